This design comes from an exercise in tuning for small area, a short achievable clock period and few clock cycles per item on the open sky130 flow, not from production work. In this exercise RTL edits were held to simulation tests only and were not proved equivalent to the original. The runs stand in the order in which they began. Some may have run side by side, so a run need not build on the results above it, and the first need not be the original design. The series may have gaps, and a smaller design here may also do less where the tests do not look. Power is estimated from default activity; no workload was simulated.

## flow/config.mk

```make
export PLATFORM = sky130hd
export DESIGN_NAME = updateNeuron
export DESIGN_NICKNAME = updateNeuron
export VERILOG_FILES = /design/flow/design.v
export SDC_FILE = /design/flow/constraint.sdc
export NUM_CORES = 4
export LEC_CHECK = 0
export CAP_MARGIN = 20
export CORE_MARGIN = 2
export CORE_UTILIZATION = 40
export SLEW_MARGIN = 20
```

## flow/constraint.sdc

```tcl
create_clock -name core_clock -period 7.2 [get_ports {clk}]
set_input_delay 1.4400 -clock core_clock [delete_from_list [all_inputs] [get_ports {clk}]]
set_output_delay 1.4400 -clock core_clock [all_outputs]
set_load 0.01 [all_outputs]
```

## flow/design.v

```verilog
`timescale 1ns/1ps
module updateNeuron
(
	input						clk				,
	input						rst_n			,
	input						i_run			,
	input						i_init			,
	input						i_s_lern		,
	input						i_s_infr		,
	input signed 	[24:0]  	exc_current		,
	input signed 	[24:0]  	inh_current		,
	output 						o_s_init		,
	output						o_spike			,
	output						o_valid			,
	output			[4:0]		o_neuron_idx	,
	output			[49:0]		d_c				,
	output			[4:0]		addr_c			,
	output						ce_c			,
	output						we_c			,
	input			[49:0]		q_c				,
	output			[54:0]		d_m				,
	output			[4:0]		addr_m			,
	output						ce_m			,
	output						we_m			,
	input			[54:0]		q_m
);
wire 					s_idle					;
wire 					s_init					;
wire 					s_read					;
wire 					s_calc					;
wire 					s_wrte					;
wire 					s_done					;
reg 			[3:0] 	fsm						;
reg 			[2:0] 	c_state					;
reg 			[2:0] 	n_state					;
reg 			[4:0] 	neuron_idx				;
reg signed 		[24:0] 	exc_cur_buf				;
reg signed 		[24:0] 	inh_cur_buf				;
wire signed 	[24:0] 	c_ge					;
wire signed 	[24:0] 	c_gi					;
wire signed 	[24:0] 	c_vm					;
wire signed 	[24:0] 	c_vt					;
wire 					c_ref_check				;
wire 			[3:0] 	c_ref_count				;
wire signed 	[24:0] 	e_rest = 25'd5242880	;		 
wire signed 	[24:0] 	e_exc = 25'd6881280		;		 
wire signed 	[24:0] 	e_inh = 25'd3604480		;		 
wire signed 	[24:0] 	thresh_add  = 25'd11240	;	 
wire signed 	[24:0] 	inh_max = 25'd655360	;		 
reg signed 		[24:0] 	mult_1_in_1				;
reg signed 		[17:0] 	mult_1_in_2				;
reg signed 		[24:0] 	mult_2_in_1				;
reg signed 		[17:0] 	mult_2_in_2				;
reg signed 		[24:0] 	add_max					;	
reg signed 		[42:0] 	mult_1_out				;
reg signed 		[42:0] 	mult_2_out				;
reg signed 		[24:0] 	n_ge					;
reg signed 		[24:0] 	n_gi					;
reg signed 		[24:0] 	n_vm					;
reg signed 		[24:0] 	n_vt					;
reg 					n_ref_check				;
reg 			[3:0] 	n_ref_count				;
reg 					fire					;
localparam S_IDLE = 3'b000;
localparam S_READ = 3'b001;
localparam S_CALC = 3'b010;
localparam S_WRTE = 3'b011;
localparam S_INIT = 3'b111;
localparam S_DONE = 3'b100;
always @(posedge clk or negedge rst_n) begin
	if(!rst_n) begin
		exc_cur_buf <= 25'd0;
		inh_cur_buf <= 25'd0;
	end else if(i_run) begin
		exc_cur_buf <= exc_current;
		inh_cur_buf <= inh_current;
	end
end
always @(*) begin
	n_state = c_state;
	case(c_state)
		S_IDLE: begin
			if(i_run)
				n_state = S_READ;
			if(i_init)
				n_state = S_INIT;
		end 
		S_INIT:
			if(neuron_idx == 5'd17) 
				n_state = S_IDLE;
		S_READ:
			n_state = S_CALC;
		S_CALC:
			if(fsm == 4'd9)
				n_state = S_WRTE;
		S_WRTE:
			n_state = S_DONE;
		S_DONE:
			n_state = S_IDLE;
	endcase
end
always @(posedge clk or negedge rst_n) begin
	if(!rst_n) begin
		c_state <= S_IDLE;
	end else begin
		c_state <= n_state;
	end
end
assign s_idle = (c_state == S_IDLE);
assign s_init = (c_state == S_INIT);
assign s_read = (c_state == S_READ);
assign s_calc = (c_state == S_CALC);
assign s_wrte = (c_state == S_WRTE);
assign s_done = (c_state == S_DONE);
always @(posedge clk or negedge rst_n) begin
	if(!rst_n) begin
		fsm <= 4'd0;
	end else begin
		if(s_calc) begin
			fsm <= fsm + 4'd1;
		end else begin
			fsm <= 4'd0;
		end
	end
end
always @(posedge clk or negedge rst_n) begin
	if(!rst_n) begin
		neuron_idx <= 5'd0;
	end else begin
		if(s_done || s_init) begin
			if(neuron_idx == 5'd17) begin
				neuron_idx <= 5'd0;
			end else begin
				neuron_idx <= neuron_idx + 5'd1;
			end
		end else begin
			neuron_idx <= neuron_idx;
		end
	end
end
reg signed [24:0] add2_1_in_1;
reg signed [24:0] add2_1_in_2;
reg signed [24:0] add2_2_in_1;
reg signed [24:0] add2_2_in_2;
reg signed [24:0] add3_1_in_1;
reg signed [24:0] add3_1_in_2;
reg signed [24:0] add3_1_in_3;
reg signed [24:0] add3_2_in_1;
reg signed [24:0] add3_2_in_2;
reg signed [24:0] add3_2_in_3;
(* dont_touch = "true" *) wire signed [24:0] add2_1_out;
(* dont_touch = "true" *) wire signed [24:0] add2_2_out;
(* dont_touch = "true" *) wire signed [24:0] add3_1_out;
(* dont_touch = "true" *) wire signed [24:0] add3_2_out;
always @(posedge clk or negedge rst_n) begin
	if(!rst_n) begin
		add2_1_in_1 <= 25'd0;
		add2_1_in_2 <= 25'd0;
		add2_2_in_1 <= 25'd0;
		add2_2_in_2 <= 25'd0;
		add3_1_in_1 <= 25'd0;
		add3_1_in_2 <= 25'd0;
		add3_1_in_3 <= 25'd0;
		add3_2_in_1 <= 25'd0;
		add3_2_in_2 <= 25'd0;
		add3_2_in_3 <= 25'd0;
	end else begin
		case (fsm)
			4'd0: begin
				add2_1_in_1 <= 25'd0;
				add2_1_in_2 <= 25'd0;
				add2_2_in_1 <= 25'd0;
				add2_2_in_2 <= 25'd0;
				add3_1_in_1 <= 25'd0;
				add3_1_in_2 <= 25'd0;
				add3_1_in_3 <= 25'd0;
				add3_2_in_1 <= 25'd0;
				add3_2_in_2 <= 25'd0;
				add3_2_in_3 <= 25'd0;
			end
			4'd1: begin
				add2_1_in_1 <= 25'd0;		
				add2_1_in_2 <= 25'd0;
				add2_2_in_1 <= 25'd0;		
				add2_2_in_2 <= 25'd0;
				add3_1_in_1 <= 25'd0;
				add3_1_in_2 <= 25'd0;
				add3_1_in_3 <= 25'd0;
				add3_2_in_1 <= c_ref_check ? 25'd0 : c_gi;
				add3_2_in_2 <= c_ref_check ? 25'd0 : inh_cur_buf;
				add3_2_in_3 <= c_ref_check ? 25'd0 : -(c_gi >>> 4);
			end
			4'd2: begin
				if(!c_ref_check) begin
					add2_1_in_1 <= e_exc;		 
					add2_1_in_2 <= -c_vm;
					add2_2_in_1 <= e_inh;		 
					add2_2_in_2 <= -c_vm;
					add3_1_in_1 <= c_ge;
					add3_1_in_2 <= exc_cur_buf;
					add3_1_in_3 <= -(c_ge >>> 3);
					add3_2_in_1 <= add3_2_in_1;
					add3_2_in_2 <= add3_2_in_2;
					add3_2_in_3 <= add3_2_in_3;
				end else begin
					add2_1_in_1 <= 25'd0;		 
					add2_1_in_2 <= 25'd0;
					add2_2_in_1 <= 25'd0;		 
					add2_2_in_2 <= 25'd0;
					add3_1_in_1 <= 25'd0;
					add3_1_in_2 <= 25'd0;
					add3_1_in_3 <= 25'd0;
					add3_2_in_1 <= 25'd0;
					add3_2_in_2 <= 25'd0;
					add3_2_in_3 <= 25'd0;
				end
			end
			4'd3: begin
				add2_1_in_1 <= add2_1_in_1;		
				add2_1_in_2 <= add2_1_in_2;
				add2_2_in_1 <= add2_2_in_1;		
				add2_2_in_2 <= add2_2_in_2;
				add3_1_in_1 <= add3_1_in_1;
				add3_1_in_2 <= add3_1_in_2;
				add3_1_in_3 <= add3_1_in_3;
				add3_2_in_1 <= add3_2_in_1;
				add3_2_in_2 <= add3_2_in_2;
				add3_2_in_3 <= add3_2_in_3;
			end
			4'd4: begin
				if(!c_ref_check) begin
					add2_1_in_1 <= e_rest;		 
					add2_1_in_2 <= -c_vm;
					add2_2_in_1 <= add2_2_in_1;		
					add2_2_in_2 <= add2_2_in_2;
					add3_1_in_1 <= add3_1_in_1;
					add3_1_in_2 <= add3_1_in_2;
					add3_1_in_3 <= add3_1_in_3;
					add3_2_in_1 <= add3_2_in_1;
					add3_2_in_2 <= add3_2_in_2;
					add3_2_in_3 <= add3_2_in_3;
				end else begin
					add2_1_in_1 <= 25'd0;		
					add2_1_in_2 <= 25'd0;
					add2_2_in_1 <= add2_2_in_1;		
					add2_2_in_2 <= add2_2_in_2;
					add3_1_in_1 <= add3_1_in_1;
					add3_1_in_2 <= add3_1_in_2;
					add3_1_in_3 <= add3_1_in_3;
					add3_2_in_1 <= add3_2_in_1;
					add3_2_in_2 <= add3_2_in_2;
					add3_2_in_3 <= add3_2_in_3;
				end
			end
			4'd5: begin
				add2_1_in_1 <= i_s_lern ? e_rest : 25'd0;		 
				add2_1_in_2 <= i_s_lern ? -c_vt : 25'd0;
				add2_2_in_1 <= add2_2_in_1;		
				add2_2_in_2 <= add2_2_in_2;
				add3_1_in_1 <= mult_1_out >>> 10;
				add3_1_in_2 <= mult_2_out >>> 10;
				add3_1_in_3 <= add2_1_out >>> 1;
				add3_2_in_1 <= add3_2_in_1;
				add3_2_in_2 <= add3_2_in_2;
				add3_2_in_3 <= add3_2_in_3;
			end
			4'd6: begin
				if(!c_ref_check) begin
					add2_1_in_1 <= c_vm;
					add2_1_in_2 <= add3_1_out >>> 7;
					add2_2_in_1 <= c_vt;
					add2_2_in_2 <= add2_1_out >>> 17;
					add3_1_in_1 <= add3_1_in_1;
					add3_1_in_2 <= add3_1_in_2;
					add3_1_in_3 <= add3_1_in_3;
					add3_2_in_1 <= add3_2_in_1;
					add3_2_in_2 <= add3_2_in_2;
					add3_2_in_3 <= add3_2_in_3;
				end else begin
					add2_1_in_1 <= c_vm;
					add2_1_in_2 <= 25'd0;
					add2_2_in_1 <= c_vt;
					add2_2_in_2 <= add2_1_out >>> 17;
					add3_1_in_1 <= add3_1_in_1;
					add3_1_in_2 <= add3_1_in_2;
					add3_1_in_3 <= add3_1_in_3;
					add3_2_in_1 <= add3_2_in_1;
					add3_2_in_2 <= add3_2_in_2;
					add3_2_in_3 <= add3_2_in_3;
				end
			end
			4'd7: begin
				add2_1_in_1 <= add2_1_in_1;
				add2_1_in_2 <= add2_1_in_2;
				add2_2_in_1 <= add2_2_in_1;
				add2_2_in_2 <= add2_2_in_2;
				add3_1_in_1 <= add3_1_in_1;
				add3_1_in_2 <= add3_1_in_2;
				add3_1_in_3 <= add3_1_in_3;
				add3_2_in_1 <= add3_2_in_1;
				add3_2_in_2 <= add3_2_in_2;
				add3_2_in_3 <= add3_2_in_3;
			end
			4'd8: begin
				if(fire) begin
					add2_1_in_1 <= i_s_infr ? 25'd0 : thresh_add;		 
					add2_1_in_2 <= n_vt;
					add2_2_in_1 <= add2_2_in_1;		
					add2_2_in_2 <= add2_2_in_2;
					add3_1_in_1 <= add3_1_in_1;
					add3_1_in_2 <= add3_1_in_2;
					add3_1_in_3 <= add3_1_in_3;
					add3_2_in_1 <= add3_2_in_1;
					add3_2_in_2 <= add3_2_in_2;
					add3_2_in_3 <= add3_2_in_3;
				end else begin
					add2_1_in_1 <= add2_1_in_1;		
					add2_1_in_2 <= add2_1_in_2;
					add2_2_in_1 <= add2_2_in_1;		
					add2_2_in_2 <= add2_2_in_2;
					add3_1_in_1 <= add3_1_in_1;
					add3_1_in_2 <= add3_1_in_2;
					add3_1_in_3 <= add3_1_in_3;
					add3_2_in_1 <= add3_2_in_1;
					add3_2_in_2 <= add3_2_in_2;
					add3_2_in_3 <= add3_2_in_3;
				end
			end
			default: begin
				add2_1_in_1 <= add2_1_in_1;
				add2_1_in_2 <= add2_1_in_2;
				add2_2_in_1 <= add2_2_in_1;
				add2_2_in_2 <= add2_2_in_2;
				add3_1_in_1 <= add3_1_in_1;
				add3_1_in_2 <= add3_1_in_2;
				add3_1_in_3 <= add3_1_in_3;
				add3_2_in_1 <= add3_2_in_1;
				add3_2_in_2 <= add3_2_in_2;
				add3_2_in_3 <= add3_2_in_3;
			end
		endcase
	end
end
assign add2_1_out = add2_1_in_1 + add2_1_in_2;
assign add2_2_out = add2_2_in_1 + add2_2_in_2;
assign add3_1_out = add3_1_in_1 + add3_1_in_2 + add3_1_in_3;
assign add3_2_out = add3_2_in_1 + add3_2_in_2 + add3_2_in_3;
always @(posedge clk or negedge rst_n) begin
	if(!rst_n) begin
		add_max <= 25'd0;
	end else begin
		if(fsm == 4'd2) begin
			add_max <= (inh_max < add3_2_out) ? inh_max : add3_2_out;
		end else if(fsm == 4'd8) begin
			add_max <= 25'd0;
		end else begin
			add_max <= add_max;
		end
	end
end
always @(posedge clk) begin
	mult_1_out <= mult_1_in_1 * mult_1_in_2;
	mult_2_out <= mult_2_in_1 * mult_2_in_2;
end
always @(posedge clk or negedge rst_n) begin
	if(!rst_n) begin
		mult_1_in_1 <= 25'd0;  
		mult_1_in_2 <= 18'd0; 
		mult_2_in_1 <= 25'd0; 
		mult_2_in_2 <= 18'd0; 
	end else begin
		if(fsm == 4'd3) begin
			mult_1_in_1 <= add3_1_out;  
			mult_1_in_2 <= add2_1_out >>> 7; 
			mult_2_in_1 <= add_max; 
			mult_2_in_2 <= add2_2_out >>> 7; 
		end else begin
			mult_1_in_1 <= 25'd0;  
			mult_1_in_2 <= 18'd0; 
			mult_2_in_1 <= 25'd0; 
			mult_2_in_2 <= 18'd0; 
		end
	end
end
always @(posedge clk or negedge rst_n) begin
	if(!rst_n) begin
		n_ge <= 25'd0;
		n_gi <= 25'd0;
		n_vm <= 25'd0;
		n_vt <= 25'd0;
		fire <= 1'd0;
		n_ref_check <= 1'b0;
		n_ref_count <= 4'd0;
	end else begin 
		case (fsm)
			4'd3: begin
				n_ge <= add3_1_out;
				n_gi <= add_max;
				fire <= 1'b0;
			end
			4'd5: begin
				if(c_ref_check) begin
					n_ref_count <= c_ref_count + 4'd1;
				end else begin
					n_ref_count <= c_ref_count;
				end
				n_ref_check <= c_ref_check;
			end
			4'd7: begin
				n_vm <= add2_1_out;
				n_vt <= add2_2_out;
				if(add2_1_out > add2_2_out) begin
					fire <= 1'b1;
					n_ref_check <= 1'b1;
					n_ge <= 25'd0;
					n_gi <= 25'd0;
				end
			end
			4'd9: begin
				if(fire) begin
					n_vm <= e_rest;		 
					n_vt <= add2_1_out;
				end
				if(n_ref_count == 4'd11) begin
					n_ref_check <= 1'b0;
					n_ref_count <= 4'd0;
				end
			end
		endcase
	end
end
assign ce_c 		= 		s_init || s_read || s_wrte;
assign we_c 		= 		s_init || s_wrte; 
assign ce_m 		= 		s_init || s_read || s_wrte;
assign we_m 		= 		s_init || s_wrte;
assign addr_c 		= 		neuron_idx;
assign addr_m 		= 		neuron_idx;
assign d_c 			= 		s_init ? 50'd0 : {n_ge, n_gi};
assign d_m 			= 		s_init ? {1'b0, 4'd0, e_rest, 25'd5406720} : {n_ref_check, n_ref_count, n_vm, n_vt};
assign c_ge 		= 		q_c[49:25];
assign c_gi 		= 		q_c[24:0];
assign c_vm 		= 		q_m[49:25];
assign c_vt 		= 		q_m[24:0];
assign c_ref_check 	= 		q_m[54];
assign c_ref_count 	= 		q_m[53:50];
assign o_s_init 	=	 	s_init;
assign o_spike 		= 		fire;
assign o_valid 		= 		s_done;
assign o_neuron_idx = 		neuron_idx;
endmodule
```

## flow/run.sh

```bash
#!/bin/bash
# synth_recipe.tcl (not shown) runs the flow's synth.tcl, then flattens the netlist and writes it again
# the make line also repeats each setting of config.mk as NAME=value (left out here)
make -C /OpenROAD-flow-scripts/flow DESIGN_CONFIG=/design/flow/config.mk WORK_HOME=/design/flow/orfs CLKGATE_MAP_FILE= SYNTH_SCRIPT=/design/flow/synth_recipe.tcl finish
```

==> results by group, run 1 <==
CTS
  – Worst-skew pair later-pin latency: 0.69 ns
  – CTS tree: built
  – H-tree levels: 3
  – CTS Buffer Depth: 3
  – CTS sink count: between 500 and 600
  – Worst-path clk slew: 0.06 ns
  – Post-cts resize count: 0
  – CTS Buf Count: 73
  – Post-CTS Hold Buffers: 0
  – Clock root cell: clkbuf_16
  – # Post-CTS Setup Buffers: 0

Yosys
  – Unique masters post-synth: 88
  – #FFs+latches synth: between 500 and 600
  – Warnings from Yosys: 1
  – Mapped Area: about 0.056 mm^2
  – Top post-synthesis cells by area: fa_1, dfrtp_1, ha_1
  – Cells after synthesis: 5733
  – Post-synthesis adder-cell area fraction: 35.2%
  – Simple-Gate Fraction of Synth Area: 14.6%
  – Top cell type by total area after synthesis: fa_1
  – Top cells by count, synth: inv_1, fa_1, nand2_1
  – Syn avg cell area: 9.73 um^2
  – Main flop type after synthesis: dfrtp_1
  – Area fraction of the dominant cell type after synthesis: approximately 28%
  – Post-synth EDFFs: 0
  – Largest family of logic cells by synthesized area: adder cells
  – Seq/Total Area, Yosys: 25.5%
  – Most frequent cell after synthesis: inv_1
  – Post-synth ARST share: 91.3%
  – Synthesized Nets: about 7000
  – Synth Area in Compound Gates: 11.1%
  – Post-synthesis mux area share: 1.08%
  – XOR/XNOR Fraction of Synth Area: slightly below 4%

Finish
  – FILL cells: 13346
  – Nets@finish: 7191
  – Layout cells sized above 1: 5.78%
  – P&R area growth vs syn: 13.6%

STA
  – Final WS setup: 0.532 ns
  – Worst-Margin Slew: ~1.1 ns
  – Total negative slack: 0 ns
  – RSZ-0062 raised after global routing: false
  – Final setup viols: 0
  – Tcrit/Tclk final: 92.6%
  – WHS: 0.468 ns
  – Final Skew: 0.0366 ns
  – Tmin final: 6.67 ns
  – Final Hold Viols: 0
  – Max Freq: ~150 MHz
  – Relative max-transition margin: 23.9%
  – Max Slew Vio Count: 0

Floorplan
  – Die Area: 0.143 mm^2
  – Starting Density: approximately two fifths
  – Core area: 0.139 mm^2
  – Rows: 137
  – # IOs: 288
  – Die height: 378 um
  – Chip width: 378 um

Route
  – Via density per instance: around 5.3
  – Via count: 41960
  – Routed length per placed instance: 21.7 um
  – DRC viols: 0
  – Detail Route Antenna Nets: 0
  – Initial DRC count: roughly 3500
  – Routed WL: 170000 um
  – DRT Pass-1 Iters: 10

Global route
  – Initial antenna violation count: 20
  – First-pass GRT wire length: 264000 um
  – Vias in the first global route: 43655
  – Total track usage: between 20% and 30%
  – Largest net degree at the start of global routing: ~190
  – Global route total overflow: 0

Placement
  – Setup Slack @ Placement: approximately 0.56 ns
  – Port bufs: between 200 and 300
  – Routability cong.: 0.910
  – DP HPWL: 134000 um

Job
  – Max capacitance violation total: 0

Critical path
  – Critical Path Sink Type: flop
  – CP Class: flop to flop
  – CP Launch Type: flop
  – Crit Path Max Fanout: 17
  – Worst path required time: a little under 8 ns
  – CP arrival: 7.27 ns

Status
  – Status: timing/DRC/antenna clean

Power
  – LEAKAGE: about 32 nW
  – Worst VDD drop: approximately 0.21 mV
  – PwrDens: 144 mW/mm^2

Hold path
  – Hold Path Class: flop to flop
## state kept, by name, indices dropped and copies added, names as in the netlist, 5 cells and up
register / flops
mult_1_in_1: 25
n_ge: 25
mult_1_out: 25
mult_1_in_2: 18
add2_1_in_1: 25
add2_2_in_1: 25
add3_1_in_2: 25
add_max: 25
add2_2_in_2: 25
add3_2_in_1: 25
add3_2_in_2: 25
add3_1_in_1: 25
exc_cur_buf: 25
inh_cur_buf: 25
n_vm: 25
mult_2_in_1: 25
n_gi: 25
neuron_idx: 5
mult_2_in_2: 18
add3_2_in_3: 24
n_vt: 25
add2_1_in_2: 25
add3_1_in_3: 25
mult_2_out: 25
## cell type report
cell class / count / area [um^2] / area share [%]
antenna: 6 / 15.0 / 0.0237
clock buffer: 99 / 1990 / 3.14
clock inverter: 34 / 429 / 0.677
inverter: 1008 / 3780 / 5.97
multi-input combinational: 3868 / 36900 / 58.1
sequential: 578 / 14200 / 22.4
tap: 1876 / 2350 / 3.70
timing repair buffer: 402 / 3780 / 5.96
## cell families after synthesis
family | after synthesis
multiplexers | 54
AO/OA/AOI/OAI | 848
buffers and inverters | 1287
AND/OR/NAND/NOR | 1622
flip-flops | 578
adder cells (fa/ha/maj) | 1099
XOR/XNOR | 245
## through the flow
stage	cell area [um^2]	cells	power, W	utilization [%]
final	63400	7871	0.00911	45.6
after global routing	63400	7865	0.00949	45.6
after CTS	63400	7862	0.00919	45.6
after detailed placement	60900	7729	0.00538	43.8
after global placement	60900	7729	0.00536	43.8
after floorplan	55800	5733	0.00464	-
## layout by cell type (no fill, tap or decap), types with 26 or more instances in the layout
cell	instances
nand2_1	594
dfrtp_1	528
o21ai_0	157
ha_1	317
and3_1	50
a221o_1	38
inv_1	1008
a21oi_1	119
mux2_2	50
o221ai_1	27
xor2_1	101
a22o_1	116
a222oi_1	68
or3_1	34
nand3_1	51
buf_4	110
dfxtp_1	50
nor2_1	196
a22oi_1	26
nor3_1	61
a21o_1	103
fa_1	782
xnor2_1	135
nor2b_1	120
and2_1	383
clkbuf_16	73
clkdlybuf4s50_1	285
## report_power, final
part | internal (W) | leakage [nW] | switching, W
sequential | 0.00342 | 7.62 | 0.000181
clock | 0.00219 | 1.19 | 0.00160
combinational | 0.000664 | 22.8 | 0.00106
## critical path, stage by stage, from the launching register on
cell and delay (ns):
dfrtp_1 0.81, buf_4 0.27, and2_1 0.15, fa_1 0.42
inv_1 0.08, fa_1 0.43, fa_1 0.51, inv_1 0.06
fa_1 0.48, fa_1 0.51, inv_1 0.05, fa_1 0.48
inv_1 0.06, ha_1 0.33, a21o_1 0.17, a21oi_1 0.17
o21ai_0 0.19, a32oi_1 0.21, o21ai_1 0.16, a221o_1 0.42
a211o_1 0.31, a21oi_1 0.18, xnor2_1 0.13
## per-layer routing
metal,wire [um],GRT usage [%]
met4,6960,9.56
met2,77100,37.8
met5,116,0
met3,13000,4.94
met1,73300,33.4
## path summary, 6_finish.rpt
kind | slack [ns] | startpoint | cells after the start | to
setup / recovery | 0.53 | mult_1_in_2[7] | 22 | mult_1_out[34]
hold / removal | 0.47 | n_gi[16] | 1 | n_gi[16]
setup reg to reg | 0.53 | mult_1_in_2[7] | 22 | mult_1_out[34]
hold reg to reg | 0.47 | n_gi[16] | 1 | n_gi[16]
max in group asynchronous | 4.79 | rst_n | 3 | mult_2_in_1[21]
min in group asynchronous | 0.80 | rst_n | 1 | add2_1_in_1[21]
Testbench counts, summed over its fixed seeds: cycles 36,288, items 2,592.
==> run 2, diff against run 1 <==
==> flow/design.v (replaced) <==
`timescale 1ns/1ps
module updateNeuron
(
	input						clk				,
	input						rst_n			,
	input						i_run			,
	input						i_init			,
	input						i_s_lern		,
	input						i_s_infr		,
	input signed 	[24:0]  	exc_current		,
	input signed 	[24:0]  	inh_current		,
	output 						o_s_init		,
	output						o_spike			,
	output						o_valid			,
	output			[4:0]		o_neuron_idx	,
	output			[49:0]		d_c				,
	output			[4:0]		addr_c			,
	output						ce_c			,
	output						we_c			,
	input			[49:0]		q_c				,
	output			[54:0]		d_m				,
	output			[4:0]		addr_m			,
	output						ce_m			,
	output						we_m			,
	input			[54:0]		q_m
);
localparam [24:0] E_REST     = 25'd5242880;	 
localparam [24:0] E_EXC      = 25'd6881280;	 
localparam [24:0] E_INH      = 25'd3604480;	 
localparam [24:0] THRESH_ADD = 25'd11240;
localparam [24:0] INH_MAX    = 25'd655360;
localparam [24:0] VT_INIT    = 25'd5406720;
reg			busy2;		 
reg			busy;		 
reg			initing;	 
reg			init_rd;	 
reg	[4:0]	idx;
wire idle       = !busy2 && !busy && !initing;
wire run        = idle && i_run;
wire init_start = idle && i_init;
wire [4:0] idx_nx = (idx == 5'd17) ? 5'd0 : idx + 5'd1;
always @(posedge clk or negedge rst_n) begin
	if (!rst_n) begin
		busy2   <= 1'b0;
		busy    <= 1'b0;
		initing <= 1'b0;
		init_rd <= 1'b0;
		idx     <= 5'd0;
	end else begin
		busy2 <= run;
		busy  <= busy2;
		if (init_start) begin
			initing <= 1'b1;
			init_rd <= 1'b1;
		end else if (initing) begin
			init_rd <= 1'b0;
			if (idx == 5'd17)
				initing <= 1'b0;
			idx <= idx_nx;
		end else if (busy) begin
			idx <= idx_nx;
		end
	end
end
wire		mem_ce   = busy2 || busy || init_start || initing;
wire		mem_we   = busy || init_start || (initing && !init_rd);
wire [4:0]	mem_addr = busy2 ? idx_nx : init_rd ? 5'd0 : idx;
wire	[24:0]	q_ge = q_c[49:25];
wire	[24:0]	q_gi = q_c[24:0];
wire	[24:0]	q_vt = q_m[24:0];
wire	[24:0]	q_dvt = E_REST - q_vt;
reg		[24:0]	pf_g, pf_gi, pf_vm, pf_vt, pf_vtl;
reg				pf_ref;
reg		[3:0]	pf_cnt;
always @(posedge clk) begin
	pf_g   <= q_ge - {{3{q_ge[24]}}, q_ge[24:3]};
	pf_gi  <= q_gi - {4'd0, q_gi[24:4]};
	pf_vm  <= q_m[49:25];
	pf_vt  <= q_vt;
	pf_vtl <= q_vt + {{17{q_dvt[24]}}, q_dvt[24:17]};	 
	pf_ref <= q_m[54];
	pf_cnt <= q_m[53:50];
end
wire	[24:0]	ge_n = pf_g + exc_current;
wire	[24:0]	gi_v = pf_gi[23:0] + inh_current[23:0];
wire	[25:0]	gi_w = pf_gi[23:0] + inh_current[23:0] + (25'd16777216 - 25'd655361);
wire	[24:0]	gi_t = {pf_gi[24] ^ inh_current[24] ^ gi_v[24], gi_v[23:0]};
wire			gi_big = !gi_t[24] && (gi_v[24] ? gi_w[25] : (gi_w[25] | gi_w[24]));
wire	[24:0]	gi_n = gi_big ? INH_MAX : gi_t;
wire	[24:0]	d_exc = E_EXC - pf_vm;
wire	[24:0]	d_inh = E_INH - pf_vm;
wire	[17:0]	ma = pf_ref ? 18'd0 : d_exc[24:7];
wire	[17:0]	mb = pf_ref ? 18'd0 : d_inh[24:7];
wire	[24:0]	d_rest = E_REST - pf_vm;
wire	[24:0]	rr = pf_ref ? 25'd0 : {d_rest[24], d_rest[24:1]};
function [26:0] bz;
	input [24:0] x;
	input [2:0]  m;		 
	reg one, two, neg;
	reg [25:0] w;
	begin
		one = m[1] ^ m[0];
		two = (m[2] & ~m[1] & ~m[0]) | (~m[2] & m[1] & m[0]);
		neg = m[2];
		w = (one ? {x[24], x} : two ? {x, 1'b0} : 26'd0) ^ {26{neg}};
		bz = {~w[25], w};
	end
endfunction
wire [18:0] ma_x = {ma, 1'b0};
wire [18:0] mb_x = {mb, 1'b0};
wire [34:0] r1 [0:8];
wire [34:0] r2 [0:8];
wire [8:0]  n1, n2;
genvar gv;
generate for (gv = 0; gv < 9; gv = gv + 1) begin : g_pp
	assign r1[gv] = {8'd0, bz(ge_n, ma_x[2*gv+2:2*gv])} << (2*gv);
	assign r2[gv] = {8'd0, bz(gi_n, mb_x[2*gv+2:2*gv])} << (2*gv);
	assign n1[gv] = ma_x[2*gv+2];
	assign n2[gv] = mb_x[2*gv+2];
end endgenerate
wire [12:0] lo1 = r1[0][9:0] + r1[1][9:0] + r1[2][9:0] + r1[3][9:0] + r1[4][9:0]
				+ {n1[4], 1'b0, n1[3], 1'b0, n1[2], 1'b0, n1[1], 1'b0, n1[0]};
wire [12:0] lo2 = r2[0][9:0] + r2[1][9:0] + r2[2][9:0] + r2[3][9:0] + r2[4][9:0]
				+ {n2[4], 1'b0, n2[3], 1'b0, n2[2], 1'b0, n2[1], 1'b0, n2[0]};
localparam [34:0] KOFF = 35'h2AC000000;
localparam [24:0] KHI  = (KOFF >> 10) + (KOFF >> 10);
wire [25:0] h [0:18];
generate for (gv = 0; gv < 9; gv = gv + 1) begin : g_hi
	if (gv >= 6) begin : g_n
		assign h[gv]     = {1'b0, r1[gv][34:10]} | ({24'd0, n1[gv-1]} << (2*gv-12));
		assign h[gv + 9] = {1'b0, r2[gv][34:10]} | ({24'd0, n2[gv-1]} << (2*gv-12));
	end else begin : g_p
		assign h[gv]     = {1'b0, r1[gv][34:10]};
		assign h[gv + 9] = {1'b0, r2[gv][34:10]};
	end
end endgenerate
assign h[18] = {1'b0, rr + KHI + ({23'd0, n1[8]} << 6) + ({23'd0, n2[8]} << 6)};
function [51:0] csa;	 
	input [25:0] x, y, z;
	begin
		csa[25:0]  = x ^ y ^ z;
		csa[51:26] = {((x & y) | (x & z) | (y & z)), 1'b0};
	end
endfunction
wire [25:0] l1 [0:12];
wire [25:0] l2 [0:8];
wire [25:0] l3 [0:5];
generate for (gv = 0; gv < 6; gv = gv + 1) begin : g_l1
	assign {l1[2*gv+1], l1[2*gv]} = csa(h[3*gv], h[3*gv+1], h[3*gv+2]);
end endgenerate
assign l1[12] = h[18];
generate for (gv = 0; gv < 4; gv = gv + 1) begin : g_l2
	assign {l2[2*gv+1], l2[2*gv]} = csa(l1[3*gv], l1[3*gv+1], l1[3*gv+2]);
end endgenerate
assign l2[8] = l1[12];
generate for (gv = 0; gv < 3; gv = gv + 1) begin : g_l3
	assign {l3[2*gv+1], l3[2*gv]} = csa(l2[3*gv], l2[3*gv+1], l2[3*gv+2]);
end endgenerate
reg [25:0] s1_u [0:5];
reg [2:0]  s1_k1, s1_k2;
reg [24:0] s1_ge, s1_gi;
integer ii;
always @(posedge clk) begin
	for (ii = 0; ii < 6; ii = ii + 1)
		s1_u[ii] <= l3[ii];
	s1_k1 <= lo1[12:10];
	s1_k2 <= lo2[12:10];
	if (run) begin
		s1_ge <= ge_n;
		s1_gi <= gi_n;
	end
end
wire [28:0] qs = s1_u[0] + s1_u[1] + s1_u[2] + s1_u[3] + s1_u[4] + s1_u[5] + s1_k1 + s1_k2;
wire [31:0] ms = {pf_vm, 7'd0} + s1_u[0] + s1_u[1] + s1_u[2] + s1_u[3] + s1_u[4] + s1_u[5] + s1_k1 + s1_k2;
wire [6:0]  corr = {3'd0, qs[28:25]} + {6'd0, qs[24]};
wire [24:0] vm_c = {ms[31:25] - corr, ms[24:7]};
reg [24:0] s2_vm;
always @(posedge clk)
	s2_vm <= vm_c;
wire [24:0] vm_n = s2_vm;
function sgt;
	input [24:0] a, b;
	reg [24:0] g, e;
	reg r;
	integer i;
	begin
		g = a & ~b;
		e = a | ~b;
		g[24] = ~a[24] & b[24];
		e[24] = ~a[24] | b[24];
		r = 1'b0;
		for (i = 0; i < 25; i = i + 1)
			r = g[i] | (e[i] & r);
		sgt = r;
	end
endfunction
wire [24:0] vt_n = i_s_lern ? pf_vtl : pf_vt;
wire [24:0] vt_f = vt_n + (i_s_infr ? 25'd0 : THRESH_ADD);
wire        fire = sgt(vm_n, vt_n);
wire [3:0]  rc1    = pf_ref ? pf_cnt + 4'd1 : pf_cnt;
wire        eleven = (rc1 == 4'd11);
wire [49:0] c_out = (fire || pf_ref) ? 50'd0 : {s1_ge, s1_gi};
wire [54:0] m_out = {(pf_ref | fire) & ~eleven, eleven ? 4'd0 : rc1,
					 fire ? E_REST : vm_n, fire ? vt_f : vt_n};
assign ce_c   = mem_ce;
assign ce_m   = mem_ce;
assign we_c   = mem_we;
assign we_m   = mem_we;
assign addr_c = mem_addr;
assign addr_m = mem_addr;
assign d_c    = busy ? c_out : 50'd0;
assign d_m    = busy ? m_out : {1'b0, 4'd0, E_REST, VT_INIT};
assign o_s_init     = initing;
assign o_spike      = fire;
assign o_valid      = busy;
assign o_neuron_idx = idx;
endmodule
==> results by group, run 2 <==
Status
  – Status: timing/DRC/antenna clean

Floorplan
  – Chip width: around 340 um
  – Die Area: ~0.11 mm^2
  – Rows: 122
  – Starting Density: 40.4%
  – Die height: between 300 and 400 um
  – Core area: 0.111 mm^2
  – # IOs: 288

Critical path
  – CP arrival: 7.54 ns
  – Worst path required time: 7.78 ns
  – Buf/Inv on CP: 3
  – Critical Path Sink Type: flop
  – Critical-path top delay cell: fa_1
  – CP Launch Type: input pin
  – Most common cell on crit path: fa_1
  – CP max stage delay: 0.50 ns
  – CP top delay family: adder cells
  – Flop-to-flop setup slack: approximately 0.4 ns
  – CP Class: input pin to flop
  – Crit Path Max Fanout: 5

Finish
  – Nets@finish: about 6500
  – FILL cells: 10785
  – Layout cells sized above 1: 10.6%
  – Max reg flops: approximately 150
  – Most frequent cells in the layout: inv_1, fa_1, buf_4, ha_1, dfxtp_1
  – Final instance area: 0.0529 mm^2
  – Most common cell after layout, fill and taps aside: inv_1
  – Final cell count without fillers: 7032
  – P&R area growth vs syn: 18.1%
  – Biggest register: s1_u

Global route
  – Global route total overflow: 0
  – Largest net degree at the start of global routing: 65
  – Vias in the first global route: 39336
  – First-pass GRT wire length: 243000 um
  – Initial antenna violation count: 1
  – Total track usage: 27.5%

STA
  – Max Slew Vio Count: 0
  – Final Hold Viols: 0
  – Worst-Margin Slew: 1.17 ns
  – Max Freq: 144 MHz
  – Relative max-transition margin: 21.6%
  – WHS: approximately 0.59 ns
  – Final Skew: 0.0444 ns
  – Tcrit/Tclk final: 96.7%
  – Final setup viols: 0
  – Tmin final: 6.97 ns
  – Total negative slack: 0 ns

Yosys
  – Top cells by count, synth: inv_1, fa_1, ha_1
  – Syn avg cell area: slightly below 9 um^2
  – Mapped Area: 0.0448 mm^2
  – Post-synthesis adder-cell area fraction: approximately a third
  – Post-synth ARST share: 2.42%
  – Top cell type by total area after synthesis: fa_1
  – Post-synthesis mux area share: under 10%
  – Synth Area in Compound Gates: 20.8%
  – Area fraction of the dominant cell type after synthesis: between 20 and 25%
  – Most frequent cell after synthesis: inv_1
  – Post-synth EDFFs: 50
  – Seq/Total Area, Yosys: between 10% and 20%
  – #FFs+latches synth: 372
  – Warnings from Yosys: 2
  – Cells after synthesis: 5133
  – Largest family of logic cells by synthesized area: adder cells
  – Unique masters post-synth: 110
  – Main flop type after synthesis: dfxtp_1
  – XOR/XNOR Fraction of Synth Area: under 10%
  – Synthesized Nets: 6127
  – Top post-synthesis cells by area: fa_1, dfxtp_1, ha_1
  – Simple-Gate Fraction of Synth Area: under 10%

Route
  – DRC viols: 0
  – Detail Route Antenna Nets: 0
  – Routed WL: 161000 um
  – Routed length per placed instance: 22.9 um
  – Initial DRC count: 3834
  – Via density per instance: 5.66
  – Via count: about 40000
  – DRT Pass-1 Iters: 8

CTS
  – Worst-path clk slew: approximately 0.060 ns
  – Worst-skew pair later-pin latency: between 0.6 and 0.7 ns
  – CTS Buf Count: 48
  – H-tree levels: 2
  – Post-CTS Hold Buffers: 0
  – CTS Buffer Depth: 3
  – CTS sink count: approximately 370
  – Clock root cell: clkbuf_16
  – CTS tree: built

Placement
  – Cells after DPL: 6937
  – DP HPWL: 128000 um
  – Port bufs: 287
  – Routability cong.: a little under 1
  – Area post-placement: 0.0511 mm^2

Hold path
  – Hold Path Class: flop to flop

Job
  – Max capacitance violation total: 0
## run 2: changes by cell type after synthesis, moves of 167 or more
cell and delta:
inv_1 -207, xnor2_1 +167, nand2_1 -398, and2_1 -361
a21oi_1 +179, dfrtp_1 -519, fa_1 -281, dfxtp_1 +263
## run 2: worst min-delay path, cell delays in order (launching register included)
cell and delay [ns]:
dfrtp_1 0.39, nor2_1 0.06, nor2_1 0.09
## run 2: final timing paths
| kind | cells after the start | end | start |
|---|---|---|---|
| worst max-delay path | 26 | s1_k2[1] | inh_current[0] |
| worst max register to register | 28 | s2_vm[24] | s1_u[1][2] |
| worst min register to register | 2 | init_rd | init_rd |
| min in group asynchronous | 1 | idx[2] | rst_n |
| max in group asynchronous | 1 | idx[0] | rst_n |
| worst min-delay path | 2 | init_rd | init_rd |
## run 2: cells by family (layout without fill, tap and decap cells)
logic type | after synthesis | in the layout
XOR/XNOR | 424 | 424
other | 0 | 2
buffers and inverters | 1162 | 1571
AND/OR/NAND/NOR | 863 | 863
multiplexers | 44 | 44
AO/OA/AOI/OAI | 1416 | 1416
flip-flops | 372 | 372
adder cells (fa/ha/maj) | 852 | 852
## run 2: what timing repair did
item | CTS | global route
endpoints found under the setup margin | 0 | 15
gates resized for setup | 0 | 18
endpoints found under the hold margin | 0 | 0
setup buffers | 0 | 4
## run 2: layer usage
| metal | wire [um] | track usage (%) | share of wire [%] | vias up |
|---|---|---|---|---|
| met4 | 8200 | 12.1 | 5.1 | 2 |
| met1 | 65500 | 35.7 | 41 | 19266 |
| met2 | 73000 | 44.2 | 45 | 1871 |
| li1 | - | - | - | 18260 |
| met5 | 11 | 0 | 0.0068 | - |
| met3 | 14300 | 5.79 | 8.9 | 383 |
## run 2: metrics by stage
| step | worst slack [ns] | utilization, % |
|---|---|---|
| final | 0.235 | 47.7 |
| after global routing | -0.0563 | 47.7 |
| after CTS | 0.126 | 47.6 |
| after detailed placement | -0.570 | 46.1 |
| after global placement | -0.508 | 46.1 |
| after floorplan | -0.0373 | - |
## run 2: layout make-up
| class | count | area [um^2] | area share (%) |
|---|---|---|---|
| antenna | 2 | 5.00 | 0.00947 |
| clock buffer | 64 | 1380 | 2.62 |
| clock inverter | 24 | 262 | 0.495 |
| inverter | 822 | 3090 | 5.84 |
| multi-input combinational | 3599 | 32400 | 61.4 |
| sequential | 372 | 7990 | 15.1 |
| tap | 1488 | 1860 | 3.52 |
| timing repair buffer | 661 | 5830 | 11.0 |
Testbench counts for the RTL of run 2, summed over its fixed seeds: cycles 7,776, items 2,592.
Power of run 2 is left out: the tool's default activity adds up to more than one toggle a clock period on the data nets, which glitch-free logic cannot reach.
==> run 3, diff against run 2 <==
--- a/flow/design.v
+++ b/flow/design.v
@@ -122,4 +122,11 @@
 				+ {n1[4], 1'b0, n1[3], 1'b0, n1[2], 1'b0, n1[1], 1'b0, n1[0]};
-wire [12:0] lo2 = r2[0][9:0] + r2[1][9:0] + r2[2][9:0] + r2[3][9:0] + r2[4][9:0]
+wire [26:0] r2t [0:4];
+generate for (gv = 0; gv < 5; gv = gv + 1) begin : g_pp2t
+	assign r2t[gv] = bz(gi_t, mb_x[2*gv+2:2*gv]);
+end endgenerate
+wire [12:0] lo2 = r2t[0][9:0] + {r2t[1][7:0], 2'd0} + {r2t[2][5:0], 4'd0}
+				+ {r2t[3][3:0], 6'd0} + {r2t[4][1:0], 8'd0}
 				+ {n2[4], 1'b0, n2[3], 1'b0, n2[2], 1'b0, n2[1], 1'b0, n2[0]};
+wire [2:0]  k2_big = {2'd0, n2[0]} + {2'd0, n2[1]} + {2'd0, n2[2]} + {2'd0, n2[3]} + {2'd0, n2[4]};
+wire [2:0]  k2 = gi_big ? k2_big : lo2[12:10];
 localparam [34:0] KOFF = 35'h2AC000000;
@@ -166,3 +173,3 @@
 	s1_k1 <= lo1[12:10];
-	s1_k2 <= lo2[12:10];
+	s1_k2 <= k2;
 	if (run) begin
==> results by group, run 3 <==
Global route
  – Global route total overflow: 0
  – Largest net degree at the start of global routing: 52
  – Total track usage: 27.3%
  – First-pass GRT wire length: 234000 um
  – Initial antenna violation count: 6
  – Vias in the first global route: 37965

Yosys
  – Synthesized Nets: 6049
  – Post-synth EDFFs: 50
  – Warnings from Yosys: 2
  – Area fraction of the dominant cell type after synthesis: 22.9%
  – Synth Area in Compound Gates: 18.6%
  – Top cells by count, synth: inv_1, fa_1, ha_1
  – Main flop type after synthesis: dfxtp_1
  – Top cell type by total area after synthesis: fa_1
  – Syn avg cell area: 8.69 um^2
  – #FFs+latches synth: 372
  – Seq/Total Area, Yosys: 18.2%
  – Post-synthesis adder-cell area fraction: 32.5%
  – Post-synthesis mux area share: 1.04%
  – Largest family of logic cells by synthesized area: adder cells
  – XOR/XNOR Fraction of Synth Area: 9.55%
  – Most frequent cell after synthesis: inv_1
  – Mapped Area: 0.0439 mm^2
  – Simple-Gate Fraction of Synth Area: about a tenth
  – Post-synth ARST share: 2.42%
  – Top post-synthesis cells by area: fa_1, dfxtp_1, ha_1
  – Unique masters post-synth: 97
  – Cells after synthesis: between 5000 and 6000

CTS
  – Post-CTS Hold Buffers: 0
  – CTS Buf Count: between 40 and 50
  – H-tree levels: 2
  – CTS tree: built
  – Worst-skew pair later-pin latency: 0.66 ns
  – CTS Buffer Depth: 3
  – Clock root cell: clkbuf_16
  – CTS sink count: 372
  – Worst-path clk slew: 0.06 ns

Critical path
  – Flop-to-flop setup slack: approximately 0.27 ns
  – CP Launch Type: flop
  – Worst R2R End: s2_vm[23]
  – Reg2Reg Depth: 30
  – Critical-path top delay cell: or4b_2
  – CP max stage delay: 0.63 ns
  – CP Class: flop to flop
  – Worst path required time: between 7 and 8 ns
  – Critical Path Sink Type: flop
  – CP arrival: between 7 and 8 ns
  – Crit Path Max Fanout: 4
  – Most common cell on crit path: inv_1
  – Critical R2R Launch: s1_u[2][1]

Status
  – Status: timing/DRC/antenna clean

Route
  – DRT Pass-1 Iters: 6
  – DRC viols: 0
  – Detail Route Antenna Nets: 0
  – Via density per instance: ~5.5
  – Via count: 38252
  – Routed length per placed instance: around 23 um
  – Routed WL: around 160000 um
  – Initial DRC count: approximately 3400

Finish
  – Nets@finish: 6444
  – Multi-input logic area: 0.0318 mm^2
  – Most frequent cells in the layout: inv_1, fa_1, buf_4, ha_1, xnor2_1
  – Biggest register: s1_u
  – Ant. Diodes: 0
  – Layout cells sized above 1: just under 10%
  – Most common cell after layout, fill and taps aside: inv_1
  – FILL cells: 10418
  – Reg area: 0.00799 mm^2
  – P&R area growth vs syn: 18.6%
  – Max reg flops: approximately 150

Floorplan
  – Starting Density: 40.3%
  – Die Area: 0.112 mm^2
  – Chip width: approximately 340 um
  – Rows: 121
  – Die height: 335 um
  – Core area: approximately 0.11 mm^2
  – # IOs: about 290

STA
  – Max Slew Vio Count: 0
  – Relative max-transition margin: approximately a quarter
  – RSZ-0062 raised after global routing: true
  – Tmin final: 6.93 ns
  – Worst-Margin Slew: 1.13 ns
  – Final Skew: 0.0415 ns
  – Tcrit/Tclk final: 96.3%
  – Final setup viols: 0
  – Final WS setup: 0.267 ns
  – Max Freq: ~140 MHz
  – Final Hold Viols: 0

Hold path
  – Hold depth: 2
  – Hold Path Class: flop to flop
  – Worst hold start: init_rd
  – Sink of the worst hold path: init_rd

Placement
  – Setup Slack @ Placement: -0.294 ns
  – Routability cong.: 1.04
  – DP HPWL: 125000 um
  – Port bufs: 287

Job
  – Max capacitance violation total: 0
## run 3: cell types whose count changed in the layout (fill, tap and decap cells not counted), sizes merged, moves of 15 or more
cell	before	now
o221ai	70	6
o21ai	282	248
xor2	113	156
buf	375	359
and2	23	83
o211ai	49	27
o21a	24	42
a21oi	305	326
nor3	79	108
and3	92	23
a22oi	188	173
nor2	229	272
## run 3: through the flow
step / util, % / hold WS, ns / TNS [ns] / std cells / area, um^2
2_1_floorplan: - / 0.379 / 0 / 5054 / 43900
3_3_place_gp: 46.2 / 0.561 / -10.15 / 6810 / 50300
3_5_place_dp: 46.2 / 0.566 / -13.81 / 6810 / 50300
4_1_cts: 47.7 / 0.582 / 0 / 6898 / 51900
5_1_grt: 47.8 / 0.623 / -0.183 / 6902 / 52100
6_report: 47.8 / 0.577 / 0 / 6902 / 52100
## run 3: logic make-up (layout without fill, tap and decap cells)
kind of cell / count (synthesis) / after routing
mux: 44 / 44
simple gates: 914 / 914
fa+ha+maj: 842 / 842
xor+xnor: 478 / 478
flops: 372 / 372
buf+inv: 1120 / 1554
compound gates: 1284 / 1284
## run 3: worst max-delay path, delay by kind of cell (launching register included)
| family | cells | cell delay (ns) |
|---|---|---|
| fa+ha+maj | 7 | 2.65 |
| compound gates | 11 | 2.10 |
| simple gates | 4 | 1.01 |
| buf+inv | 7 | 0.60 |
| flops | 1 | 0.34 |
| xor+xnor | 1 | 0.16 |
## run 3: how the worst max path moves through the flow
stage	endpoint	start	cells after the start
after floorplan	s1_k1[1]	pf_vm[6]	26
after global placement	s1_k2[1]	inh_current[0]	26
final	s2_vm[23]	s1_u[2][1]	30
after global routing	s2_vm[23]	s1_u[1][1]	30
after CTS	s2_vm[23]	s1_u[2][1]	30
after detailed placement	s1_k2[1]	inh_current[0]	26
## run 3: final cells by class
class / instances / area share [%]
Sequential cell: 372 / 15.4
Clock inverter: 26 / 0.586
Tap cell: 1414 / 3.40
Multi-Input combinational cell: 3562 / 61.0
Clock buffer: 62 / 2.59
Inverter: 819 / 5.90
Timing Repair Buffer: 647 / 11.1
## run 3: timing repair
item | in CTS | in global routing
cloned | 0 | 1
gates resized for setup | 5 | 17
buffers inserted | 0 | 2
setup endpoints to repair | 91 | 87
pin swaps | 0 | 7
## run 3: layer usage
metal	global-route usage (%)	part of all wire, %	wire, um
met1	36.2	42	65300
met2	43.1	44	68400
met3	4.63	8.5	13300
met4	13.6	5.5	8630
met5	0	0.0084	13
Testbench counts for the RTL of run 3, summed over its fixed seeds: cycles 7,776, items 2,592.
Power of run 3 is left out for the same reason.
==> run 4, diff against run 3 <==
--- a/flow/design.v
+++ b/flow/design.v
@@ -71,3 +71,9 @@
 wire	[24:0]	q_dvt = E_REST - q_vt;
-reg		[24:0]	pf_g, pf_gi, pf_vm, pf_vt, pf_vtl;
+wire	[24:0]	q_vm = q_m[49:25];
+wire			q_ref = q_m[54];
+wire	[24:0]	q_dexc = E_EXC - q_vm;
+wire	[24:0]	q_dinh = E_INH - q_vm;
+wire	[24:0]	q_drest = E_REST - q_vm;
+reg		[24:0]	pf_g, pf_gi, pf_vm, pf_vt, pf_vtl, pf_rr;
+reg		[17:0]	pf_ma, pf_mb;
 reg				pf_ref;
@@ -77,3 +83,6 @@
 	pf_gi  <= q_gi - {4'd0, q_gi[24:4]};
-	pf_vm  <= q_m[49:25];
+	pf_vm  <= q_vm;
+	pf_ma  <= q_ref ? 18'd0 : q_dexc[24:7];
+	pf_mb  <= q_ref ? 18'd0 : q_dinh[24:7];
+	pf_rr  <= q_ref ? 25'd0 : {q_drest[24], q_drest[24:1]};
 	pf_vt  <= q_vt;
@@ -89,8 +98,5 @@
 wire	[24:0]	gi_n = gi_big ? INH_MAX : gi_t;
-wire	[24:0]	d_exc = E_EXC - pf_vm;
-wire	[24:0]	d_inh = E_INH - pf_vm;
-wire	[17:0]	ma = pf_ref ? 18'd0 : d_exc[24:7];
-wire	[17:0]	mb = pf_ref ? 18'd0 : d_inh[24:7];
-wire	[24:0]	d_rest = E_REST - pf_vm;
-wire	[24:0]	rr = pf_ref ? 25'd0 : {d_rest[24], d_rest[24:1]};
+wire	[17:0]	ma = pf_ma;
+wire	[17:0]	mb = pf_mb;
+wire	[24:0]	rr = pf_rr;
 function [26:0] bz;
@@ -182,25 +188,34 @@
 wire [6:0]  corr = {3'd0, qs[28:25]} + {6'd0, qs[24]};
-wire [24:0] vm_c = {ms[31:25] - corr, ms[24:7]};
-reg [24:0] s2_vm;
-always @(posedge clk)
-	s2_vm <= vm_c;
-wire [24:0] vm_n = s2_vm;
+reg        lern_r, infr_r;
+reg [24:0] s2_y;
+reg [3:0]  s2_corr;
+always @(posedge clk) begin
+	if (run) begin
+		lern_r <= i_s_lern;
+		infr_r <= i_s_infr;
+	end
+	s2_y    <= ms[31:7];
+	s2_corr <= corr[3:0];
+end
+wire [24:0] vm_n = {s2_y[24:18] - {3'd0, s2_corr}, s2_y[17:0]};
 function sgt;
 	input [24:0] a, b;
-	reg [24:0] g, e;
-	reg r;
-	integer i;
+	reg [31:0] g, e;
+	integer i, l;
 	begin
-		g = a & ~b;
-		e = a | ~b;
+		g = {7'd0, a & ~b};
+		e = {7'd0, a | ~b};
 		g[24] = ~a[24] & b[24];
 		e[24] = ~a[24] | b[24];
-		r = 1'b0;
-		for (i = 0; i < 25; i = i + 1)
-			r = g[i] | (e[i] & r);
-		sgt = r;
+		for (l = 1; l < 32; l = l * 2)
+			for (i = 31; i >= 0; i = i - 1)
+				if (i % (2 * l) >= l) begin
+					e[i] = g[i] | (e[i] & e[i - (i % (2 * l)) + l - 1]);
+					g[i] = g[i] | (e[i] & g[i - (i % (2 * l)) + l - 1]);
+				end
+		sgt = g[24];
 	end
 endfunction
-wire [24:0] vt_n = i_s_lern ? pf_vtl : pf_vt;
-wire [24:0] vt_f = vt_n + (i_s_infr ? 25'd0 : THRESH_ADD);
+wire [24:0] vt_n = lern_r ? pf_vtl : pf_vt;
+wire [24:0] vt_f = vt_n + (infr_r ? 25'd0 : THRESH_ADD);
 wire        fire = sgt(vm_n, vt_n);
==> results by group, run 4 <==
Status
  – Status: timing/DRC/antenna clean

Yosys
  – Post-synth EDFFs: 52
  – Synthesized Nets: a little over 7000
  – Syn avg cell area: 8.19 um^2
  – Top cells by count, synth: inv_1, fa_1, a21oi_1
  – #FFs+latches synth: 419
  – Seq/Total Area, Yosys: ~18%
  – Top cell type by total area after synthesis: fa_1
  – Post-synthesis adder-cell area fraction: 30.2%
  – Synth Area in Compound Gates: 22.1%
  – Area fraction of the dominant cell type after synthesis: between 10% and 20%
  – XOR/XNOR Fraction of Synth Area: 6.34%
  – Simple-Gate Fraction of Synth Area: 12.8%
  – Cells after synthesis: 6230
  – Unique masters post-synth: 100
  – Warnings from Yosys: 2
  – Mapped Area: between 0.05 and 0.06 mm^2
  – Post-synthesis mux area share: 0.922%
  – Post-synth ARST share: around 2.1%
  – Main flop type after synthesis: dfxtp_1
  – Most frequent cell after synthesis: inv_1
  – Largest family of logic cells by synthesized area: adder cells
  – Top post-synthesis cells by area: fa_1, dfxtp_1, ha_1

Finish
  – P&R area growth vs syn: 14.3%
  – Max reg flops: roughly 150
  – Most common cell after layout, fill and taps aside: inv_1
  – Nets@finish: 7332
  – Biggest register: s1_u
  – Most frequent cells in the layout: inv_1, fa_1, a21oi_1, nor2_1, nand2_1
  – Final cell count without fillers: roughly 8000
  – Layout cells sized above 1: 8.24%

Global route
  – Total track usage: 27.1%
  – First-pass GRT wire length: 272000 um
  – Initial antenna violation count: 8
  – Global route total overflow: 0
  – Vias in the first global route: 43938
  – Largest net degree at the start of global routing: 101

STA
  – Final WS setup: approximately 0.54 ns
  – Relative max-transition margin: a little over a quarter
  – Worst-Margin Slew: around 1.1 ns
  – Tcrit/Tclk final: 92.5%
  – RSZ-0062 raised after global routing: false
  – Max Slew Vio Count: 0
  – Max Freq: 150 MHz
  – Final setup viols: 0
  – WHS: 0.411 ns
  – Tmin final: around 6.7 ns
  – Final Hold Viols: 0
  – Final Skew: slightly above 0.07 ns

Placement
  – Cells after DPL: between 7000 and 8000
  – Setup Slack @ Placement: -0.0436 ns
  – Port bufs: around 290
  – DP HPWL: 140000 um
  – Routability cong.: 0.949

Critical path
  – CP top delay family: buffers and inverters
  – CP Class: flop to primary output
  – CP Cell Sequence: buf_4 -> buf_4 -> mux2_4 -> and2_4 -> maj3_2 -> maj3_2 -> maj3_2 -> maj3_2 -> or2_1 -> buf_4 -> or3_1 -> a21oi_1 -> clkdlybuf4s50_1
  – Crit Path Max Fanout: 30
  – Critical R2R Launch: s1_u[1][2]
  – CP Launch Type: flop
  – Most common cell on crit path: maj3_2
  – Buf/Inv on CP: 4
  – Critical-path top delay cell: clkdlybuf4s50_1
  – Worst path required time: 5.76 ns
  – Worst R2R End: s2_corr[3]
  – CP arrival: around 5.2 ns
  – Flop-to-flop setup slack: 0.91 ns
  – Critical Path Sink Type: primary output
  – CP max stage delay: between 0.6 and 0.7 ns
  – Reg2Reg Depth: 23

Route
  – DRC viols: 0
  – Routed WL: approximately 180000 um
  – Via density per instance: about 5.8
  – Initial DRC count: 4847
  – DRT Pass-1 Iters: 7
  – Via count: 46333
  – Routed length per placed instance: 22.5 um
  – Detail Route Antenna Nets: 0

Hold path
  – Worst hold start: pf_vm[24]
  – Hold depth: 1
  – Hold Path Class: flop to flop
  – Sink of the worst hold path: s2_y[24]

Floorplan
  – # IOs: 288
  – Core area: 0.127 mm^2
  – Die height: 361 um
  – Rows: 131
  – Starting Density: between 40 and 50%
  – Die Area: between 0.1 and 0.15 mm^2
  – Chip width: 361 um

CTS
  – CTS sink count: 419
  – Worst-skew pair later-pin latency: around 0.7 ns
  – Clock root cell: clkbuf_16
  – CTS Buffer Depth: 3
  – CTS Buf Count: 56
  – Worst-path clk slew: 0.06 ns
  – CTS tree: built
  – H-tree levels: 2
  – Post-CTS Hold Buffers: 0

Job
  – Max capacitance violation total: 0
## run 4: layout make-up
| type | count | area, um^2 |
|---|---|---|
| timing repair buffer | 566 | 5230 |
| inverter | 819 | 3070 |
| clock buffer | 68 | 1510 |
| fill | 12384 | 68700 |
| sequential | 419 | 9000 |
| clock inverter | 37 | 370 |
| tap | 1662 | 2080 |
| antenna | 2 | 5.00 |
| multi-input combinational | 4478 | 37000 |
## run 4: cells by family (layout without fill, tap and decap cells)
logic type | count (synthesis) | count (layout)
AND/OR/NAND/NOR | 1394 | 1394
adder cells (fa/ha/maj) | 958 | 958
buffers and inverters | 1333 | 1490
flip-flops | 419 | 419
other | 0 | 2
multiplexers | 45 | 45
XOR/XNOR | 366 | 366
AO/OA/AOI/OAI | 1715 | 1715
## run 4: worst max path at each step
stage / startpoint / endpoint / slack [ns] / cells after the start
after floorplan: inh_current[20] / s1_u[2][8] / 0.75 / 21
after global placement: exc_current[0] / s1_u[0][15] / 0.08 / 22
after detailed placement: inh_current[13] / s1_u[2][13] / -0.04 / 21
after CTS: lern_r / d_m[12] / 0.23 / 12
after global routing: s2_y[18] / d_c[4] / 0.20 / 15
final: lern_r / d_m[12] / 0.54 / 13
## run 4: what timing repair did
item | CTS | global route
endpoints found under the setup margin | 0 | 1
hold endpoints to repair | 0 | 0
resized for setup | 0 | 0
setup buffers | 0 | 4
## run 4: stage by stage
stage / util, % / cell area, um^2 / TNS, ns
2_1_floorplan: - / 51000 / 0
3_3_place_gp: 44.4 / 56400 / 0
3_5_place_dp: 44.4 / 56400 / -0.0436
4_1_cts: 45.9 / 58300 / 0
5_1_grt: 45.9 / 58300 / 0
6_report: 45.9 / 58300 / 0
## run 4: worst reg2reg max path, stage by stage, from the launching register on
cell	delay (ns)
dfxtp_1	0.31
fa_1	0.50
fa_1	0.54
inv_1	0.05
fa_1	0.45
fa_1	0.49
inv_1	0.04
ha_1	0.26
nor4bb_1	0.15
o21a_1	0.17
o2111ai_1	0.51
nand2_1	0.21
a21o_1	0.22
a21oi_1	0.16
o21ai_0	0.34
a21oi_1	0.35
nand2_1	0.16
a21oi_1	0.20
xnor2_1	0.08
ha_1	0.26
nand2_1	0.11
nor3_1	0.05
o41ai_1	0.39
nand3_1	0.13
## run 4: layer usage
metal | up-vias | part of all wire, % | wire length (um) | track usage, %
met5 | - | 0.012 | 22 | 0
li1 | 21570 | - | - | -
met2 | 1955 | 45 | 81700 | 43.5
met1 | 22456 | 41 | 74900 | 35.6
met4 | 4 | 4.5 | 8100 | 11.1
met3 | 348 | 9.1 | 16500 | 5.39
Testbench counts for the RTL of run 4, summed over its fixed seeds: cycles 7,776, items 2,592.
Power of run 4 is left out for the same reason.
==> run 5, diff against run 4 <==
--- a/flow/design.v
+++ b/flow/design.v
@@ -32,3 +32,2 @@
 localparam [24:0] VT_INIT    = 25'd5406720;
-reg			busy2;		 
 reg			busy;		 
@@ -37,3 +36,3 @@
 reg	[4:0]	idx;
-wire idle       = !busy2 && !busy && !initing;
+wire idle       = !busy && !initing;
 wire run        = idle && i_run;
@@ -43,3 +42,2 @@
 	if (!rst_n) begin
-		busy2   <= 1'b0;
 		busy    <= 1'b0;
@@ -49,4 +47,3 @@
 	end else begin
-		busy2 <= run;
-		busy  <= busy2;
+		busy <= run;
 		if (init_start) begin
@@ -64,5 +61,5 @@
 end
-wire		mem_ce   = busy2 || busy || init_start || initing;
+wire		mem_ce   = run || busy || init_start || initing;
 wire		mem_we   = busy || init_start || (initing && !init_rd);
-wire [4:0]	mem_addr = busy2 ? idx_nx : init_rd ? 5'd0 : idx;
+wire [4:0]	mem_addr = run ? idx_nx : init_rd ? 5'd0 : idx;
 wire	[24:0]	q_ge = q_c[49:25];
@@ -160,2 +157,4 @@
 wire [25:0] l3 [0:5];
+wire [25:0] l4 [0:3];
+wire [25:0] l5 [0:2];
 generate for (gv = 0; gv < 6; gv = gv + 1) begin : g_l1
@@ -171,31 +170,23 @@
 end endgenerate
-reg [25:0] s1_u [0:5];
+generate for (gv = 0; gv < 2; gv = gv + 1) begin : g_l4
+	assign {l4[2*gv+1], l4[2*gv]} = csa(l3[3*gv], l3[3*gv+1], l3[3*gv+2]);
+end endgenerate
+assign {l5[1], l5[0]} = csa(l4[0], l4[1], l4[2]);
+assign l5[2] = l4[3];
+reg [25:0] s1_u0, s1_u1, s1_u2;
 reg [2:0]  s1_k1, s1_k2;
 reg [24:0] s1_ge, s1_gi;
-integer ii;
 always @(posedge clk) begin
-	for (ii = 0; ii < 6; ii = ii + 1)
-		s1_u[ii] <= l3[ii];
+	s1_u0 <= l5[0];
+	s1_u1 <= l5[1];
+	s1_u2 <= l5[2];
 	s1_k1 <= lo1[12:10];
 	s1_k2 <= k2;
-	if (run) begin
-		s1_ge <= ge_n;
-		s1_gi <= gi_n;
-	end
+	s1_ge <= ge_n;
+	s1_gi <= gi_n;
 end
-wire [28:0] qs = s1_u[0] + s1_u[1] + s1_u[2] + s1_u[3] + s1_u[4] + s1_u[5] + s1_k1 + s1_k2;
-wire [31:0] ms = {pf_vm, 7'd0} + s1_u[0] + s1_u[1] + s1_u[2] + s1_u[3] + s1_u[4] + s1_u[5] + s1_k1 + s1_k2;
-wire [6:0]  corr = {3'd0, qs[28:25]} + {6'd0, qs[24]};
-reg        lern_r, infr_r;
-reg [24:0] s2_y;
-reg [3:0]  s2_corr;
-always @(posedge clk) begin
-	if (run) begin
-		lern_r <= i_s_lern;
-		infr_r <= i_s_infr;
-	end
-	s2_y    <= ms[31:7];
-	s2_corr <= corr[3:0];
-end
-wire [24:0] vm_n = {s2_y[24:18] - {3'd0, s2_corr}, s2_y[17:0]};
+wire [27:0] qs = s1_u0 + s1_u1 + s1_u2 + s1_k1 + s1_k2;
+wire [31:0] ms = {pf_vm, 7'd0} + s1_u0 + s1_u1 + s1_u2 + s1_k1 + s1_k2;
+wire [6:0]  corr = {4'd0, qs[27:25]} + {6'd0, qs[24]};
+wire [24:0] vm_n = {ms[31:25] - corr, ms[24:7]};
 function sgt;
@@ -218,2 +209,8 @@
 endfunction
+reg         lern_r, infr_r;
+always @(posedge clk)
+	if (run) begin
+		lern_r <= i_s_lern;
+		infr_r <= i_s_infr;
+	end
 wire [24:0] vt_n = lern_r ? pf_vtl : pf_vt;
--- a/flow/config.mk
+++ b/flow/config.mk
@@ -7,2 +7,3 @@
 export LEC_CHECK = 0
+export ABC_AREA = 1
 export CAP_MARGIN = 20
==> results by group, run 5 <==
STA
  – RSZ-0062 raised after global routing: true
  – Relative max-transition margin: approximately 33%
  – Worst-Margin Slew: around 1.0 ns
  – Final setup viols: 99
  – Max Slew Vio Count: 0
  – Tcrit/Tclk final: 113%
  – Tmin final: roughly 8 ns
  – Final Hold Viols: 0
  – Final WS setup: -0.918 ns
  – Final Skew: 0.0283 ns
  – Max Freq: between 100 and 150 MHz

Yosys
  – Mapped Area: 0.0407 mm^2
  – Unique masters post-synth: 61
  – Post-synth ARST share: under 10%
  – Synthesized Nets: around 6300
  – Most frequent cell after synthesis: inv_1
  – Post-synth EDFFs: 2
  – Cells after synthesis: 5294
  – Top post-synthesis cells by area: fa_1, dfxtp_1, ha_1
  – Main flop type after synthesis: dfxtp_1
  – #FFs+latches synth: 312
  – Top cell type by total area after synthesis: fa_1
  – Syn avg cell area: 7.69 um^2
  – Warnings from Yosys: 1
  – Area fraction of the dominant cell type after synthesis: 21.4%
  – Top cells by count, synth: inv_1, nand2_1, xor2_1
  – Seq/Total Area, Yosys: about 15%

CTS
  – Clock root cell: clkbuf_16
  – Post-CTS Hold Buffers: 0
  – Worst-path clk slew: approximately 0.060 ns
  – Worst-skew pair later-pin latency: 0.61 ns
  – H-tree levels: 2
  – CTS Buf Count: 39
  – CTS sink count: about 310
  – CTS Buffer Depth: 3
  – CTS tree: built

Global route
  – Vias in the first global route: 37415
  – Largest net degree at the start of global routing: 49
  – Global route total overflow: 0
  – Busiest grt layer: met2
  – Routing usage on met3: 4.27%
  – M1 GR Usage: approximately a third
  – Initial antenna violation count: 8
  – Met2 GRT Util: 46.2%
  – Total track usage: 27.4%
  – First-pass GRT wire length: 218000 um

Route
  – Routed length per placed instance: 20.1 um
  – DRT Pass-1 Iters: 6
  – Initial DRC count: just over 3000
  – Detail Route Antenna Nets: 0
  – Via density per instance: 5.16
  – Routed WL: 147000 um
  – DRC viols: 0
  – Via count: approximately 38000

Status
  – SO Viols: negative setup slack
  – Status: complete, but fails checks

Job
  – Max capacitance violation total: 0

Critical path
  – Worst path required time: 5.76 ns
  – Crit Path Max Fanout: 5
  – CP max stage delay: 0.54 ns
  – Critical-path top delay cell: fa_1
  – CP Launch Type: flop
  – Critical Path Sink Type: primary output
  – Most common cell on crit path: nand2_1
  – CP arrival: between 6 and 7 ns
  – CP Class: flop to primary output

Finish
  – Most frequent cells in the layout: inv_1, nand2_1, xor2_1, buf_4, fa_1
  – Layout cells sized above 1: 15.3%
  – P&R area growth vs syn: 25.8%
  – Max reg flops: 26
  – Biggest register: s1_u0
  – Nets@finish: 6906
  – Most common cell after layout, fill and taps aside: inv_1

Placement
  – Routability cong.: 1.00
  – DP HPWL: 115000 um
  – Port bufs: approximately 290
  – Setup Slack @ Placement: -0.679 ns

Floorplan
  – Rows: 117
  – Starting Density: ~40%
  – Die Area: 0.104 mm^2
  – # IOs: between 200 and 300
  – Core area: ~0.10 mm^2
  – Chip width: about 320 um
  – Die height: 323 um

Hold path
  – Hold Path Class: flop to flop
-- run 5: cell types whose count changed in the layout (fill, tap and decap cells not counted), sizes merged, moves of 146 or more --
cell	delta
buf	+325
o22ai	+181
inv	+264
a21oi	-180
xnor2	-235
xor2	+433
nand2	+449
a22oi	-146
-- run 5: layer usage --
metal,share of wire (%),wire (um),vias up
met5,0.018,27,-
met4,5.6,8190,4
met3,7.2,10600,366
met2,47,68800,1562
met1,41,59700,17946
li1,-,-,17982
-- run 5: cells by family after synthesis --
kind of cell / share of synthesized area [%]
AOI/OAI and AO/OA: 13.3
xor gates and xnor gates: 12.1
adders and majority gates: 32.8
buffers and inverters: 12.2
DFF: 15.5
muxes: 0.0984
and+or+nand+nor: 13.9
-- run 5: critical path, delay by kind of cell (launching register included) --
kind                     cells  cell delay, ns
flip-flops                   1            0.32
AND/OR/NAND/NOR             17            1.36
XOR/XNOR                     1            0.15
AO/OA/AOI/OAI                6            1.03
adder cells (fa/ha/maj)      5            2.03
buffers and inverters       11            1.16
-- run 5: final timing paths --
kind,depth (start not counted),slack (ns),endpoint,from
worst max-delay path,40,-0.92,d_m[31],s1_u0[2]
worst min-delay path,2,0.57,idx[1],idx[1]
worst max register to register,28,1.17,s1_u0[5],pf_gi[0]
worst min register to register,2,0.57,idx[1],idx[1]
max in group asynchronous,1,5.78,init_rd,rst_n
min in group asynchronous,1,1.13,idx[2],rst_n
-- run 5: final cells by class --
class	count	area, um^2
Clock buffer	50	1090
Antenna cell	3	7.51
Tap cell	1368	1710
Sequential cell	312	6320
Inverter	1088	4090
Multi-Input combinational cell	3689	30300
Timing Repair Buffer	808	7390
Clock inverter	22	289
Fill cell	9936	50100
-- run 5: through the flow --
| stage | hold slack (ns) | cell area [um^2] | utilization (%) | setup TNS, ns | std cells |
|---|---|---|---|---|---|
| finish | 0.571 | 51200 | 50.6 | -75.57 | 7340 |
| global route | 0.615 | 51200 | 50.6 | -116.45 | 7338 |
| CTS | 0.578 | 50400 | 49.7 | -68.89 | 7318 |
| detailed placement | 0.565 | 48500 | 47.8 | -80.84 | 7214 |
| global placement | 0.549 | 48500 | 47.8 | -74.53 | 7214 |
| floorplan | 0.528 | 40700 | - | 0 | 5294 |
-- run 5: repair_timing --
action                                  in CTS  in global routing
endpoints found under the hold margin        0                  0
endpoints found under the setup margin      99                144
pin swaps                                   19                 57
cloned                                       4                 10
gates resized for setup                    411                267
setup buffers                               31                 15
Testbench counts for the RTL of run 5, summed over its fixed seeds: cycles 5,184, items 2,592.
Power of run 5 is left out for the same reason.
==> run 6, diff against run 5 <==
==> flow/design.v: back to that of run 4 <==
==> results by group, run 6 <==
CTS
  – H-tree levels: 2
  – CTS Buf Count: 52
  – Worst-skew pair later-pin latency: 0.67 ns
  – Post-CTS Hold Buffers: 0
  – CTS sink count: 419
  – CTS Buffer Depth: 3
  – CTS tree: built
  – Post-cts resize count: 0
  – Worst-path clk slew: around 0.060 ns
  – # Post-CTS Setup Buffers: 0
  – Clock root cell: clkbuf_16

Yosys
  – Syn avg cell area: 7.50 um^2
  – Post-synth ARST share: approximately 2.1%
  – Post-synthesis adder-cell area fraction: 30.0%
  – #FFs+latches synth: about 420
  – Mapped Area: 0.0472 mm^2
  – Cells after synthesis: 6285
  – Synthesized Nets: 7277
  – Warnings from Yosys: 2
  – Main flop type after synthesis: dfxtp_1
  – Top cells by count, synth: nand2_1, inv_1, fa_1
  – Synth Area in Compound Gates: 11.8%
  – Largest family of logic cells by synthesized area: adder cells
  – Post-synth EDFFs: 52
  – Area fraction of the dominant cell type after synthesis: between 20% and 30%
  – XOR/XNOR Fraction of Synth Area: 7.99%
  – Unique masters post-synth: 60
  – Top cell type by total area after synthesis: fa_1
  – Post-synthesis mux area share: 0.106%
  – Simple-Gate Fraction of Synth Area: 19.2%
  – Top post-synthesis cells by area: fa_1, dfxtp_1, nand2_1
  – Seq/Total Area, Yosys: 19.0%
  – Most frequent cell after synthesis: nand2_1

Finish
  – Multi-input logic area: 0.0326 mm^2
  – P&R area growth vs syn: 13.8%
  – Ant. Diodes: 0
  – Final cell count without fillers: slightly above 8000
  – Reg area: 0.00896 mm^2
  – Final instance area: 0.0536 mm^2
  – Most common cell after layout, fill and taps aside: nand2_1
  – Biggest register: s1_u
  – Max reg flops: 152
  – Nets@finish: 7495
  – Layout cells sized above 1: 4.25%
  – Most frequent cells in the layout: nand2_1, inv_1, fa_1, xor2_1, nor2_1
  – FILL cells: 11830

Critical path
  – Crit Path Max Fanout: 11
  – CP Launch Point: inh_current[0]
  – CP max stage delay: 0.52 ns
  – Worst path required time: between 7 and 8 ns
  – Critical R2R Launch: pf_mb[7]
  – Reg2Reg Depth: 20
  – CP arrival: ~7 ns
  – CP Cell Sequence: clkdlybuf4s50_1 -> ha_1 -> inv_1 -> fa_1 -> inv_1 -> nand3_1 -> nand2_1 -> nand2_1 -> nand2_1 -> a21oi_1 -> o21ai_0 -> xor2_1 -> inv_1 -> nand2_2 -> inv_1 -> nand2_1 -> o21ai_0 -> nand2_1 -> nand2_1 -> fa_1 -> inv_1 -> fa_1 -> inv_1 -> fa_1
  – Critical-path top delay cell: fa_1
  – Cell count along the critical path: 24
  – CP Class: input pin to flop
  – Critical Path Sink Type: flop
  – CP top delay family: adder cells
  – Worst R2R End: s1_k2[1]
  – CP Capture Point: s1_u[2][9]
  – CP Launch Type: input pin
  – Flop-to-flop setup slack: 1.53 ns
  – Buf/Inv on CP: 7

Placement
  – Routability cong.: 0.968
  – Port bufs: 287
  – Cells after DPL: 7973
  – DP HPWL: 136000 um
  – Area post-placement: ~0.052 mm^2
  – Setup Slack @ Placement: approximately 0.37 ns

Floorplan
  – Starting Density: 40.5%
  – Rows: 125
  – Die Area: 0.121 mm^2
  – # IOs: 288
  – Die height: 347 um
  – Core area: 0.117 mm^2
  – Chip width: 347 um

Global route
  – First-pass GRT wire length: around 250000 um
  – M1 GR Usage: 34.9%
  – Met2 GRT Util: ~45%
  – Initial antenna violation count: 6
  – Busiest grt layer: met2
  – Routing usage on met3: 4.29%
  – Total track usage: 27.3%
  – Largest net degree at the start of global routing: 75
  – Vias in the first global route: around 43000
  – Global route total overflow: 0

STA
  – Final setup viols: 0
  – Worst-Margin Slew: 1.13 ns
  – Total negative slack: 0 ns
  – Final Hold Viols: 0
  – Tcrit/Tclk final: 87.0%
  – Final Skew: 0.0388 ns
  – Max Slew Vio Count: 0
  – Tmin final: around 6.3 ns
  – RSZ-0062 raised after global routing: false
  – Final WS setup: 0.938 ns
  – Max Freq: approximately 160 MHz
  – Relative max-transition margin: about a quarter

Job
  – Max capacitance violation total: 0

Hold path
  – Hold Path Class: flop to flop

Route
  – DRC viols: 0
  – Via density per instance: 5.31
  – Routed length per placed instance: 20.8 um
  – Detail Route Antenna Nets: 0
  – Via count: 42833
  – DRT Pass-1 Iters: 7
  – Initial DRC count: 3472
  – Routed WL: 168000 um

Status
  – Status: timing/DRC/antenna clean
==> run 6: changes by cell type after synthesis, moves of 56 or more <==
cell / before / now
dfxtp_1: 302 / 358
xor2_1: 501 / 383
fa_1: 435 / 499
nand3_1: 130 / 289
inv_1: 1061 / 1191
nor2_1: 324 / 381
nand2_1: 795 / 1331
==> run 6: area by class of cell <==
| class | count | area share, % |
|---|---|---|
| Multi-Input combinational cell | 4411 | 60.7 |
| Sequential cell | 419 | 16.7 |
| Inverter | 1222 | 8.55 |
| Timing Repair Buffer | 397 | 6.92 |
| Tap cell | 1524 | 3.55 |
| Clock buffer | 65 | 2.70 |
| Clock inverter | 32 | 0.835 |
==> run 6: cell families after synthesis <==
| family | after synthesis |
|---|---|
| xor+xnor | 430 |
| compound gates | 952 |
| simple gates | 2193 |
| fa+ha+maj | 831 |
| flops | 419 |
| mux | 5 |
| buf+inv | 1455 |
==> run 6: metal layers <==
| metal | share of wire, % | routed length [um] |
|---|---|---|
| met1 | 41 | 69500 |
| met2 | 46 | 76300 |
| met3 | 7.8 | 13100 |
| met4 | 5.2 | 8810 |
| met5 | 0.0077 | 13 |
==> run 6: worst min-delay path by stage <==
stage | start | endpoint | depth (start not counted)
6_report | busy2 | busy | 0
5_1_grt | busy2 | busy | 0
4_1_cts | busy2 | busy | 0
3_5_place_dp | busy2 | busy | 0
3_3_place_gp | busy2 | busy | 0
2_1_floorplan | busy2 | busy | 0
==> run 6: through the flow <==
stage / hold slack [ns] / utilization, %
floorplan: 0.361 / -
global placement: 0.367 / 44.4
detailed placement: 0.367 / 44.4
CTS: 0.380 / 46.0
global route: 0.399 / 46.0
finish: 0.377 / 46.0
Testbench counts for the RTL of run 6, summed over its fixed seeds: cycles 7,776, items 2,592.
Power of run 6 is left out for the same reason.
==> run 7, diff against run 6 <==
--- a/flow/design.v
+++ b/flow/design.v
@@ -32,3 +32,2 @@
 localparam [24:0] VT_INIT    = 25'd5406720;
-reg			busy2;		 
 reg			busy;		 
@@ -37,3 +36,3 @@
 reg	[4:0]	idx;
-wire idle       = !busy2 && !busy && !initing;
+wire idle       = !busy && !initing;
 wire run        = idle && i_run;
@@ -43,3 +42,2 @@
 	if (!rst_n) begin
-		busy2   <= 1'b0;
 		busy    <= 1'b0;
@@ -49,4 +47,3 @@
 	end else begin
-		busy2 <= run;
-		busy  <= busy2;
+		busy <= run;
 		if (init_start) begin
@@ -64,5 +61,5 @@
 end
-wire		mem_ce   = busy2 || busy || init_start || initing;
+wire		mem_ce   = run || busy || init_start || initing;
 wire		mem_we   = busy || init_start || (initing && !init_rd);
-wire [4:0]	mem_addr = busy2 ? idx_nx : init_rd ? 5'd0 : idx;
+wire [4:0]	mem_addr = run ? idx_nx : init_rd ? 5'd0 : idx;
 wire	[24:0]	q_ge = q_c[49:25];
@@ -160,2 +157,4 @@
 wire [25:0] l3 [0:5];
+wire [25:0] l4 [0:3];
+wire [25:0] l5 [0:2];
 generate for (gv = 0; gv < 6; gv = gv + 1) begin : g_l1
@@ -171,31 +170,31 @@
 end endgenerate
-reg [25:0] s1_u [0:5];
-reg [2:0]  s1_k1, s1_k2;
+generate for (gv = 0; gv < 2; gv = gv + 1) begin : g_l4
+	assign {l4[2*gv+1], l4[2*gv]} = csa(l3[3*gv], l3[3*gv+1], l3[3*gv+2]);
+end endgenerate
+assign {l5[1], l5[0]} = csa(l4[0], l4[1], l4[2]);
+assign l5[2] = l4[3];
+wire [25:0] l6 [0:1];
+assign {l6[1], l6[0]} = csa(l5[0], l5[1], l5[2]);
+reg [25:0] s1_u0, s1_u1;
+reg [3:0]  s1_k;
 reg [24:0] s1_ge, s1_gi;
-integer ii;
 always @(posedge clk) begin
-	for (ii = 0; ii < 6; ii = ii + 1)
-		s1_u[ii] <= l3[ii];
-	s1_k1 <= lo1[12:10];
-	s1_k2 <= k2;
-	if (run) begin
-		s1_ge <= ge_n;
-		s1_gi <= gi_n;
-	end
+	s1_u0 <= l6[0];
+	s1_u1 <= l6[1];
+	s1_k  <= {1'b0, lo1[12:10]} + {1'b0, k2};
+	s1_ge <= ge_n;
+	s1_gi <= gi_n;
 end
-wire [28:0] qs = s1_u[0] + s1_u[1] + s1_u[2] + s1_u[3] + s1_u[4] + s1_u[5] + s1_k1 + s1_k2;
-wire [31:0] ms = {pf_vm, 7'd0} + s1_u[0] + s1_u[1] + s1_u[2] + s1_u[3] + s1_u[4] + s1_u[5] + s1_k1 + s1_k2;
-wire [6:0]  corr = {3'd0, qs[28:25]} + {6'd0, qs[24]};
-reg        lern_r, infr_r;
-reg [24:0] s2_y;
-reg [3:0]  s2_corr;
-always @(posedge clk) begin
-	if (run) begin
-		lern_r <= i_s_lern;
-		infr_r <= i_s_infr;
-	end
-	s2_y    <= ms[31:7];
-	s2_corr <= corr[3:0];
-end
-wire [24:0] vm_n = {s2_y[24:18] - {3'd0, s2_corr}, s2_y[17:0]};
+wire [31:0] m_x = {6'd0, s1_u0};
+wire [31:0] m_y = {6'd0, s1_u1};
+wire [31:0] m_z = {pf_vm, 3'd0, s1_k};
+wire [31:0] m_s = m_x ^ m_y ^ m_z;
+wire [31:0] m_c = {((m_x & m_y) | (m_x & m_z) | (m_y & m_z)), 1'b0};
+wire [31:0] ms = m_s + m_c;
+wire [27:0] qq_z = {24'd0, s1_k};
+wire [27:0] qq_s = m_x[27:0] ^ m_y[27:0] ^ qq_z;
+wire [27:0] qq_c = {((m_x[26:0] & m_y[26:0]) | (m_x[26:0] & qq_z[26:0]) | (m_y[26:0] & qq_z[26:0])), 1'b0};
+wire [27:0] qs = qq_s + qq_c;
+wire [6:0]  corr = {4'd0, qs[27:25]} + {6'd0, qs[24]};
+wire [24:0] vm_n = {ms[31:25] - corr, ms[24:7]};
 function sgt;
@@ -218,5 +217,26 @@
 endfunction
+reg         lern_r, infr_r;
+always @(posedge clk)
+	if (run) begin
+		lern_r <= i_s_lern;
+		infr_r <= i_s_infr;
+	end
 wire [24:0] vt_n = lern_r ? pf_vtl : pf_vt;
 wire [24:0] vt_f = vt_n + (infr_r ? 25'd0 : THRESH_ADD);
-wire        fire = sgt(vm_n, vt_n);
+wire [6:0]  yt = ms[31:25];
+wire [6:0]  vtop = vt_n[24:18];
+wire        low_gt = ms[24:7] > vt_n[17:0];
+wire [7:0]  fire_c;
+generate for (gv = 0; gv < 8; gv = gv + 1) begin : g_fire
+	wire [7:0] yb = {1'b0, yt ^ 7'h40};
+	wire [7:0] lhs = yb + ((yb < gv) ? 8'd128 : 8'd0);
+	wire [7:0] rhs = {1'b0, vtop ^ 7'h40} + gv;
+	wire [6:0] veq = vtop + gv;
+	assign fire_c[gv] = (lhs > rhs) | ((yt == veq) & low_gt);
+end endgenerate
+wire [15:0] fire_t;
+generate for (gv = 0; gv < 16; gv = gv + 1) begin : g_fire_t
+	assign fire_t[gv] = fire_c[((gv + 1) / 2) % 8];
+end endgenerate
+wire        fire = fire_t[qs[27:24]];
 wire [3:0]  rc1    = pf_ref ? pf_cnt + 4'd1 : pf_cnt;
==> results by group, run 7 <==
STA
  – Max Freq: 140 MHz
  – Tcrit/Tclk final: 99.4%
  – Worst-Margin Slew: approximately 1.2 ns
  – RSZ-0062 raised after global routing: true
  – Final Hold Viols: 0
  – Relative max-transition margin: 21.8%
  – Final setup viols: 0
  – Max Slew Vio Count: 0
  – Tmin final: 7.16 ns
  – Final Skew: 0.0322 ns
  – Final WS setup: 0.0426 ns

CTS
  – Worst-skew pair later-pin latency: ~0.61 ns
  – CTS tree: built
  – Worst-path clk slew: 0.06 ns
  – CTS Buffer Depth: 3
  – Post-CTS Hold Buffers: 0
  – H-tree levels: 2
  – Clock root cell: clkbuf_16
  – CTS Buf Count: 36
  – CTS sink count: approximately 290

Yosys
  – Synthesized Nets: 6789
  – #FFs+latches synth: roughly 290
  – Unique masters post-synth: 68
  – Top cells by count, synth: nand2_1, inv_1, xor2_1
  – Cells after synthesis: just under 6000
  – Post-synth EDFFs: 2
  – Syn avg cell area: approximately 7.3 um^2
  – Top cell type by total area after synthesis: fa_1
  – Area fraction of the dominant cell type after synthesis: approximately a fifth
  – Seq/Total Area, Yosys: 13.6%
  – Post-synth ARST share: under 10%
  – Most frequent cell after synthesis: nand2_1
  – Warnings from Yosys: 1
  – Top post-synthesis cells by area: fa_1, dfxtp_1, ha_1
  – Mapped Area: 0.0423 mm^2
  – Main flop type after synthesis: dfxtp_1

Critical path
  – CP max stage delay: 0.52 ns
  – Critical Path Sink Type: primary output
  – CP arrival: 5.72 ns
  – Buf/Inv on CP: 7
  – Worst path required time: between 5 and 6 ns
  – CP Class: flop to primary output
  – Crit Path Max Fanout: 6
  – CP Launch Type: flop
  – Critical-path top delay cell: fa_1
  – Flop-to-flop setup slack: 0.89 ns
  – CP top delay family: simple AND/OR/NAND/NOR gates
  – Most common cell on crit path: nand2_4

Global route
  – First-pass GRT wire length: approximately 240000 um
  – Initial antenna violation count: 8
  – Vias in the first global route: 40689
  – Largest net degree at the start of global routing: 47
  – Total track usage: between 20 and 30%
  – Global route total overflow: 0

Hold path
  – Hold Path Class: flop to flop

Finish
  – Layout cells sized above 1: around 18%
  – Most frequent cells in the layout: nand2_1, inv_1, buf_4, xor2_1, fa_1
  – P&R area growth vs syn: 26.7%
  – Final core utilization: between 50% and 60%
  – Most common cell after layout, fill and taps aside: nand2_1
  – Max reg flops: 26
  – Biggest register: s1_u0
  – Nets@finish: 7500

Route
  – Detail Route Antenna Nets: 0
  – Initial DRC count: 3536
  – DRT Pass-1 Iters: 6
  – Wire length on met2: ~73000 um
  – Met3 WL: 13600 um
  – DRC viols: 0
  – M1 WL: 68500 um
  – Routed length per placed instance: 20.7 um
  – Routed WL: ~160000 um
  – Via density per instance: between 5 and 6
  – Top Layer Used: met5
  – Via count: 42150

Job
  – Max capacitance violation total: 0

Floorplan
  – Core area: 0.105 mm^2
  – Starting Density: 40.2%
  – Die height: 329 um
  – Die Area: ~0.11 mm^2
  – Chip width: 329 um
  – # IOs: 288
  – Rows: 119

Placement
  – Routability cong.: 0.986
  – Port bufs: 287
  – Setup Slack @ Placement: -0.798 ns
  – DP HPWL: 131000 um

Status
  – Status: timing/DRC/antenna clean
==> run 7: cell count changes after synthesis, sizes merged, moves of 39 or more <==
cell	change
edfxtp	-50
ha	+70
o211ai	-39
dfxtp	-83
nand2	-142
inv	-177
fa	-83
xor2	+41
==> run 7: layout make-up <==
class | count | area, um^2
well taps | 1391 | 1740
clock inverters | 15 | 203
inverters | 1051 | 3980
flip-flops and latches | 285 | 5810
repair inverters | 2 | 15.0
multi-input cells | 4256 | 33100
fillers | 10396 | 51500
clock buffers | 48 | 996
diodes | 4 | 10.0
repair buffers | 889 | 7720
==> run 7: worst min-delay path, stage by stage, from the launching register on <==
cell and delay [ns]:
dfrtp_1 0.38, nand2_1 0.06, o21ai_0 0.07
==> run 7: through the flow <==
stage | hold slack, ns | setup TNS (ns) | area (um^2) | instances
global placement | 0.493 | -39.46 | 50300 | 7808
CTS | 0.548 | 0 | 51800 | 7885
finish | 0.545 | 0 | 53600 | 7941
detailed placement | 0.538 | -45.11 | 50300 | 7808
floorplan | 0.439 | 0 | 42300 | 5810
global route | 0.581 | -3.39 | 53600 | 7940
==> run 7: what timing repair did <==
action | 4_1_cts | 5_1_grt
gates resized for setup | 220 | 581
pin swaps | 15 | 125
gates cloned | 1 | 6
hold endpoints to repair | 0 | 0
setup buffers | 13 | 48
endpoints found under the setup margin | 130 | 150
==> run 7: logic make-up (layout without fill, tap and decap cells) <==
logic type / after synthesis / in the layout / share of synthesized area (%)
compound gates: 924 / 924 / 12.8
xor+xnor: 493 / 493 / 10.2
fa+ha+maj: 818 / 818 / 31.6
buf+inv: 1269 / 2005 / 11.7
flops: 285 / 285 / 13.6
mux: 8 / 8 / 0.189
other cells: 0 / 4 / 0
simple gates: 2013 / 2013 / 19.8
==> run 7: layer usage <==
metal  vias up  GRT usage [%]
met4         4           13.6
li1      19860              -
met5         -              0
met2      1910           46.4
met3       423           5.08
met1     19953           38.1
==> run 7: path summary, 6_finish.rpt <==
| kind | start | cells after the start | end |
|---|---|---|---|
| max in group asynchronous | rst_n | 1 | idx[0] |
| min in group asynchronous | rst_n | 1 | initing |
| worst min register to register | idx[3] | 2 | idx[3] |
| worst max-delay path | s1_k[3] | 32 | d_c[24] |
| worst min-delay path | idx[3] | 2 | idx[3] |
| worst max register to register | pf_gi[5] | 28 | s1_u1[21] |
Testbench counts for the RTL of run 7, summed over its fixed seeds: cycles 5,184, items 2,592.
Power of run 7 is left out for the same reason.
==> run 8, diff against run 7 <==
--- a/flow/config.mk
+++ b/flow/config.mk
@@ -10,3 +10,4 @@
 export CORE_MARGIN = 2
-export CORE_UTILIZATION = 40
+export CORE_UTILIZATION = 60
+export PLACE_DENSITY = 0.7
 export SLEW_MARGIN = 20
==> results by group, run 8 <==
Floorplan
  – Core area: 0.0699 mm^2
  – Die Area: slightly above 0.07 mm^2
  – Starting Density: around three fifths
  – Die height: 270 um
  – Rows: 97
  – Chip width: 270 um
  – # IOs: 288

Finish
  – Layout cells sized above 1: 15.6%
  – Max reg flops: 26
  – Final instance area: about 0.053 mm^2
  – Biggest register: s1_u0
  – P&R area growth vs syn: 24.6%
  – Most common cell after layout, fill and taps aside: nand2_1
  – Most frequent cells in the layout: nand2_1, inv_1, buf_4, xor2_1, fa_1
  – Nets@finish: 7461

Yosys
  – Cells after synthesis: about 5800
  – #FFs+latches synth: 285
  – Warnings from Yosys: 1
  – Top cell type by total area after synthesis: fa_1
  – Unique masters post-synth: 68
  – Seq/Total Area, Yosys: 13.6%
  – Syn avg cell area: about 7.3 um^2
  – Top post-synthesis cells by area: fa_1, dfxtp_1, ha_1
  – Synthesized Nets: 6789
  – Most frequent cell after synthesis: nand2_1
  – Main flop type after synthesis: dfxtp_1
  – Area fraction of the dominant cell type after synthesis: 19.7%
  – Mapped Area: 0.0423 mm^2
  – Top cells by count, synth: nand2_1, inv_1, xor2_1
  – Post-synth EDFFs: 2
  – Post-synth ARST share: 2.81%

CTS
  – Clock root cell: clkbuf_16
  – CTS tree: built
  – CTS Buf Count: 35
  – CTS Buffer Depth: 3
  – H-tree levels: 2
  – Worst-path clk slew: 0.06 ns
  – Worst-skew pair later-pin latency: 0.58 ns
  – CTS sink count: 285

Critical path
  – Critical R2R Launch: pf_mb[8]
  – CP max stage delay: 0.59 ns
  – CP arrival: 5.91 ns
  – Worst R2R End: s1_k[1]
  – CP Launch Type: flop
  – Reg2Reg Depth: 24
  – Flop-to-flop setup slack: between 0.6 and 0.7 ns
  – Most common cell on crit path: nand2_1
  – Critical Path Sink Type: primary output
  – Critical-path top delay cell: fa_1
  – Crit Path Max Fanout: 8
  – Worst path required time: 5.76 ns
  – CP Class: flop to primary output

Route
  – DRC viols: 0
  – Via density per instance: 5.84
  – Via count: 43544
  – Routed length per placed instance: between 20 and 25 um
  – Detail Route Antenna Nets: 0
  – DRT Pass-1 Iters: 10
  – Routed WL: 160000 um
  – Initial DRC count: around 4800

STA
  – RSZ-0062 raised after global routing: true
  – Relative max-transition margin: about 22%
  – Final Hold Viols: 0
  – Max Freq: ~140 MHz
  – Max Slew Vio Count: 0
  – Final Skew: 0.0291 ns
  – Tcrit/Tclk final: 102%
  – Tmin final: 7.35 ns
  – Total negative slack: -4.64 ns
  – Final setup viols: 67
  – Final WS setup: -0.153 ns
  – Worst-Margin Slew: approximately 1.2 ns

Placement
  – Port bufs: ~290
  – Area post-placement: 0.0495 mm^2
  – DP HPWL: 123000 um
  – Routability cong.: 1.06

Status
  – Status: complete, but fails checks
  – SO Viols: negative setup slack

Hold path
  – Hold depth: 2
  – Sink of the worst hold path: idx[3]
  – Worst hold start: idx[3]
  – Hold Path Class: flop to flop

Global route
  – Global route total overflow: 0
  – Largest net degree at the start of global routing: 52
  – Total track usage: 42.7%
  – Initial antenna violation count: 6
  – First-pass GRT wire length: 242000 um
  – Vias in the first global route: roughly 43000

Job
  – Max capacitance violation total: 0
[run 8: layout make-up]
| class | instances | area (um^2) |
|---|---|---|
| Timing Repair Buffer | 852 | 7720 |
| Tap cell | 940 | 1180 |
| Antenna cell | 5 | 12.5 |
| Clock buffer | 47 | 1020 |
| Inverter | 1051 | 3950 |
| Sequential cell | 285 | 5790 |
| Multi-Input combinational cell | 4257 | 32800 |
| Fill cell | 5412 | 17200 |
| Clock inverter | 17 | 258 |
[run 8: per-layer routing]
layer | vias up | part of all wire, % | global-route usage [%]
met1 | 20336 | 37 | 52.0
met5 | - | 0.0081 | 0
li1 | 19794 | - | -
met2 | 2671 | 44 | 68.7
met4 | 2 | 7.1 | 23.7
met3 | 741 | 12 | 11.6
[run 8: timing repair]
item	CTS	global route
setup buffers	29	16
gates cloned	10	0
gates resized for setup	334	245
pin swaps	22	70
endpoints found under the hold margin	0	0
hold buffers	0	0
setup endpoints to repair	140	151
[run 8: worst max path at each step]
stage                               start         to  slack, ns
after floorplan            exc_current[0]  s1_u0[13]       0.29
after global placement    inh_current[23]   s1_u0[4]      -0.60
after detailed placement  inh_current[23]   s1_u0[8]      -0.69
after CTS                         s1_k[3]    d_c[24]      -0.05
after global routing            s1_u0[16]    d_m[31]      -0.36
final                           s1_u0[16]    d_m[48]      -0.15
[run 8: through the flow]
| stage | util (%) | setup WS, ns | hold slack (ns) | cells |
|---|---|---|---|---|
| finish | 75.4 | -0.153 | 0.531 | 7454 |
| global placement | 70.8 | -0.601 | 0.502 | 7332 |
| detailed placement | 70.9 | -0.689 | 0.515 | 7332 |
| CTS | 74.0 | -0.0475 | 0.528 | 7435 |
| global route | 75.4 | -0.357 | 0.559 | 7449 |
| floorplan | - | 0.294 | 0.439 | 5810 |
[run 8: critical path, delay by kind of cell (launching register included)]
kind,cells,cell delay (ns)
compound gates,6,1.17
fa+ha+maj,3,1.14
buf+inv,8,1.18
flops,1,0.35
simple gates,14,1.48
[run 8: cells by family (layout without fill, tap and decap cells)]
family / Yosys count / count (layout) / share of synthesized area (%)
AOI/OAI and AO/OA: 924 / 924 / 12.8
xor gates and xnor gates: 493 / 493 / 10.2
adders and majority gates: 818 / 818 / 31.6
buffers and inverters: 1269 / 1967 / 11.7
DFF: 285 / 285 / 13.6
muxes: 8 / 8 / 0.189
other: 0 / 5 / 0
and+or+nand+nor: 2013 / 2014 / 19.8
Power of run 8 is left out for the same reason.
==> run 9, diff against run 8 <==
--- a/flow/design.v
+++ b/flow/design.v
@@ -177,9 +177,13 @@
 assign {l6[1], l6[0]} = csa(l5[0], l5[1], l5[2]);
-reg [25:0] s1_u0, s1_u1;
-reg [3:0]  s1_k;
+wire [3:0]  k_sum = {1'b0, lo1[12:10]} + {1'b0, k2};
+wire [31:0] m_x = {6'd0, l6[0]};
+wire [31:0] m_y = {6'd0, l6[1]};
+wire [31:0] m_z = {pf_vm, 3'd0, k_sum};
+wire [31:0] m_s = m_x ^ m_y ^ m_z;
+wire [31:0] m_c = {((m_x[30:0] & m_y[30:0]) | (m_x[30:0] & m_z[30:0]) | (m_y[30:0] & m_z[30:0])), 1'b0};
+reg [31:0] s1_ms, s1_mc;
 reg [24:0] s1_ge, s1_gi;
 always @(posedge clk) begin
-	s1_u0 <= l6[0];
-	s1_u1 <= l6[1];
-	s1_k  <= {1'b0, lo1[12:10]} + {1'b0, k2};
+	s1_ms <= m_s;
+	s1_mc <= m_c;
 	s1_ge <= ge_n;
@@ -187,12 +191,7 @@
 end
-wire [31:0] m_x = {6'd0, s1_u0};
-wire [31:0] m_y = {6'd0, s1_u1};
-wire [31:0] m_z = {pf_vm, 3'd0, s1_k};
-wire [31:0] m_s = m_x ^ m_y ^ m_z;
-wire [31:0] m_c = {((m_x & m_y) | (m_x & m_z) | (m_y & m_z)), 1'b0};
-wire [31:0] ms = m_s + m_c;
-wire [27:0] qq_z = {24'd0, s1_k};
-wire [27:0] qq_s = m_x[27:0] ^ m_y[27:0] ^ qq_z;
-wire [27:0] qq_c = {((m_x[26:0] & m_y[26:0]) | (m_x[26:0] & qq_z[26:0]) | (m_y[26:0] & qq_z[26:0])), 1'b0};
-wire [27:0] qs = qq_s + qq_c;
+wire [31:0] ms = s1_ms + s1_mc;
+wire [31:0] qq_z = ~{pf_vm, 7'd0};
+wire [31:0] qq_s = s1_ms ^ s1_mc ^ qq_z;
+wire [31:0] qq_c = {((s1_ms[30:0] & s1_mc[30:0]) | (s1_ms[30:0] & qq_z[30:0]) | (s1_mc[30:0] & qq_z[30:0])), 1'b0};
+wire [31:0] qs = qq_s + qq_c + 32'd1;
 wire [6:0]  corr = {4'd0, qs[27:25]} + {6'd0, qs[24]};
@@ -230,4 +229,4 @@
 generate for (gv = 0; gv < 8; gv = gv + 1) begin : g_fire
-	wire [7:0] yb = {1'b0, yt ^ 7'h40};
-	wire [7:0] lhs = yb + ((yb < gv) ? 8'd128 : 8'd0);
+	wire [6:0] yb = yt ^ 7'h40;
+	wire [7:0] lhs = {yb < gv, yb};
 	wire [7:0] rhs = {1'b0, vtop ^ 7'h40} + gv;
--- a/flow/config.mk
+++ b/flow/config.mk
@@ -10,4 +10,3 @@
 export CORE_MARGIN = 2
-export CORE_UTILIZATION = 60
-export PLACE_DENSITY = 0.7
+export CORE_UTILIZATION = 40
 export SLEW_MARGIN = 20
==> results by group, run 9 <==
Status
  – Status: complete, but fails checks
  – SO Viols: max-capacitance violations, max-slew violations, negative setup slack

Floorplan
  – Die height: 328 um
  – Die Area: between 0.1 and 0.15 mm^2
  – Core area: 0.104 mm^2
  – # IOs: 288
  – Rows: roughly 120
  – Starting Density: 40.4%
  – Chip width: 328 um

Global route
  – Largest net degree at the start of global routing: 51
  – First-pass GRT wire length: between 200000 and 250000 um
  – Initial antenna violation count: 4
  – Total track usage: 28.6%
  – Vias in the first global route: around 40000
  – Global route total overflow: 0

Finish
  – Most frequent cells in the layout: inv_1, nand2_1, buf_4, xor2_1, ha_1
  – Biggest registers after layout: s1_ms x32, s1_mc x26
  – FILL cells: approximately 10000
  – P&R area growth vs syn: 31.1%
  – Layout cells sized above 1: 21.7%
  – Final core utilization: 53.0%
  – Final instance area: around 0.055 mm^2
  – Max reg flops: 32
  – Nets@finish: 7206
  – Biggest register: s1_ms
  – Most common cell after layout, fill and taps aside: inv_1

Critical path
  – Worst R2R End: s1_ms[17]
  – Reg2Reg Depth: 31
  – CP Class: input pin to flop
  – CP arrival: 7.82 ns
  – Crit Path Max Fanout: 8
  – Flop-to-flop setup slack: 0.43 ns
  – Critical-path top delay cell: fa_2
  – Critical Path Sink Type: flop
  – Critical R2R Launch: pf_gi[0]
  – Worst path required time: 7.71 ns
  – CP max stage delay: 0.60 ns
  – CP Launch Type: input pin

STA
  – Worst-Margin Slew: roughly 1.5 ns
  – RSZ-0062 raised after global routing: true
  – Total negative slack: -0.894 ns
  – Final setup viols: 16
  – Tmin final: 7.31 ns
  – Tcrit/Tclk final: 102%
  – Max Slew Vio Count: 25
  – Final WS setup: -0.112 ns
  – Final Hold Viols: 0
  – Max Freq: 137 MHz
  – WHS: 0.324 ns
  – Relative max-transition margin: -1.11%
  – Final Skew: 0.0282 ns

CTS
  – Clock root cell: clkbuf_16
  – Worst-skew pair later-pin latency: a little over 0.6 ns
  – Worst-path clk slew: 0.06 ns
  – Post-CTS Hold Buffers: 0
  – CTS sink count: 289
  – CTS tree: built
  – CTS Buf Count: 38
  – H-tree levels: 2
  – CTS Buffer Depth: 3

Yosys
  – #FFs+latches synth: 289
  – Post-synth ARST share: around 2.8%
  – Top cells by count, synth: inv_1, nand2_1, xor2_1
  – Unique masters post-synth: 65
  – XOR/XNOR Fraction of Synth Area: 12.1%
  – Main flop type after synthesis: dfxtp_1
  – Largest family of logic cells by synthesized area: adder cells
  – Post-synth EDFFs: 2
  – Top post-synthesis cells by area: fa_1, dfxtp_1, ha_1
  – Top cell type by total area after synthesis: fa_1
  – Most frequent cell after synthesis: inv_1
  – Warnings from Yosys: 1
  – Mapped Area: around 0.042 mm^2
  – Syn avg cell area: between 7 and 8 um^2
  – Cells after synthesis: 5492
  – Area fraction of the dominant cell type after synthesis: about a fifth
  – Synth Area in Compound Gates: approximately 14%
  – Seq/Total Area, Yosys: 13.9%
  – Post-synthesis adder-cell area fraction: 32.8%
  – Post-synthesis mux area share: 0.0477%
  – Synthesized Nets: 6492
  – Simple-Gate Fraction of Synth Area: 15.3%

Route
  – Detail Route Antenna Nets: 0
  – DRC viols: 0
  – Initial DRC count: 3382
  – DRT Pass-1 Iters: 8
  – Via density per instance: 5.30
  – Routed length per placed instance: 20.8 um
  – Via count: just over 40000
  – Routed WL: between 150000 and 200000 um

Placement
  – Routability cong.: 1.02
  – Port bufs: 287
  – Area post-placement: 0.0505 mm^2
  – DP HPWL: about 130000 um

Hold path
  – Hold depth: 0
  – Worst hold start: pf_vm[23]
  – Sink of the worst hold path: s1_ms[30]
  – Hold Path Class: flop to flop

Job
  – Max capacitance violation total: 1
[run 9: cell count changes after synthesis, sizes merged, moves of 10 or more]
cell	change
inv	+29
nand2	-392
buf	-32
xor2	+96
nor2	-49
a21o	-10
a21oi	+28
or2	+10
fa	+19
nand3	-88
o22ai	+47
clkbuf	+25
o221ai	+13
[run 9: critical path, delay by kind of cell]
kind / cells / cell delay [ns]
adders and majority gates: 9 / 4.06
xor gates and xnor gates: 1 / 0.20
buffers and inverters: 11 / 1.09
AOI/OAI and AO/OA: 2 / 0.26
and+or+nand+nor: 9 / 0.74
[run 9: logic make-up after synthesis]
group	Yosys count
multiplexers	2
adder cells (fa/ha/maj)	839
XOR/XNOR	580
AND/OR/NAND/NOR	1492
flip-flops	289
AO/OA/AOI/OAI	1006
buffers and inverters	1284
[run 9: final cells by class]
type	instances	area, um^2	area share, %
multi-input cells	3923	34000	61.8
repair buffers	881	8000	14.6
flip-flops and latches	289	5850	10.6
inverters	1073	4070	7.40
well taps	1380	1730	3.14
clock buffers	45	1060	1.93
clock inverters	22	298	0.542
diodes	4	10.0	0.0182
[run 9: through the flow]
stage / setup slack [ns] / std cells
final: -0.112 / 7617
after global routing: -0.294 / 7615
after CTS: -0.00505 / 7556
after detailed placement: -1.23 / 7455
after global placement: -1.13 / 7455
after floorplan: -0.155 / 5492
[run 9: how the worst max path moves through the flow]
stage               slack [ns]             from  cells after the start        end
floorplan                -0.15  inh_current[23]                     32  s1_ms[24]
global placement         -1.13   inh_current[0]                     25  s1_ms[15]
detailed placement       -1.23   inh_current[0]                     28   s1_ms[2]
CTS                     -0.005   inh_current[6]                     26  s1_ms[14]
global route             -0.29  inh_current[19]                     28  s1_ms[17]
finish                   -0.11   inh_current[0]                     32  s1_ms[17]
[run 9: timing repair]
action                                  in CTS  in global routing
endpoints found under the setup margin     149                148
cloned                                       5                  4
pin swaps                                   85                242
setup buffers                               29                 53
resized for setup                          337                534
[run 9: layer usage]
layer / global-route usage, % / vias to the layer above / part of all wire [%]
li1: - / 18956 / -
met1: 37.4 / 19224 / 42
met2: 44.9 / 1763 / 44
met3: 5.94 / 389 / 8.4
met4: 14.2 / 2 / 5.7
met5: 0.754 / - / 0.072
Testbench counts for the RTL of run 9, summed over its fixed seeds: cycles 5,184, items 2,592.
Power of run 9 is left out for the same reason.
==> run 10, diff against run 9 <==
--- a/flow/design.v
+++ b/flow/design.v
@@ -177,13 +177,9 @@
 assign {l6[1], l6[0]} = csa(l5[0], l5[1], l5[2]);
-wire [3:0]  k_sum = {1'b0, lo1[12:10]} + {1'b0, k2};
-wire [31:0] m_x = {6'd0, l6[0]};
-wire [31:0] m_y = {6'd0, l6[1]};
-wire [31:0] m_z = {pf_vm, 3'd0, k_sum};
-wire [31:0] m_s = m_x ^ m_y ^ m_z;
-wire [31:0] m_c = {((m_x[30:0] & m_y[30:0]) | (m_x[30:0] & m_z[30:0]) | (m_y[30:0] & m_z[30:0])), 1'b0};
-reg [31:0] s1_ms, s1_mc;
+reg [25:0] s1_u0, s1_u1;
+reg [3:0]  s1_k;
 reg [24:0] s1_ge, s1_gi;
 always @(posedge clk) begin
-	s1_ms <= m_s;
-	s1_mc <= m_c;
+	s1_u0 <= l6[0];
+	s1_u1 <= l6[1];
+	s1_k  <= {1'b0, lo1[12:10]} + {1'b0, k2};
 	s1_ge <= ge_n;
@@ -191,8 +187,13 @@
 end
-wire [31:0] ms = s1_ms + s1_mc;
-wire [31:0] qq_z = ~{pf_vm, 7'd0};
-wire [31:0] qq_s = s1_ms ^ s1_mc ^ qq_z;
-wire [31:0] qq_c = {((s1_ms[30:0] & s1_mc[30:0]) | (s1_ms[30:0] & qq_z[30:0]) | (s1_mc[30:0] & qq_z[30:0])), 1'b0};
-wire [31:0] qs = qq_s + qq_c + 32'd1;
-wire [6:0]  corr = {4'd0, qs[27:25]} + {6'd0, qs[24]};
+wire [31:0] m_x = {6'd0, s1_u0};
+wire [31:0] m_y = {6'd0, s1_u1};
+wire [31:0] m_z = {pf_vm, 3'd0, s1_k};
+wire [31:0] m_s = m_x ^ m_y ^ m_z;
+wire [31:0] m_c = {((m_x & m_y) | (m_x & m_z) | (m_y & m_z)), 1'b0};
+wire [31:0] ms = m_s + m_c;
+wire [27:0] qq_z = {24'd0, s1_k};
+wire [27:0] qq_s = m_x[27:0] ^ m_y[27:0] ^ qq_z;
+wire [27:0] qq_c = {((m_x[26:0] & m_y[26:0]) | (m_x[26:0] & qq_z[26:0]) | (m_y[26:0] & qq_z[26:0])), 1'b0};
+wire [27:0] qs = qq_s + qq_c;
+wire [6:0]  corr = {3'd0, qs[27:25]} + {6'd0, qs[24]};
 wire [24:0] vm_n = {ms[31:25] - corr, ms[24:7]};
@@ -227,6 +228,6 @@
 wire        low_gt = ms[24:7] > vt_n[17:0];
-wire [7:0]  fire_c;
-generate for (gv = 0; gv < 8; gv = gv + 1) begin : g_fire
-	wire [6:0] yb = yt ^ 7'h40;
-	wire [7:0] lhs = {yb < gv, yb};
+wire [4:0]  fire_c;
+generate for (gv = 0; gv < 5; gv = gv + 1) begin : g_fire
+	wire [7:0] yb = {1'b0, yt ^ 7'h40};
+	wire [7:0] lhs = yb + ((yb < gv) ? 8'd128 : 8'd0);
 	wire [7:0] rhs = {1'b0, vtop ^ 7'h40} + gv;
@@ -235,5 +236,5 @@
 end endgenerate
-wire [15:0] fire_t;
-generate for (gv = 0; gv < 16; gv = gv + 1) begin : g_fire_t
-	assign fire_t[gv] = fire_c[((gv + 1) / 2) % 8];
+wire [8:0]  fire_t;
+generate for (gv = 0; gv < 9; gv = gv + 1) begin : g_fire_t
+	assign fire_t[gv] = fire_c[(gv + 1) / 2];
 end endgenerate
==> results by group, run 10 <==
Hold path
  – Hold depth: 2
  – Hold Path Class: flop to flop

Global route
  – First-pass GRT wire length: 242000 um
  – Vias in the first global route: 40396
  – Largest net degree at the start of global routing: between 50 and 60
  – Initial antenna violation count: 4
  – Global route total overflow: 0
  – Total track usage: 29.8%

STA
  – Relative max-transition margin: 14.0%
  – RSZ-0062 raised after global routing: true
  – Worst-Margin Slew: approximately 1.3 ns
  – Tcrit/Tclk final: between 90% and 100%
  – Max Freq: between 100 and 150 MHz
  – Tmin final: between 7 and 8 ns
  – Final Hold Viols: 0
  – Final Skew: between 0.02 and 0.03 ns
  – Total negative slack: 0 ns
  – Final setup viols: 0
  – Max Slew Vio Count: 0

Yosys
  – Seq/Total Area, Yosys: 13.8%
  – Main flop type after synthesis: dfxtp_1
  – Post-synth EDFFs: 2
  – Mapped Area: 0.0417 mm^2
  – Post-synth ARST share: 2.81%
  – Top post-synthesis cells by area: fa_1, dfxtp_1, ha_1
  – Area fraction of the dominant cell type after synthesis: ~20%
  – Most frequent cell after synthesis: inv_1
  – Top cells by count, synth: inv_1, nand2_1, xor2_1
  – Top cell type by total area after synthesis: fa_1
  – Syn avg cell area: 7.42 um^2
  – Warnings from Yosys: 1
  – Cells after synthesis: about 5600
  – Unique masters post-synth: 60
  – Synthesized Nets: 6577
  – #FFs+latches synth: 285

Critical path
  – Critical-path top delay cell: fa_1
  – CP Launch Type: input pin
  – Reg2Reg Depth: 15
  – CP max stage delay: approximately 0.55 ns
  – Critical Path Sink Type: flop
  – Most common cell on crit path: fa_1
  – Cell count along the critical path: 28
  – CP Class: input pin to flop
  – CP arrival: 7.62 ns
  – CP top delay family: adder cells
  – Worst path required time: 7.75 ns
  – Buf/Inv on CP: 9
  – Crit Path Max Fanout: 6

Floorplan
  – Core area: approximately 0.10 mm^2
  – Starting Density: 40.3%
  – Die Area: 0.107 mm^2
  – Chip width: 327 um
  – # IOs: 288
  – Die height: 327 um
  – Rows: 118

Route
  – Routed WL: about 160000 um
  – Routed length per placed instance: 21.0 um
  – Via count: 40530
  – DRT Pass-1 Iters: 6
  – DRC viols: 0
  – Via density per instance: 5.25
  – Detail Route Antenna Nets: 0
  – Initial DRC count: 3514

Finish
  – Most common cell after layout, fill and taps aside: inv_1
  – Most frequent cells in the layout: inv_1, nand2_1, buf_4, xor2_1, fa_1
  – Nets@finish: 7269
  – P&R area growth vs syn: 27.1%
  – Biggest register: s1_u0
  – Layout cells sized above 1: 17.1%
  – Max reg flops: 26

CTS
  – Worst-path clk slew: ~0.06 ns
  – CTS sink count: approximately 290
  – CTS Buf Count: 39
  – CTS tree: built
  – CTS Buffer Depth: 3
  – H-tree levels: 2
  – Clock root cell: clkbuf_16
  – Worst-skew pair later-pin latency: ~0.62 ns

Status
  – Status: timing/DRC/antenna clean

Placement
  – DP HPWL: roughly 130000 um
  – Port bufs: 287
  – Routability cong.: between 1 and 1.5

Job
  – Max capacitance violation total: 0
run 10: timing repair:
action	4_1_cts	5_1_grt
setup buffers	19	37
hold endpoints to repair	0	0
setup endpoints to repair	147	150
cloned	7	3
resized for setup	304	442
pin swaps	40	102
hold buffers	0	0
run 10: logic make-up after synthesis:
family / share of synthesized area [%]
DFF: 13.8
adders and majority gates: 31.5
xor gates and xnor gates: 11.5
muxes: 0.120
AOI/OAI and AO/OA: 13.7
and+or+nand+nor: 17.4
buffers and inverters: 11.9
run 10: path summary, 6_finish.rpt:
path	start	slack, ns	to
min in group asynchronous	rst_n	1.12	idx[2]
hold / removal	idx[3]	0.53	idx[3]
setup / recovery	inh_current[4]	0.13	s1_u0[11]
hold reg to reg	idx[3]	0.53	idx[3]
max in group asynchronous	rst_n	5.82	busy
setup reg to reg	pf_mb[3]	0.38	s1_u0[5]
run 10: final cells by class:
cell class / count / area [um^2]
repair buffers: 858 / 7730
clock buffers: 49 / 1060
fillers: 10172 / 50500
clock inverters: 22 / 287
well taps: 1380 / 1730
multi-input cells: 4068 / 32400
diodes: 2 / 5.00
inverters: 1057 / 3980
flip-flops and latches: 285 / 5790
run 10: per-stage QoR:
stage / cell area [um^2] / hold WS [ns] / cells / setup slack (ns) / util, %
3_3_place_gp: 49500 / 0.499 / 7584 / -0.906 / 47.9
6_report: 52900 / 0.526 / 7721 / 0.129 / 51.2
2_1_floorplan: 41700 / 0.439 / 5617 / 0.268 / -
3_5_place_dp: 49500 / 0.510 / 7584 / -0.942 / 47.9
5_1_grt: 52900 / 0.537 / 7720 / -0.117 / 51.2
4_1_cts: 51400 / 0.522 / 7681 / 0.000323 / 49.6
run 10: per-layer routing:
layer / share of wire, % / wire length [um] / GRT usage, % / up-vias
li1: - / - / - / 19240
met1: 40 / 65100 / 37.7 / 18942
met2: 45 / 73100 / 48.2 / 1936
met3: 8.7 / 14100 / 5.44 / 408
met4: 6.3 / 10200 / 16.1 / 4
met5: 0.017 / 27 / 0 / -
run 10: tightest hold or removal path, delay by kind of cell (launching register included):
| family | cells | cell delay, ns |
|---|---|---|
| AOI/OAI and AO/OA | 1 | 0.06 |
| and+or+nand+nor | 1 | 0.06 |
| DFF | 1 | 0.37 |
Testbench counts for the RTL of run 10, summed over its fixed seeds: cycles 5,184, items 2,592.
Power of run 10 is left out for the same reason.
==> run 11, diff against run 10 <==
--- a/flow/config.mk
+++ b/flow/config.mk
@@ -8,5 +8,5 @@
 export ABC_AREA = 1
-export CAP_MARGIN = 20
+export CAP_MARGIN = 5
 export CORE_MARGIN = 2
 export CORE_UTILIZATION = 40
-export SLEW_MARGIN = 20
+export SLEW_MARGIN = 5
==> results by group, run 11 <==
Yosys
  – Mapped Area: 0.0417 mm^2
  – Cells after synthesis: 5617
  – Seq/Total Area, Yosys: 13.8%
  – Area fraction of the dominant cell type after synthesis: 19.9%
  – Post-synth EDFFs: 2
  – #FFs+latches synth: 285
  – Top post-synthesis cells by area: fa_1, dfxtp_1, ha_1
  – Warnings from Yosys: 1
  – Syn avg cell area: roughly 7.4 um^2
  – Main flop type after synthesis: dfxtp_1
  – Post-synth ARST share: 2.81%
  – Top cell type by total area after synthesis: fa_1
  – Top cells by count, synth: inv_1, nand2_1, xor2_1
  – Unique masters post-synth: 60
  – Synthesized Nets: approximately 6600
  – Most frequent cell after synthesis: inv_1

Finish
  – Nets@finish: roughly 7300
  – Layout cells sized above 1: 17.1%
  – Biggest register: s1_u0
  – Final cell count without fillers: 7719
  – Max reg flops: 26
  – Most common cell after layout, fill and taps aside: inv_1
  – Most frequent cells in the layout: inv_1, nand2_1, buf_4, xor2_1, fa_1
  – P&R area growth vs syn: 26.6%

Critical path
  – Crit Path Max Fanout: 6
  – CP Class: input pin to flop
  – CP Launch Type: input pin
  – Worst path required time: 7.75 ns
  – CP arrival: 7.63 ns
  – Critical Path Sink Type: flop

Route
  – Wire length on met2: 72600 um
  – DRT Pass-1 Iters: 6
  – Via density per instance: 5.25
  – Routed length per placed instance: 21.1 um
  – Routed WL: around 160000 um
  – Via count: around 40000
  – Met3 WL: 13700 um
  – DRC viols: 0
  – Top Layer Used: met5
  – M1 WL: 65600 um
  – Initial DRC count: 3645
  – Detail Route Antenna Nets: 0

Floorplan
  – Chip width: 327 um
  – Starting Density: 40.3%
  – Core area: roughly 0.10 mm^2
  – Die height: 327 um
  – Rows: 118
  – Die Area: 0.107 mm^2
  – # IOs: around 290

Job
  – Max capacitance violation total: 0

STA
  – Final Hold Viols: 0
  – RSZ-0062 raised after global routing: true
  – Tmin final: 7.09 ns
  – Worst-Margin Slew: around 1.3 ns
  – Max Slew Vio Count: 0
  – Final setup viols: 0
  – Relative max-transition margin: 15.5%
  – Final Skew: 0.0263 ns
  – Tcrit/Tclk final: between 90% and 100%
  – Max Freq: 141 MHz

Hold path
  – Hold Path Class: flop to flop

CTS
  – Post-CTS Hold Buffers: 0
  – Clock root cell: clkbuf_16
  – Worst-path clk slew: about 0.060 ns
  – CTS tree: built
  – H-tree levels: 2
  – CTS sink count: around 290
  – Worst-skew pair later-pin latency: roughly 0.62 ns
  – CTS Buffer Depth: 3
  – CTS Buf Count: 39

Global route
  – First-pass GRT wire length: 242000 um
  – Largest net degree at the start of global routing: 51
  – Initial antenna violation count: 4
  – Vias in the first global route: 40396
  – Total track usage: 29.8%
  – Global route total overflow: 0

Placement
  – Port bufs: approximately 290
  – Cells after DPL: 7584
  – DP HPWL: 128000 um
  – Routability cong.: slightly above 1

Status
  – Status: timing/DRC/antenna clean
-- run 11: critical path, cell delays in order --
cell and delay (ns):
clkdlybuf4s50_1 0.48, inv_1 0.07, ha_4 0.27, inv_1 0.04, ha_1 0.18, a21oi_2 0.13, o21a_1 0.13, nand2_2 0.10
nand2_2 0.09, nand3_2 0.07, nor2_2 0.10, nand2_2 0.07, nand3_4 0.18, buf_12 0.17, buf_12 0.11, nand2_8 0.07
buf_12 0.14, o22ai_1 0.18, xor2_1 0.35, fa_1 0.50, fa_1 0.54, inv_1 0.06, fa_1 0.55, inv_1 0.06
fa_1 0.47, fa_1 0.49, inv_1 0.05, fa_1 0.52
-- run 11: through the flow --
stage               utilization, %  hold WS [ns]  setup TNS [ns]  instance area [um^2]  setup slack [ns]
global route                  51.0         0.537          -0.932                 52700            -0.110
CTS                           49.6         0.522               0                 51400          0.000323
finish                        51.0         0.526               0                 52700             0.115
detailed placement            47.9         0.510          -41.20                 49500            -0.942
global placement              47.9         0.499          -38.09                 49500            -0.906
floorplan                        -         0.439               0                 41700             0.268
-- run 11: kinds of logic after synthesis --
kind of cell / count (synthesis) / share of synthesized area [%]
mux: 5 / 0.120
flops: 285 / 13.8
compound gates: 985 / 13.7
simple gates: 1728 / 17.4
buf+inv: 1266 / 11.9
xor+xnor: 549 / 11.5
fa+ha+maj: 799 / 31.5
-- run 11: what timing repair did --
action                     in CTS  in global routing
buffers inserted               19                 35
resized for setup             304                418
gates cloned                    7                  3
pin swaps                      40                101
setup endpoints to repair     147                150
-- run 11: area by class of cell --
class                           count  area (um^2)
Clock inverter                     22          287
Fill cell                       10196        50700
Sequential cell                   285         5790
Antenna cell                        2         5.00
Tap cell                         1380         1730
Inverter                         1057         3980
Clock buffer                       49         1060
Multi-Input combinational cell   4068        32300
Timing Repair Buffer              856         7600
-- run 11: final timing paths --
kind	startpoint	endpoint	slack [ns]	cells after the start
worst max-delay path	inh_current[4]	s1_u0[11]	0.11	28
worst min-delay path	idx[3]	idx[3]	0.53	2
worst max register to register	pf_mb[5]	s1_u0[7]	0.36	17
worst min register to register	idx[3]	idx[3]	0.53	2
max in group asynchronous	rst_n	busy	5.82	1
min in group asynchronous	rst_n	init_rd	1.12	1
-- run 11: per-layer routing --
| layer | vias to the layer above | GRT usage, % |
|---|---|---|
| met5 | - | 0 |
| met4 | 4 | 16.1 |
| met3 | 424 | 5.44 |
| met2 | 1912 | 48.2 |
| met1 | 18953 | 37.7 |
| li1 | 19221 | - |
Power of run 11 is left out for the same reason.
==> run 12, diff against run 11 <==
--- a/flow/config.mk
+++ b/flow/config.mk
@@ -11,2 +11,3 @@
 export CORE_UTILIZATION = 40
+export SETUP_SLACK_MARGIN = 0.2
 export SLEW_MARGIN = 5
==> results by group, run 12 <==
Placement
  – Setup Slack @ Placement: -0.942 ns
  – Routability cong.: 1.02
  – Port bufs: 287
  – DP HPWL: 128000 um

Yosys
  – Mapped Area: 0.0417 mm^2
  – Most frequent cell after synthesis: inv_1
  – Warnings from Yosys: 1
  – Seq/Total Area, Yosys: 13.8%
  – Top post-synthesis cells by area: fa_1, dfxtp_1, ha_1
  – Area fraction of the dominant cell type after synthesis: between 10% and 20%
  – Synthesized Nets: 6577
  – Syn avg cell area: 7.42 um^2
  – Post-synth ARST share: roughly 2.8%
  – Main flop type after synthesis: dfxtp_1
  – #FFs+latches synth: about 290
  – Post-synth EDFFs: 2
  – Cells after synthesis: 5617
  – Top cell type by total area after synthesis: fa_1
  – Unique masters post-synth: 60
  – Top cells by count, synth: inv_1, nand2_1, xor2_1

Critical path
  – Crit Path Max Fanout: 6
  – CP arrival: 5.65 ns
  – CP Launch Type: flop
  – Most common cell on crit path: nand2_4
  – Critical Path Sink Type: primary output
  – CP max stage delay: 0.54 ns
  – CP Class: flop to primary output
  – Worst path required time: 5.76 ns
  – Critical-path top delay cell: fa_1

CTS
  – Clock root cell: clkbuf_16
  – Worst-path clk slew: 0.06 ns
  – H-tree levels: 2
  – CTS tree: built
  – Post-CTS Hold Buffers: 0
  – Worst-skew pair later-pin latency: 0.62 ns
  – CTS sink count: around 290
  – CTS Buffer Depth: 3
  – CTS Buf Count: 39

Route
  – Via count: 41222
  – Initial DRC count: 3152
  – DRT Pass-1 Iters: 6
  – Met3 WL: 14200 um
  – M1 WL: 65900 um
  – DRC viols: 0
  – Via density per instance: 5.29
  – Top Layer Used: met4
  – Wire length on met2: 74500 um
  – Routed WL: 166000 um
  – Detail Route Antenna Nets: 0
  – Routed length per placed instance: 21.3 um

Status
  – Status: timing/DRC/antenna clean

STA
  – Final Skew: 0.0280 ns
  – Max Slew Vio Count: 0
  – Tcrit/Tclk final: 98.4%
  – RSZ-0062 raised after global routing: true
  – Final setup viols: 0
  – Final WS setup: 0.115 ns
  – Final Hold Viols: 0
  – Max Freq: 141 MHz
  – Relative max-transition margin: 10.1%
  – Worst-Margin Slew: 1.35 ns
  – Tmin final: about 7.1 ns

Global route
  – First-pass GRT wire length: 245000 um
  – Global route total overflow: 0
  – Vias in the first global route: 40835
  – Largest net degree at the start of global routing: 51
  – Total track usage: 30.1%
  – Initial antenna violation count: 1

Finish
  – Reg area: 0.00579 mm^2
  – Multi-input logic area: roughly 0.034 mm^2
  – Most frequent cells in the layout: inv_1, nand2_1, buf_4, xor2_1, fa_1
  – Max reg flops: 26
  – FILL cells: 9921
  – Layout cells sized above 1: between 20 and 25%
  – P&R area growth vs syn: 32.2%
  – Nets@finish: 7341
  – Biggest register: s1_u0
  – Most common cell after layout, fill and taps aside: inv_1

Floorplan
  – Rows: 118
  – Chip width: 327 um
  – Die height: approximately 330 um
  – # IOs: ~290
  – Die Area: 0.107 mm^2
  – Starting Density: roughly two fifths
  – Core area: a little over 0.1 mm^2

Job
  – Max capacitance violation total: 0

Hold path
  – Hold Path Class: flop to flop
## run 12: cell counts after synthesis
No cell type changed its count.
## run 12: cell type report
class | instances | area share, %
inverters | 1057 | 7.26
clock buffers | 49 | 1.93
repair buffers | 931 | 15.6
clock inverters | 22 | 0.520
multi-input cells | 4067 | 61.1
well taps | 1380 | 3.13
flip-flops and latches | 285 | 10.5
diodes | 1 | 0.00454
## run 12: routing by layer
layer | vias to the layer above | GRT usage [%]
li1 | 19383 | -
met1 | 19300 | 38.1
met2 | 2034 | 48.5
met3 | 505 | 5.30
met4 | 0 | 16.9
met5 | - | 0
## run 12: cells by family after synthesis
group                    after synthesis  synth area share, %
adder cells (fa/ha/maj)              799                 31.5
multiplexers                           5                0.120
AO/OA/AOI/OAI                        985                 13.7
XOR/XNOR                             549                 11.5
AND/OR/NAND/NOR                     1728                 17.4
flip-flops                           285                 13.8
buffers and inverters               1266                 11.9
## run 12: final timing paths
check	start	to	slack, ns	depth (start not counted)
max	s1_u0[3]	d_m[25]	0.11	37
max in group asynchronous	rst_n	idx[0]	5.82	1
min	idx[3]	idx[3]	0.53	2
min in group asynchronous	rst_n	init_rd	1.12	1
max reg2reg	pf_mb[5]	s1_k[1]	0.74	24
min reg2reg	idx[3]	idx[3]	0.53	2
## run 12: through the flow
stage | instance area [um^2] | hold WS [ns] | setup TNS (ns) | instances | utilization, %
floorplan | 41700 | 0.439 | 0 | 5617 | -
global placement | 49500 | 0.499 | -38.09 | 7584 | 47.9
detailed placement | 49500 | 0.510 | -41.20 | 7584 | 47.9
CTS | 52300 | 0.522 | 0 | 7711 | 50.6
global route | 55100 | 0.537 | -1.81 | 7792 | 53.2
finish | 55100 | 0.526 | 0 | 7792 | 53.2
## run 12: timing repair
action,4_1_cts,5_1_grt
buffers inserted,48,75
cloned,8,5
gates resized for setup,576,695
setup endpoints to repair,148,151
pin swaps,130,252
## run 12: critical path: cells and delay by family, from the launching register on
family          cells  cell delay, ns
buf+inv            14            1.55
flops               1            0.33
simple gates       15            1.35
compound gates      5            0.68
fa+ha+maj           3            1.07
Power of run 12 is left out for the same reason.
==> run 13, diff against run 12 <==
--- a/flow/design.v
+++ b/flow/design.v
@@ -225,5 +225,21 @@
 wire [24:0] vt_f = vt_n + (infr_r ? 25'd0 : THRESH_ADD);
+function ugt18;
+	input [17:0] a, b;
+	reg [31:0] g, e;
+	integer i, l;
+	begin
+		g = {14'd0, a & ~b};
+		e = {14'd0, a | ~b};
+		for (l = 1; l < 32; l = l * 2)
+			for (i = 31; i >= 0; i = i - 1)
+				if (i % (2 * l) >= l) begin
+					e[i] = g[i] | (e[i] & e[i - (i % (2 * l)) + l - 1]);
+					g[i] = g[i] | (e[i] & g[i - (i % (2 * l)) + l - 1]);
+				end
+		ugt18 = g[17];
+	end
+endfunction
 wire [6:0]  yt = ms[31:25];
 wire [6:0]  vtop = vt_n[24:18];
-wire        low_gt = ms[24:7] > vt_n[17:0];
+wire        low_gt = ugt18(ms[24:7], vt_n[17:0]);
 wire [4:0]  fire_c;
--- a/flow/config.mk
+++ b/flow/config.mk
@@ -11,3 +11,3 @@
 export CORE_UTILIZATION = 40
-export SETUP_SLACK_MARGIN = 0.2
+export GPL_ROUTABILITY_DRIVEN = 0
 export SLEW_MARGIN = 5
==> results by group, run 13 <==
Status
  – Status: timing/DRC/antenna clean

Placement
  – Cells after DPL: 6956
  – Port bufs: around 290
  – DP HPWL: 111000 um

Critical path
  – Most common cell on crit path: buf_4
  – CP Launch Point: s1_u0[11]
  – CP arrival: between 5 and 6 ns
  – CP max stage delay: 0.60 ns
  – Crit Path Max Fanout: 8
  – Critical R2R Launch: pf_gi[7]
  – CP Class: flop to primary output
  – Critical-path top delay cell: fa_1
  – Worst path required time: between 5 and 6 ns
  – CP Launch Type: flop
  – Critical Path Sink Type: primary output

Global route
  – Initial antenna violation count: 6
  – First-pass GRT wire length: 216000 um
  – Largest net degree at the start of global routing: 52
  – Total track usage: 27.4%
  – Global route total overflow: 0
  – Vias in the first global route: 37883

Yosys
  – Synthesized Nets: 6059
  – Warnings from Yosys: 1
  – Mapped Area: 0.0396 mm^2
  – Top cells by count, synth: inv_1, nand2_1, xor2_1
  – Unique masters post-synth: 71
  – Top cell type by total area after synthesis: fa_1
  – Syn avg cell area: 7.75 um^2
  – #FFs+latches synth: between 200 and 300
  – Top post-synthesis cells by area: fa_1, dfxtp_1, ha_1
  – Cells after synthesis: approximately 5000
  – Most frequent cell after synthesis: inv_1
  – Main flop type after synthesis: dfxtp_1
  – Seq/Total Area, Yosys: 14.5%
  – Post-synth EDFFs: 2
  – Area fraction of the dominant cell type after synthesis: a little over a fifth
  – Post-synth ARST share: under 10%

Route
  – Via density per instance: between 5 and 6
  – Top Layer Used: met5
  – Routed WL: 143000 um
  – Initial DRC count: 3078
  – Met3 WL: 13000 um
  – Routed length per placed instance: about 20 um
  – Detail Route Antenna Nets: 0
  – M1 WL: 56300 um
  – Wire length on met2: 66200 um
  – DRT Pass-1 Iters: 6
  – Via count: 37744
  – DRC viols: 0

Finish
  – Nets@finish: 6747
  – P&R area growth vs syn: 30.4%
  – Most common cell after layout, fill and taps aside: inv_1
  – FILL cells: 9246
  – Most frequent cells in the layout: inv_1, nand2_1, buf_4, xor2_1, fa_1
  – Biggest register: s1_u0
  – Final cell count without fillers: 7122
  – Layout cells sized above 1: 22.7%
  – Max reg flops: 26

STA
  – Max Slew Vio Count: 0
  – Final Skew: approximately 0.022 ns
  – Tmin final: 7.08 ns
  – RSZ-0062 raised after global routing: true
  – Final setup viols: 0
  – Tcrit/Tclk final: 98.3%
  – Final Hold Viols: 0
  – Max Freq: around 140 MHz
  – Worst-Margin Slew: around 1.2 ns
  – Relative max-transition margin: 23.2%

CTS
  – CTS tree: built
  – Clock root cell: clkbuf_16
  – CTS sink count: approximately 290
  – H-tree levels: 2
  – Worst-skew pair later-pin latency: 0.63 ns
  – Worst-path clk slew: 0.06 ns
  – CTS Buffer Depth: 3
  – CTS Buf Count: 40
  – Post-CTS Hold Buffers: 0

Floorplan
  – Starting Density: between 40% and 50%
  – # IOs: 288
  – Rows: about 120
  – Die height: about 320 um
  – Chip width: around 320 um
  – Core area: approximately 0.098 mm^2
  – Die Area: 0.102 mm^2

Hold path
  – Worst hold start: idx[3]
  – Hold Path Class: flop to flop

Job
  – Max capacitance violation total: 0
## run 13: cell count changes in the layout (fill, tap and decap cells not counted), moves of 16 or more
cell / delta
a21o_1: -16
a21oi_1: -26
buf_4: -34
buf_6: -42
inv_1: -38
nand2_1: -258
nand2_8: -17
nand3_1: -17
nor2_1: -77
nor3_1: -21
o21ai_0: -37
o22ai_1: +47
## run 13: cell type report
type | instances | area, um^2 | area share (%)
inverters | 1015 | 3830 | 7.41
repair inverters | 1 | 20.0 | 0.0387
repair buffers | 853 | 7610 | 14.7
diodes | 2 | 5.00 | 0.00969
clock inverters | 21 | 246 | 0.477
well taps | 1287 | 1610 | 3.12
clock buffers | 53 | 1130 | 2.19
multi-input cells | 3605 | 31400 | 60.8
flip-flops and latches | 285 | 5820 | 11.3
## run 13: kinds of logic after synthesis
kind of cell / after synthesis / share of synthesized area (%)
xor+xnor: 558 / 12.4
flops: 285 / 14.5
compound gates: 932 / 13.8
simple gates: 1326 / 14.4
mux: 3 / 0.0789
fa+ha+maj: 785 / 32.7
buf+inv: 1224 / 12.0
## run 13: timing repair
item,in CTS,in global routing
pin swaps,163,172
endpoints found under the setup margin,148,151
cloned,7,4
endpoints found under the hold margin,0,0
resized for setup,566,459
setup buffers,56,26
## run 13: per-stage QoR
stage	setup WS (ns)	TNS (ns)	util, %	area [um^2]	hold slack [ns]
6_report	0.123	0	52.6	51700	0.505
3_5_place_dp	-1.14	-49.82	48.0	47200	0.497
4_1_cts	-0.00750	-0.0103	51.0	50100	0.511
3_3_place_gp	-1.00	-45.38	48.0	47200	0.497
2_1_floorplan	-0.00712	-0.0141	-	39700	0.439
5_1_grt	-0.134	-5.01	52.6	51700	0.540
## run 13: layer usage
metal  vias up  track usage (%)
met1     18031             33.4
li1      17667                -
met5         -                0
met2      1649             44.9
met4         6             13.9
met3       391             6.78
## run 13: path summary, 6_finish.rpt
kind / end / slack [ns] / cells past startpoint
min reg2reg: idx[3] / 0.51 / 2
min: idx[3] / 0.51 / 2
min in group asynchronous: idx[0] / 1.13 / 1
max reg2reg: s1_u0[16] / 0.69 / 31
max: d_c[46] / 0.12 / 33
max in group asynchronous: busy / 5.79 / 1
## run 13: worst max-delay path: cells and delay by family, from the launching register on
| kind | cells | cell delay (ns) |
|---|---|---|
| AND/OR/NAND/NOR | 12 | 1.27 |
| adder cells (fa/ha/maj) | 3 | 1.10 |
| buffers and inverters | 10 | 1.19 |
| AO/OA/AOI/OAI | 7 | 0.88 |
| flip-flops | 1 | 0.37 |
| XOR/XNOR | 1 | 0.16 |
Testbench counts for the RTL of run 13, summed over its fixed seeds: cycles 5,184, items 2,592.
Power of run 13 is left out for the same reason.

==> afterwards: timing with drivers on the ports <==
The flow's constraints put no driver on any port. The routed layouts listed below were extracted and timed again, unchanged, in two steps.
Step 1 sets driving cells, clkbuf_16 on the clock port and buf_2 on the other inputs (assumed; they add their load-dependent delay and slew).
Step 2 also shifts input and output timing later by t, the mid clock arrival at the registers, as if the neighbouring blocks saw the same clock.
Three values: no drivers, after step 1, after step 2; two values: the first two.
| run | shift t [ns] | setup slack, ns | hold WS [ns] | worst setup path after step 2 | worst slew at a driven data input, ns |
|---|---|---|---|---|---|
| run 1 | 0.754 | 0.532 / 0.532 / 0.532 | 0.468 / 0.468 / 0.468 | register to register | 0.16 |
| run 2 | 0.724 | 0.235 / 0.292 / -0.432 | 0.588 / 0.588 / 0.588 | input to register | 0.08 |
| run 3 | 0.712 | 0.267 / 0.267 / -0.237 | 0.577 / 0.577 / 0.577 | input to register | 0.06 |
| run 4 | 0.758 | 0.541 / 0.464 / -0.081 | 0.411 / 0.411 / 0.411 | input to register | 0.12 |
| run 5 | 0.663 | -0.918 / -0.987 / -0.452 | 0.571 / 0.571 / 0.571 | input to register | 0.13 |
| run 6 | 0.729 | 0.938 / 0.975 / 0.246 | 0.377 / 0.377 / 0.377 | input to register | 0.10 |
| run 7 | 0.669 | 0.043 / -0.035 / -0.543 | 0.545 / 0.545 / 0.545 | input to register | 0.11 |
| run 8 | 0.633 | -0.153 / -0.221 / -0.626 | 0.531 / 0.531 / 0.531 | input to register | 0.07 |
| run 9 | 0.684 | -0.112 / -0.089 / -0.773 | 0.324 / 0.324 / 0.324 | input to register | 0.14 |
| run 10 | 0.676 | 0.129 / 0.081 / -0.498 | 0.526 / 0.526 / 0.526 | input to register | 0.11 |
| run 11 | 0.676 | 0.115 / 0.065 / -0.512 | 0.526 / 0.526 / 0.526 | input to register | 0.10 |
| run 12 | 0.682 | 0.115 / 0.041 / -0.325 | 0.526 / 0.526 / 0.526 | input to register | 0.10 |
| run 13 | 0.690 | 0.123 / 0.048 / -0.509 | 0.505 / 0.505 / 0.505 | input to register | 0.11 |
With both steps, setup timing fails in 8 of these runs, where it was met with ideal ports. For run 6, which loses most, drivers alone change the setup slack by +0.037 ns; drivers and shift together by -0.692 ns.
